From an optimization exercise on the open Yosys and OpenROAD flow, aimed at small area and a short achievable clock period; shortcuts taken in it are not production practice.
RTL that was checked went through simulation tests only; none was proved equivalent to the original.
The runs stand in the order in which they began. Some may have run side by side, so a run need not build on the results above it, and the first need not be the original design.
The series may have gaps, and a smaller design here may also do less where the tests do not look.
No functional check of the RTL was part of runs 2 and 3.
Power is estimated from default activity; no workload was simulated.

## flow/config.mk

```make
export PLATFORM = sky130hd
export DESIGN_NAME = SymbolsCounter
export DESIGN_NICKNAME = SymbolsCounter
export VERILOG_FILES = /design/flow/design.v
export SDC_FILE = /design/flow/constraint.sdc
export NUM_CORES = 4
export LEC_CHECK = 0
export CAP_MARGIN = 35
export CORE_MARGIN = 2
export CORE_UTILIZATION = 30
export PLACE_DENSITY = 0.45
export SLEW_MARGIN = 35
```

## flow/constraint.sdc

```tcl
create_clock -name core_clock -period 10.0 [get_ports {clock}]
set_input_delay 2.0000 -clock core_clock [delete_from_list [all_inputs] [get_ports {clock}]]
set_output_delay 2.0000 -clock core_clock [all_outputs]
set_load 0.01 [all_outputs]
```

## flow/design.v

```verilog
`timescale 1ns / 1ps
module SingleCount
#(
    parameter S_WIDTH = 8  
)(
    input mode,  
    input [S_WIDTH-1:0]alphabet_symbol,  
    input [S_WIDTH-1:0]symbol_in,  
    input [7:0]symbol_cnt_in,  
    output [7:0]symbol_cnt_out  
);
assign symbol_cnt_out = mode && (alphabet_symbol == symbol_in) ? symbol_cnt_in + 1 : symbol_cnt_in;
endmodule
`timescale 1ns / 1ps
module SymbolsCounter
#(
    parameter S_WIDTH = 8  
)(
    input clock,  
    input reset,  
    input start,  
    input mode,  
    input end_flag,  
    input [S_WIDTH-1:0]symbol_in,  
    output reg [7:0]count_array,  
    output reg [S_WIDTH-1:0]symbol_out,  
    output ready_out  
);
reg [S_WIDTH-1:0]alphabet_memory[255:0];  
reg [7:0]alphabet_counter;  
reg ready;
reg [7:0]result_memory[255:0];  
reg [7:0]result_counter;
reg [7:0]output_counter;
parameter S1 = 4'h01, S2 = 4'h02, S3 = 4'h03, S4 = 4'h04;
reg [2:0] state;
wire [S_WIDTH-1:0]memory_write;  
wire [7:0]result_write[255:0];  
assign memory_write = symbol_in;
integer i;
always @(posedge clock)
begin
    if(reset == 1'b1)  
    begin
        result_counter <= 0;
        alphabet_counter <= 0;
        output_counter <= 0;
        ready <= 0;
        state <= S1;
        count_array <= 0;
        symbol_out <= 0;
        for(i = 0; i < 256; i = i + 1)
        begin
            result_memory[i] <= 0;
            alphabet_memory[i] <= 0;
        end
    end
    else  
    begin
        case(state)
        S1:
            begin
                if(start == 1'b1) state <= S2; else state <= S1;
            end
        S2:
            begin
                ready <= 0;
                state <= S3;
            end        
        S3:
            begin
                if (end_flag != 1'b1)
                begin
                    case(mode)
                        0: 
                        begin  
                            alphabet_memory[alphabet_counter] <= memory_write;
                            alphabet_counter <= alphabet_counter + 1;
                            result_counter <= alphabet_counter + 1;
                        end
                        1: 
                        begin  
                            for(i = 0; i < 256; i = i + 1)
                            begin
                                if(i < result_counter) result_memory[i] <= result_write[i];
                            end
                        end
                    endcase
                end
                else  
                begin
                    if(result_counter > 0)
                    begin
                        count_array <= result_memory[output_counter];
                        symbol_out <= alphabet_memory[output_counter];
                        result_counter <= result_counter - 1;
                        output_counter <= output_counter + 1;
                    end
                    else
                    begin
                        result_counter <= output_counter;
                        output_counter <= 0;
                    end
                end
                ready <= 1;
                state <= S4;
            end
        S4:
            begin
                if(start == 1'b0) state <= S1; else state <= S4;
            end
        endcase
    end
end
assign ready_out = ready;  
genvar j;
generate for (j=0; j<256; j=j+1)
    begin: counter_loop
    SingleCount #(.S_WIDTH(S_WIDTH)) counter_step_0 (
        .mode(mode),
        .alphabet_symbol(alphabet_memory[j]),
        .symbol_in(symbol_in),
        .symbol_cnt_in(result_memory[j]),
        .symbol_cnt_out(result_write[j])
    );
    end
endgenerate
endmodule
```

## flow/run.sh

```bash
#!/bin/bash
# synth_recipe.tcl (not shown) runs the flow's synth.tcl, then flattens the netlist and writes it again
# the make line also repeats each setting of config.mk as NAME=value (left out here)
make -C /OpenROAD-flow-scripts/flow DESIGN_CONFIG=/design/flow/config.mk WORK_HOME=/design/flow/orfs CLKGATE_MAP_FILE= SYNTH_SCRIPT=/design/flow/synth_recipe.tcl finish
```

==> results of run 1 <==
[report_power, final]
group | internal [mW] | total (mW) | switching [mW]
combinational | 0.843 | 2.68 | 1.84
clock | 10.9 | 19.2 | 8.28
sequential | 18.1 | 18.5 | 0.335
[layout make-up]
class                   instances  share of cell area, %
clock inverters               185                  0.812
diodes                        249                  0.243
multi-input cells           15200                   44.3
well taps                    9796                   4.79
repair buffers               1038                   3.59
flip-flops and latches       4132                   40.4
clock buffers                 745                   5.79
inverters                      60                 0.0909
[cells in the mapped netlist (112+ instances only)]
| master | number |
|---|---|
| edfxtp_1 | 2048 |
| dfxtp_1 | 2084 |
| mux4_2 | 644 |
| o22ai_1 | 132 |
| clkbuf_1 | 1231 |
| and3_1 | 2307 |
| nor2_1 | 1963 |
| ha_1 | 266 |
| mux2i_1 | 290 |
| nor4_1 | 245 |
| or3_1 | 452 |
| a22o_1 | 112 |
| nand2_1 | 1287 |
| nor4_2 | 115 |
| and2_1 | 220 |
| nand4_1 | 711 |
| a22oi_1 | 624 |
| a21oi_1 | 584 |
| nand3_1 | 665 |
| buf_1 | 176 |
| o21ai_0 | 505 |
| buf_2 | 251 |
| xnor2_1 | 1686 |
| xor2_1 | 1713 |
[per-layer routing]
layer / track usage (%) / part of all wire [%]
met2: 50.9 / 40
met4: 27.8 / 8.8
met5: 1.02 / 0.092
met1: 48.1 / 41
met3: 13.6 / 11
[worst paths after layout]
kind / to
setup / recovery: count_array[0]
setup reg to reg: count_array[0]
hold / removal: result_memory[219][7]
hold reg to reg: result_memory[219][7]
[flip-flops by register name, summed over array words and instances (netlist names)]
register          cells
alphabet_memory    2048
alphabet_counter      8
output_counter        8
count_array           8
symbol_out            8
ready                 1
state                 3
result_memory      2040
result_counter        8
[cell families after synthesis]
logic type                 after synthesis
AOI/OAI and AO/OA                     2369
xor gates and xnor gates              3399
adders and majority gates              266
buffers and inverters                 1754
DFF                                   4132
muxes                                  944
and+or+nand+nor                       8253
[per-stage QoR]
stage / util, % / worst slack, ns / hold WS (ns) / instance area (sq um) / power, mW
floorplan: - / 5.27 / 0.455 / 221000 / 20.2
global placement: 32.3 / 2.64 / 0.466 / 236000 / 21.4
detailed placement: 32.5 / 2.68 / 0.476 / 238000 / 21.5
CTS: 34.8 / 3.93 / 0.483 / 255000 / 40.5
global route: 34.9 / 3.71 / 0.498 / 255000 / 41.3
finish: 35.0 / 3.43 / 0.484 / 256000 / 40.3
[worst max-delay path, stage by stage, from the launching register on]
cell	delay, ns
dfxtp_4	0.40
buf_4	0.35
buf_4	0.44
nand3_1	0.31
buf_4	0.31
buf_4	0.45
nor2_1	0.08
buf_4	0.22
a32o_1	0.28
a221oi_1	0.68
nand3_1	0.96
nor4_1	0.50
buf_4	0.26
nand4_1	0.13
or4_1	0.54
a22oi_1	0.17
nor2_1	0.06
==> flow_summary.json, run 1 <==
{
  "syn_area_sq_um": 221000,
  "portBuffers": 29,
  "cp.required_ns": 11.00,
  "synth.area.top_cells": "edfxtp_1 28%, dfxtp_1 19%, xor2_1 6.8%, xnor2_1 6.7%, mux4_2 6.6%",
  "critPathKind": "register to register",
  "layout_commonest_cell": "and3_1",
  "powerDensity_nw_per_um2": 158,
  "layout-drive-gt1-share_pct": 14.2,
  "synth_cell_types": 96,
  "setup_tns_ns": 0,
  "synthCells": 21100,
  "worstSetupStartpoint": "output_counter[2]",
  "vias": 189000,
  "drt_pass1_iterations": 9,
  "fin_crit_ns": 6.57,
  "cts_made_buffers": 524,
  "hold_start": "result_memory[219][7]",
  "postRouteWirelength_um": 1440000,
  "ioPinCount": 30,
  "post_cts_buffers": 0,
  "syn2layout_area_growth_pct": 16.0,
  "final_cell_mix": "2303 x and3_1, 2048 x edfxtp_1, 2041 x dfxtp_1",
  "fillers": 73200,
  "ys_ff_latch": 4132,
  "synth_top_family_by_area": "simple AND/OR/NAND/NOR gates",
  "synth_ff_type": "dfxtp_1",
  "arrival_ns": 7.58,
  "cts_tree": "built",
  "grt_pass1_wl_um": 1820000,
  "ir_drop_uv": 203,
  "drt_iter0_markers": 28700,
  "finalSetupViolations": 0,
  "viasPerCell": 6.01,
  "power_leakage_nw": 91.5,
  "synth_compound_area_share_pct": 7.06,
  "synth_area_leader_cell": "edfxtp_1",
  "max_clock_freq_mhz": 152,
  "r2r_setup_slack_ns": 3.43,
  "hold_viol": 0,
  "synth_enable_flop_cells": 2048,
  "multi_input_area_sq_um": 113000,
  "grt.total_usage_pct": 37.4,
  "die_area_sq_um": 742000,
  "grt_pass1_vias": 169000,
  "dp_hpwl_um": 1130000,
  "antenna_found_initial": 330,
  "hold_buffers": 0,
  "die_w_um": 861,
  "yosysWarnings": 3,
  "wire_per_inst_um": 45.7,
  "dp.cells": 30200,
  "slew_headroom_pct": 24.4,
  "post_cts_resize_count": 0,
  "drc": 0,
  "initial_core_util_pct": 30.1,
  "syn_nets": 21400,
  "insertion_delay_ns": 1.15,
  "clk_pin_slew_worst_paths_ns": 0.07,
  "end_kind": "register",
  "outcome": "timing/DRC/antenna clean",
  "fin_skew_ns": 0.0773,
  "synthSimpleGateAreaFrac_pct": 20.0,
  "clk_path_buf_depth": 4,
  "holdPathStages": 2,
  "slew_viol_final": 0,
  "fin_crit_sh_pct": 65.7,
  "grt_max_degree": 192,
  "synth_area_per_cell_sq_um": 10.4,
  "yosys.area_share.adder_pct": 1.51,
  "gr-total-overflow": 0,
  "finalNetCount": 21300,
  "rsz0062_at_grt": "no",
  "hp-class": "register to register",
  "worstRegToRegCells": 16,
  "htreeDepth": 6,
  "die_h_um": 861,
  "r2r_start": "output_counter[2]",
  "synthArstFlopShare_pct": 0,
  "fin_cells": 31400,
  "start_kind": "register",
  "max_slew.worst_pin.slew_ns": 1.13,
  "seq_area_sq_um": 103000,
  "core_sq_um": 732000,
  "cts_sinks": 4132,
  "rows": 314,
  "clock-root-buffer": "clkbuf_16",
  "timing.max_cap.violations": 0,
  "synth_top_area_share_pct": 27.9,
  "gp_congestion": 1.21,
  "muxShareOfSynthArea_pct": 7.94,
  "yosysSeqAreaShare_pct": 46.8,
  "synth_xor_area_share_pct": 13.5,
  "drtAntennaViolNets": 0,
  "critPathMaxFanout": 23
}
==> run 2: changes to the inputs <==
==> flow/design.v (replaced) <==
`timescale 1ns / 1ps
module SingleCount
#(
    parameter S_WIDTH = 8
)(
    input clock,
    input reset,
    input we,                        
    input tv,                        
    input [S_WIDTH-1:0] wsym,        
    output reg [S_WIDTH-1:0] sym,    
    output reg [7:0] cnt             
);
wire hit = tv && (sym == wsym);
wire [7:0] cnt_nxt = {~cnt[6:0], cnt[7] ^ (~cnt[0] & ~cnt[4]) ^ (cnt[6:0] == 7'h2a)};
always @(posedge clock)
begin
    if (reset | we) sym <= reset ? {S_WIDTH{1'b0}} : wsym;
    if (reset | hit) cnt <= reset ? 8'd0 : cnt_nxt;
end
endmodule
`timescale 1ns / 1ps
module SymbolsCounter
#(
    parameter S_WIDTH = 8
)(
    input clock,
    input reset,
    input start,
    input mode,
    input end_flag,
    input [S_WIDTH-1:0] symbol_in,
    output reg [7:0] count_array,
    output reg [S_WIDTH-1:0] symbol_out,
    output ready_out
);
localparam S1 = 2'd0, S2 = 2'd1, S3 = 2'd2, S4 = 2'd3;
reg [1:0] state;
reg ready;
reg [7:0] alphabet_counter;
reg [7:0] result_counter;
reg [7:0] output_counter;
reg [S_WIDTH-1:0] psym;    
reg pw;                    
reg pt;                    
wire [S_WIDTH-1:0] sym_mem [0:255];
wire [7:0] cnt_mem [0:255];
reg [S_WIDTH-1:0] rd_sym;
reg [7:0] rd_cnt;
always @(posedge clock)
begin
    rd_sym <= sym_mem[output_counter];
    rd_cnt <= cnt_mem[output_counter];
    if (state == S3) psym <= symbol_in;
end
reg [7:0] cnt_dec;
always @*
begin
    case (rd_cnt)
        8'h00: cnt_dec = 8'd0;
        8'hff: cnt_dec = 8'd1;
        8'h01: cnt_dec = 8'd2;
        8'hfc: cnt_dec = 8'd3;
        8'h07: cnt_dec = 8'd4;
        8'hf0: cnt_dec = 8'd5;
        8'h1f: cnt_dec = 8'd6;
        8'hc0: cnt_dec = 8'd7;
        8'h7e: cnt_dec = 8'd8;
        8'h02: cnt_dec = 8'd9;
        8'hfb: cnt_dec = 8'd10;
        8'h09: cnt_dec = 8'd11;
        8'hec: cnt_dec = 8'd12;
        8'h26: cnt_dec = 8'd13;
        8'hb3: cnt_dec = 8'd14;
        8'h99: cnt_dec = 8'd15;
        8'hcd: cnt_dec = 8'd16;
        8'h65: cnt_dec = 8'd17;
        8'h34: cnt_dec = 8'd18;
        8'h96: cnt_dec = 8'd19;
        8'hd3: cnt_dec = 8'd20;
        8'h59: cnt_dec = 8'd21;
        8'h4c: cnt_dec = 8'd22;
        8'h67: cnt_dec = 8'd23;
        8'h30: cnt_dec = 8'd24;
        8'h9e: cnt_dec = 8'd25;
        8'hc3: cnt_dec = 8'd26;
        8'h79: cnt_dec = 8'd27;
        8'h0c: cnt_dec = 8'd28;
        8'he7: cnt_dec = 8'd29;
        8'h31: cnt_dec = 8'd30;
        8'h9c: cnt_dec = 8'd31;
        8'hc7: cnt_dec = 8'd32;
        8'h71: cnt_dec = 8'd33;
        8'h1c: cnt_dec = 8'd34;
        8'hc6: cnt_dec = 8'd35;
        8'h72: cnt_dec = 8'd36;
        8'h1a: cnt_dec = 8'd37;
        8'hca: cnt_dec = 8'd38;
        8'h6a: cnt_dec = 8'd39;
        8'h2b: cnt_dec = 8'd40;
        8'ha8: cnt_dec = 8'd41;
        8'hae: cnt_dec = 8'd42;
        8'ha2: cnt_dec = 8'd43;
        8'hba: cnt_dec = 8'd44;
        8'h8b: cnt_dec = 8'd45;
        8'he9: cnt_dec = 8'd46;
        8'h2d: cnt_dec = 8'd47;
        8'ha4: cnt_dec = 8'd48;
        8'hb6: cnt_dec = 8'd49;
        8'h93: cnt_dec = 8'd50;
        8'hd9: cnt_dec = 8'd51;
        8'h4d: cnt_dec = 8'd52;
        8'h64: cnt_dec = 8'd53;
        8'h37: cnt_dec = 8'd54;
        8'h90: cnt_dec = 8'd55;
        8'hdf: cnt_dec = 8'd56;
        8'h41: cnt_dec = 8'd57;
        8'h7c: cnt_dec = 8'd58;
        8'h06: cnt_dec = 8'd59;
        8'hf3: cnt_dec = 8'd60;
        8'h19: cnt_dec = 8'd61;
        8'hcc: cnt_dec = 8'd62;
        8'h66: cnt_dec = 8'd63;
        8'h33: cnt_dec = 8'd64;
        8'h98: cnt_dec = 8'd65;
        8'hcf: cnt_dec = 8'd66;
        8'h61: cnt_dec = 8'd67;
        8'h3c: cnt_dec = 8'd68;
        8'h86: cnt_dec = 8'd69;
        8'hf2: cnt_dec = 8'd70;
        8'h1b: cnt_dec = 8'd71;
        8'hc8: cnt_dec = 8'd72;
        8'h6e: cnt_dec = 8'd73;
        8'h23: cnt_dec = 8'd74;
        8'hb8: cnt_dec = 8'd75;
        8'h8f: cnt_dec = 8'd76;
        8'he1: cnt_dec = 8'd77;
        8'h3d: cnt_dec = 8'd78;
        8'h84: cnt_dec = 8'd79;
        8'hf6: cnt_dec = 8'd80;
        8'h13: cnt_dec = 8'd81;
        8'hd8: cnt_dec = 8'd82;
        8'h4f: cnt_dec = 8'd83;
        8'h60: cnt_dec = 8'd84;
        8'h3f: cnt_dec = 8'd85;
        8'h80: cnt_dec = 8'd86;
        8'hfe: cnt_dec = 8'd87;
        8'h03: cnt_dec = 8'd88;
        8'hf8: cnt_dec = 8'd89;
        8'h0f: cnt_dec = 8'd90;
        8'he0: cnt_dec = 8'd91;
        8'h3e: cnt_dec = 8'd92;
        8'h82: cnt_dec = 8'd93;
        8'hfa: cnt_dec = 8'd94;
        8'h0b: cnt_dec = 8'd95;
        8'he8: cnt_dec = 8'd96;
        8'h2e: cnt_dec = 8'd97;
        8'ha3: cnt_dec = 8'd98;
        8'hb9: cnt_dec = 8'd99;
        8'h8d: cnt_dec = 8'd100;
        8'he5: cnt_dec = 8'd101;
        8'h35: cnt_dec = 8'd102;
        8'h94: cnt_dec = 8'd103;
        8'hd7: cnt_dec = 8'd104;
        8'h51: cnt_dec = 8'd105;
        8'h5c: cnt_dec = 8'd106;
        8'h46: cnt_dec = 8'd107;
        8'h73: cnt_dec = 8'd108;
        8'h18: cnt_dec = 8'd109;
        8'hce: cnt_dec = 8'd110;
        8'h62: cnt_dec = 8'd111;
        8'h3b: cnt_dec = 8'd112;
        8'h88: cnt_dec = 8'd113;
        8'hee: cnt_dec = 8'd114;
        8'h22: cnt_dec = 8'd115;
        8'hbb: cnt_dec = 8'd116;
        8'h89: cnt_dec = 8'd117;
        8'hed: cnt_dec = 8'd118;
        8'h25: cnt_dec = 8'd119;
        8'hb4: cnt_dec = 8'd120;
        8'h97: cnt_dec = 8'd121;
        8'hd1: cnt_dec = 8'd122;
        8'h5d: cnt_dec = 8'd123;
        8'h44: cnt_dec = 8'd124;
        8'h77: cnt_dec = 8'd125;
        8'h10: cnt_dec = 8'd126;
        8'hde: cnt_dec = 8'd127;
        8'h43: cnt_dec = 8'd128;
        8'h78: cnt_dec = 8'd129;
        8'h0e: cnt_dec = 8'd130;
        8'he3: cnt_dec = 8'd131;
        8'h39: cnt_dec = 8'd132;
        8'h8c: cnt_dec = 8'd133;
        8'he6: cnt_dec = 8'd134;
        8'h32: cnt_dec = 8'd135;
        8'h9a: cnt_dec = 8'd136;
        8'hcb: cnt_dec = 8'd137;
        8'h69: cnt_dec = 8'd138;
        8'h2c: cnt_dec = 8'd139;
        8'ha7: cnt_dec = 8'd140;
        8'hb1: cnt_dec = 8'd141;
        8'h9d: cnt_dec = 8'd142;
        8'hc5: cnt_dec = 8'd143;
        8'h75: cnt_dec = 8'd144;
        8'h14: cnt_dec = 8'd145;
        8'hd6: cnt_dec = 8'd146;
        8'h53: cnt_dec = 8'd147;
        8'h58: cnt_dec = 8'd148;
        8'h4e: cnt_dec = 8'd149;
        8'h63: cnt_dec = 8'd150;
        8'h38: cnt_dec = 8'd151;
        8'h8e: cnt_dec = 8'd152;
        8'he2: cnt_dec = 8'd153;
        8'h3a: cnt_dec = 8'd154;
        8'h8a: cnt_dec = 8'd155;
        8'hea: cnt_dec = 8'd156;
        8'h2a: cnt_dec = 8'd157;
        8'haa: cnt_dec = 8'd158;
        8'hab: cnt_dec = 8'd159;
        8'ha9: cnt_dec = 8'd160;
        8'had: cnt_dec = 8'd161;
        8'ha5: cnt_dec = 8'd162;
        8'hb5: cnt_dec = 8'd163;
        8'h95: cnt_dec = 8'd164;
        8'hd5: cnt_dec = 8'd165;
        8'h55: cnt_dec = 8'd166;
        8'h54: cnt_dec = 8'd167;
        8'h56: cnt_dec = 8'd168;
        8'h52: cnt_dec = 8'd169;
        8'h5a: cnt_dec = 8'd170;
        8'h4a: cnt_dec = 8'd171;
        8'h6b: cnt_dec = 8'd172;
        8'h28: cnt_dec = 8'd173;
        8'haf: cnt_dec = 8'd174;
        8'ha1: cnt_dec = 8'd175;
        8'hbd: cnt_dec = 8'd176;
        8'h85: cnt_dec = 8'd177;
        8'hf5: cnt_dec = 8'd178;
        8'h15: cnt_dec = 8'd179;
        8'hd4: cnt_dec = 8'd180;
        8'h57: cnt_dec = 8'd181;
        8'h50: cnt_dec = 8'd182;
        8'h5e: cnt_dec = 8'd183;
        8'h42: cnt_dec = 8'd184;
        8'h7b: cnt_dec = 8'd185;
        8'h08: cnt_dec = 8'd186;
        8'hef: cnt_dec = 8'd187;
        8'h21: cnt_dec = 8'd188;
        8'hbc: cnt_dec = 8'd189;
        8'h87: cnt_dec = 8'd190;
        8'hf1: cnt_dec = 8'd191;
        8'h1d: cnt_dec = 8'd192;
        8'hc4: cnt_dec = 8'd193;
        8'h76: cnt_dec = 8'd194;
        8'h12: cnt_dec = 8'd195;
        8'hda: cnt_dec = 8'd196;
        8'h4b: cnt_dec = 8'd197;
        8'h68: cnt_dec = 8'd198;
        8'h2f: cnt_dec = 8'd199;
        8'ha0: cnt_dec = 8'd200;
        8'hbe: cnt_dec = 8'd201;
        8'h83: cnt_dec = 8'd202;
        8'hf9: cnt_dec = 8'd203;
        8'h0d: cnt_dec = 8'd204;
        8'he4: cnt_dec = 8'd205;
        8'h36: cnt_dec = 8'd206;
        8'h92: cnt_dec = 8'd207;
        8'hdb: cnt_dec = 8'd208;
        8'h49: cnt_dec = 8'd209;
        8'h6c: cnt_dec = 8'd210;
        8'h27: cnt_dec = 8'd211;
        8'hb0: cnt_dec = 8'd212;
        8'h9f: cnt_dec = 8'd213;
        8'hc1: cnt_dec = 8'd214;
        8'h7d: cnt_dec = 8'd215;
        8'h04: cnt_dec = 8'd216;
        8'hf7: cnt_dec = 8'd217;
        8'h11: cnt_dec = 8'd218;
        8'hdc: cnt_dec = 8'd219;
        8'h47: cnt_dec = 8'd220;
        8'h70: cnt_dec = 8'd221;
        8'h1e: cnt_dec = 8'd222;
        8'hc2: cnt_dec = 8'd223;
        8'h7a: cnt_dec = 8'd224;
        8'h0a: cnt_dec = 8'd225;
        8'heb: cnt_dec = 8'd226;
        8'h29: cnt_dec = 8'd227;
        8'hac: cnt_dec = 8'd228;
        8'ha6: cnt_dec = 8'd229;
        8'hb2: cnt_dec = 8'd230;
        8'h9b: cnt_dec = 8'd231;
        8'hc9: cnt_dec = 8'd232;
        8'h6d: cnt_dec = 8'd233;
        8'h24: cnt_dec = 8'd234;
        8'hb7: cnt_dec = 8'd235;
        8'h91: cnt_dec = 8'd236;
        8'hdd: cnt_dec = 8'd237;
        8'h45: cnt_dec = 8'd238;
        8'h74: cnt_dec = 8'd239;
        8'h16: cnt_dec = 8'd240;
        8'hd2: cnt_dec = 8'd241;
        8'h5b: cnt_dec = 8'd242;
        8'h48: cnt_dec = 8'd243;
        8'h6f: cnt_dec = 8'd244;
        8'h20: cnt_dec = 8'd245;
        8'hbf: cnt_dec = 8'd246;
        8'h81: cnt_dec = 8'd247;
        8'hfd: cnt_dec = 8'd248;
        8'h05: cnt_dec = 8'd249;
        8'hf4: cnt_dec = 8'd250;
        8'h17: cnt_dec = 8'd251;
        8'hd0: cnt_dec = 8'd252;
        8'h5f: cnt_dec = 8'd253;
        8'h40: cnt_dec = 8'd254;
        8'h7f: cnt_dec = 8'd255;
        default: cnt_dec = 8'd0;
    endcase
end
always @(posedge clock)
begin
    if (reset == 1'b1)
    begin
        state <= S1;
        ready <= 1'b0;
        alphabet_counter <= 8'd0;
        result_counter <= 8'd0;
        output_counter <= 8'd0;
        count_array <= 8'd0;
        symbol_out <= {S_WIDTH{1'b0}};
        pw <= 1'b0;
        pt <= 1'b0;
    end
    else
    begin
        pw <= 1'b0;
        pt <= 1'b0;
        if (pw) alphabet_counter <= alphabet_counter + 8'd1;
        case (state)
        S1: if (start == 1'b1) state <= S2;
        S2:
            begin
                ready <= 1'b0;
                state <= S3;
            end
        S3:
            begin
                if (end_flag != 1'b1)
                begin
                    if (mode == 1'b0)
                    begin
                        pw <= 1'b1;
                        result_counter <= alphabet_counter + 8'd1;
                    end
                    else
                        pt <= 1'b1;
                end
                else if (result_counter != 8'd0)
                begin
                    count_array <= cnt_dec;
                    symbol_out <= rd_sym;
                    result_counter <= result_counter - 8'd1;
                    output_counter <= output_counter + 8'd1;
                end
                else
                begin
                    result_counter <= output_counter;
                    output_counter <= 8'd0;
                end
                ready <= 1'b1;
                state <= S4;
            end
        S4: if (start == 1'b0) state <= S1;
        endcase
    end
end
assign ready_out = ready;
wire [15:0] tv_gt_hi, tv_eq_hi, gt_lo, we_hi, we_lo;
genvar h;
generate for (h = 0; h < 16; h = h + 1)
    begin: nib
    assign tv_gt_hi[h] = pt && (result_counter[7:4] > h);
    assign tv_eq_hi[h] = pt && (result_counter[7:4] == h);
    assign gt_lo[h] = (result_counter[3:0] > h);
    assign we_hi[h] = pw && (alphabet_counter[7:4] == h);
    assign we_lo[h] = (alphabet_counter[3:0] == h);
    end
endgenerate
genvar j;
generate for (j = 0; j < 256; j = j + 1)
    begin: entry
    SingleCount #(.S_WIDTH(S_WIDTH)) e (
        .clock(clock),
        .reset(reset),
        .we(we_hi[j / 16] && we_lo[j % 16]),
        .tv(tv_gt_hi[j / 16] || (tv_eq_hi[j / 16] && gt_lo[j % 16])),
        .wsym(psym),
        .sym(sym_mem[j]),
        .cnt(cnt_mem[j])
    );
    end
endgenerate
endmodule
--- a/flow/config.mk
+++ b/flow/config.mk
@@ -7,6 +7,7 @@
 export LEC_CHECK = 0
 export CAP_MARGIN = 35
 export CORE_MARGIN = 2
-export CORE_UTILIZATION = 30
-export PLACE_DENSITY = 0.45
+export CORE_UTILIZATION = 50
+export PLACE_DENSITY = 0.6
+export SETUP_SLACK_MARGIN = 5
 export SLEW_MARGIN = 35
==> run 2 against run 1 <==
The flow now stops in global routing. Synthesized cell count is 21% lower. Synthesized area is 9.2% lower.
==> flow_summary.json, run 2 <==
{
  "rows": 232,
  "clk_path_buf_depth": 4,
  "toolErrorMsg": "[ERROR GRT-0116] Global routing finished with congestion. Check the congestion regions in the DRC Viewer.",
  "syn_nets": 16800,
  "synthCells": 16700,
  "grt_pass1_wl_um": 2620000,
  "yosysWarnings": 2,
  "cts_sinks": 4165,
  "synth_cell_types": 92,
  "synth_ff_type": "edfxtp_1",
  "die_h_um": 637,
  "synth.area.top_cells": "edfxtp_1 62%, xor2_1 6.9%, nor2_1 4.6%, a22oi_1 4.5%, xnor2_1 3.2%",
  "syn_area_sq_um": 200000,
  "haltStage": "global routing",
  "synth_area_per_cell_sq_um": 12.0,
  "portBuffers": 29,
  "grt.total_usage_pct": 96.9,
  "ys_ff_latch": 4165,
  "gr-total-overflow": 23300,
  "ioPinCount": 30,
  "yosysSeqAreaShare_pct": 62.1,
  "synth_area_leader_cell": "edfxtp_1",
  "htreeDepth": 5,
  "netlist_top_cells_count": "4104 x edfxtp_1, 2435 x nor2_1, 1571 x xor2_1",
  "synthArstFlopShare_pct": 0,
  "initial_core_util_pct": 50.2,
  "outcome": "aborted with a tool error",
  "synth_enable_flop_cells": 4104,
  "grt_pass1_vias": 214000,
  "die_w_um": 637,
  "clock-root-buffer": "clkbuf_16",
  "synth_top_area_share_pct": 61.5,
  "dp_hpwl_um": 1330000,
  "gp_congestion": 1.52,
  "cts_made_buffers": 448,
  "grt_max_degree": 218,
  "yosysMostFrequentCell": "edfxtp_1"
}
## run 2: cell count changes after synthesis, moves of 501 or more
cell      previous run  this run
edfxtp_1          2048      4104
dfxtp_1           2084        61
and3_1            2307       318
xnor2_1           1686       742
nand2_1           1287       609
mux4_2             644        10
a22oi_1            624      1192
nor3_1             100       601
## run 2: how the worst max path moves through the flow
| stage | cells past startpoint | startpoint | endpoint | slack [ns] |
|---|---|---|---|---|
| 2_1_floorplan | 4 | reset | entry[0].e.sym[4] | 4.85 |
| 3_3_place_gp | 9 | output_counter[4] | rd_cnt[6] | 4.09 |
| 3_5_place_dp | 10 | output_counter[4] | rd_cnt[3] | 4.45 |
| 4_1_cts | 12 | output_counter[0] | rd_cnt[3] | 4.97 |
## run 2: power groups by stage
stage	Clock, mW	Combinational [mW]	Sequential, mW
floorplan	0	4.14	22.2
global placement	0	6.97	24.4
detailed placement	0	7.09	24.4
CTS	17.2	7.13	24.1
## run 2: cells by family after synthesis
logic type	count (synthesis)	synth area share [%]
and+or+nand+nor	6112	14.5
DFF	4165	62.1
AOI/OAI and AO/OA	2825	10.2
xor gates and xnor gates	2313	10.1
buffers and inverters	1240	2.48
muxes	43	0.279
adders and majority gates	36	0.224
## run 2: layer usage
layer / track usage [%] / GRT overflow
met5: 73.8 / 196
met4: 93.3 / 4650
met3: 86.3 / 1405
met2: 112 / 15200
met1: 94.3 / 1861
## run 2: through the flow
step	instance area [sq um]	worst slack [ns]	hold WS (ns)	cells
floorplan	200000	4.85	0.417	16700
CTS	227000	4.97	0.455	22500
detailed placement	212000	4.45	0.447	21700
global placement	211000	4.09	0.446	21600
## run 2: repair_timing
item / in CTS
buffers inserted: 6
hold buffers: 0
endpoints found under the setup margin: 16
gates resized for setup: 24
pin swaps: 1
==> run 3: changes to the inputs <==
--- a/flow/design.v
+++ b/flow/design.v
@@ -4,7 +4,7 @@
     parameter S_WIDTH = 8
 )(
     input clock,
-    input reset,
+    input reset,                     
     input we,                        
     input tv,                        
     input [S_WIDTH-1:0] wsym,        
@@ -37,26 +37,27 @@
 localparam S1 = 2'd0, S2 = 2'd1, S3 = 2'd2, S4 = 2'd3;
 reg [1:0] state;
 reg ready;
+reg reset_d;
 reg [7:0] alphabet_counter;
 reg [7:0] result_counter;
 reg [7:0] output_counter;
-reg [S_WIDTH-1:0] psym;    
-reg pw;                    
-reg pt;                    
+reg cmd;
+reg cmd_end;
+reg cmd_mode;
+reg [S_WIDTH-1:0] cmd_sym;
+wire pw = cmd && !cmd_end && !cmd_mode;    
+wire pt = cmd && !cmd_end && cmd_mode;     
+wire pr = cmd && cmd_end;                  
 wire [S_WIDTH-1:0] sym_mem [0:255];
 wire [7:0] cnt_mem [0:255];
-reg [S_WIDTH-1:0] rd_sym;
-reg [7:0] rd_cnt;
-always @(posedge clock)
-begin
-    rd_sym <= sym_mem[output_counter];
-    rd_cnt <= cnt_mem[output_counter];
-    if (state == S3) psym <= symbol_in;
-end
+reg [S_WIDTH-1:0] rd_a_sym [0:3];
+reg [7:0] rd_a_cnt [0:3];
+reg [S_WIDTH-1:0] rd_b_sym;
+reg [7:0] rd_b_cnt;
 reg [7:0] cnt_dec;
 always @*
 begin
-    case (rd_cnt)
+    case (rd_a_cnt[output_counter[1:0]])
         8'h00: cnt_dec = 8'd0;
         8'hff: cnt_dec = 8'd1;
         8'h01: cnt_dec = 8'd2;
@@ -316,25 +317,34 @@
         default: cnt_dec = 8'd0;
     endcase
 end
+integer k;
+always @(posedge clock)
+begin
+    for (k = 0; k < 4; k = k + 1)
+    begin
+        rd_a_sym[k] <= reset_d ? {S_WIDTH{1'b0}} : sym_mem[{output_counter[7:2], k[1:0]}];
+        rd_a_cnt[k] <= reset_d ? 8'd0 : cnt_mem[{output_counter[7:2], k[1:0]}];
+    end
+    rd_b_sym <= reset_d ? {S_WIDTH{1'b0}} : rd_a_sym[output_counter[1:0]];
+    rd_b_cnt <= reset_d ? 8'd0 : cnt_dec;
+    cmd_end <= end_flag;
+    cmd_mode <= mode;
+    cmd_sym <= symbol_in;
+    reset_d <= reset;
+end
 always @(posedge clock)
 begin
     if (reset == 1'b1)
     begin
         state <= S1;
         ready <= 1'b0;
-        alphabet_counter <= 8'd0;
-        result_counter <= 8'd0;
-        output_counter <= 8'd0;
+        cmd <= 1'b0;
         count_array <= 8'd0;
         symbol_out <= {S_WIDTH{1'b0}};
-        pw <= 1'b0;
-        pt <= 1'b0;
     end
     else
     begin
-        pw <= 1'b0;
-        pt <= 1'b0;
-        if (pw) alphabet_counter <= alphabet_counter + 8'd1;
+        cmd <= (state == S3);
         case (state)
         S1: if (start == 1'b1) state <= S2;
         S2:
@@ -344,27 +354,10 @@
             end
         S3:
             begin
-                if (end_flag != 1'b1)
-                begin
-                    if (mode == 1'b0)
-                    begin
-                        pw <= 1'b1;
-                        result_counter <= alphabet_counter + 8'd1;
-                    end
-                    else
-                        pt <= 1'b1;
-                end
-                else if (result_counter != 8'd0)
+                if (end_flag == 1'b1 && result_counter != 8'd0)
                 begin
-                    count_array <= cnt_dec;
-                    symbol_out <= rd_sym;
-                    result_counter <= result_counter - 8'd1;
-                    output_counter <= output_counter + 8'd1;
-                end
-                else
-                begin
-                    result_counter <= output_counter;
-                    output_counter <= 8'd0;
+                    count_array <= rd_b_cnt;
+                    symbol_out <= rd_b_sym;
                 end
                 ready <= 1'b1;
                 state <= S4;
@@ -373,6 +366,33 @@
         endcase
     end
 end
+always @(posedge clock)
+begin
+    if (reset_d == 1'b1)
+    begin
+        alphabet_counter <= 8'd0;
+        result_counter <= 8'd0;
+        output_counter <= 8'd0;
+    end
+    else if (pw)
+    begin
+        alphabet_counter <= alphabet_counter + 8'd1;
+        result_counter <= alphabet_counter + 8'd1;
+    end
+    else if (pr)
+    begin
+        if (result_counter != 8'd0)
+        begin
+            result_counter <= result_counter - 8'd1;
+            output_counter <= output_counter + 8'd1;
+        end
+        else
+        begin
+            result_counter <= output_counter;
+            output_counter <= 8'd0;
+        end
+    end
+end
 assign ready_out = ready;
 wire [15:0] tv_gt_hi, tv_eq_hi, gt_lo, we_hi, we_lo;
 genvar h;
@@ -390,10 +410,10 @@
     begin: entry
     SingleCount #(.S_WIDTH(S_WIDTH)) e (
         .clock(clock),
-        .reset(reset),
+        .reset(reset_d),
         .we(we_hi[j / 16] && we_lo[j % 16]),
         .tv(tv_gt_hi[j / 16] || (tv_eq_hi[j / 16] && gt_lo[j % 16])),
-        .wsym(psym),
+        .wsym(cmd_sym),
         .sym(sym_mem[j]),
         .cnt(cnt_mem[j])
     );
--- a/flow/config.mk
+++ b/flow/config.mk
@@ -7,7 +7,7 @@
 export LEC_CHECK = 0
 export CAP_MARGIN = 35
 export CORE_MARGIN = 2
-export CORE_UTILIZATION = 50
-export PLACE_DENSITY = 0.6
+export CORE_UTILIZATION = 40
+export PLACE_DENSITY = 0.55
 export SETUP_SLACK_MARGIN = 5
 export SLEW_MARGIN = 35
==> run 3 against run 2 <==
The run now finishes clean. Synthesized cell count fell by 6.7%. Synthesized area fell by 1.8%.
==> flow_summary.json, run 3 <==
{
  "outcome": "timing/DRC/antenna clean",
  "cp_num_cells": 13,
  "cp_slowest_cell": "a22oi_1",
  "synth_ff_type": "edfxtp_1",
  "synthCells": 15600,
  "finalNetCount": 15700,
  "cts_tree": "built",
  "layout_commonest_cell": "edfxtp_1",
  "r2r_start": "output_counter[0]",
  "max_clock_freq_mhz": 199,
  "grt.total_usage_pct": 41.2,
  "ioPinCount": 30,
  "powerDensity_nw_per_um2": 198,
  "arrival_ns": 5.96,
  "critPathMaxFanout": 18,
  "slew_headroom_pct": 21.3,
  "clock-root-buffer": "clkbuf_16",
  "rows": 257,
  "synth_top_area_share_pct": 62.5,
  "cp.required_ns": 10.94,
  "htreeDepth": 5,
  "cts_made_buffers": 457,
  "vias": 164000,
  "cts_sinks": 4231,
  "antenna_found_initial": 115,
  "critPathTopFamily": "compound AO/OA/AOI/OAI gates",
  "setup_ws_ns": 4.98,
  "initial_core_util_pct": 40.2,
  "grt_max_degree": 223,
  "hold_viol": 0,
  "core_sq_um": 490000,
  "clk_pin_slew_worst_paths_ns": 0.07,
  "critPathBufInv": 4,
  "fin_crit_sh_pct": 50.2,
  "end_kind": "register",
  "synthArstFlopShare_pct": 0,
  "crit_end": "rd_b_cnt[6]",
  "place_ws_ns": 4.87,
  "final_cell_area_sq_um": 223000,
  "setup_tns_ns": 0,
  "fillers": 44400,
  "gp_congestion": 1.08,
  "synth_cell_types": 81,
  "dp_hpwl_um": 745000,
  "drc": 0,
  "r2r_end": "rd_b_cnt[6]",
  "multi_input_area_sq_um": 67800,
  "rsz0062_at_grt": "no",
  "netlist_top_cells_count": "4096 x edfxtp_1, 2428 x nor2_1, 1842 x xor2_1",
  "portBuffers": 29,
  "worstSetupStartpoint": "output_counter[0]",
  "seq_area_sq_um": 126000,
  "final_cell_mix": "4096 x edfxtp_1, 2408 x nor2_1, 1842 x xor2_1",
  "finalSetupViolations": 0,
  "gr-total-overflow": 0,
  "layout-drive-gt1-share_pct": 10.1,
  "ys_ff_latch": 4231,
  "fin_skew_ns": 0.0928,
  "fin_crit_ns": 5.02,
  "worstRegToRegCells": 13,
  "die_h_um": 705,
  "die_area_sq_um": 497000,
  "place_area_sq_um": 207000,
  "slowest_delay_ns": 0.73,
  "synth.area.top_cells": "edfxtp_1 63%, xor2_1 8.2%, nor2_1 4.6%, a22oi_1 4.3%, xnor2_1 2.1%",
  "yosysSeqAreaShare_pct": 63.9,
  "hold_buffers": 0,
  "grt_pass1_vias": 143000,
  "syn2layout_area_growth_pct": 13.5,
  "largestRegisters": "entry.e.cnt (2048), entry.e.sym (2048)",
  "die_w_um": 705,
  "finalPower_mw": 44.1,
  "yosysMostFrequentCell": "edfxtp_1",
  "drtAntennaViolNets": 0,
  "drt_iter0_markers": 36600,
  "syn_nets": 15700,
  "max_slew.worst_pin.slew_ns": 1.18,
  "critPathKind": "register to register",
  "wire_per_inst_um": 47.3,
  "path_cells": "inv_1 > ha_2 > a22oi_1 > a22o_1 > buf_4 > clkinvlp_4 > ha_1 > inv_1 > nor3_1 > a211oi_1 > o21ai_0 > nor3_1 > o41ai_2",
  "synth_area_per_cell_sq_um": 12.6,
  "power_leakage_nw": 75.3,
  "insertion_delay_ns": 1.11,
  "drt_pass1_iterations": 9,
  "hp-class": "register to register",
  "grt_pass1_wl_um": 1380000,
  "fin_cells": 22600,
  "syn_area_sq_um": 197000,
  "ir_drop_uv": 167,
  "synth_enable_flop_cells": 4096,
  "dp.cells": 21600,
  "postRouteWirelength_um": 1070000,
  "yosysWarnings": 6,
  "synth_area_leader_cell": "edfxtp_1",
  "clk_path_buf_depth": 4,
  "viasPerCell": 7.23,
  "slew_viol_final": 0,
  "r2r_setup_slack_ns": 4.98,
  "timing.max_cap.violations": 0,
  "start_kind": "register"
}
[run 3: cell count changes after synthesis, sizes merged, moves of 121 or more]
cell / delta
xor2: +271
o22ai: -150
xnor2: -271
o31ai: +121
a22o: +289
nand2: -177
and3: -300
nand4b: +178
clkbuf: -196
nand3: -583
nor3: -345
a221oi: +388
[run 3: cell type report]
class / instances / share of cell area [%]
antenna: 141 / 0.158
clock buffer: 550 / 5.41
clock inverter: 295 / 1.33
inverter: 27 / 0.0516
multi-input combinational: 10200 / 30.4
sequential: 4231 / 56.3
tap: 6475 / 3.63
timing repair buffer: 667 / 2.71
[run 3: through the flow]
stage / utilization (%) / hold slack [ns]
6_report: 45.6 / 0.440
5_1_grt: 45.5 / 0.467
4_1_cts: 45.4 / 0.445
3_5_place_dp: 42.3 / 0.432
3_3_place_gp: 42.2 / 0.454
2_1_floorplan: - / 0.417
[run 3: worst reg2reg max path: cells and delay by family (launching register included)]
family	cells	cell delay (ns)
AOI/OAI and AO/OA	5	1.84
adders and majority gates	2	0.94
buffers and inverters	4	1.20
DFF	1	0.48
and+or+nand+nor	2	0.40
[run 3: layer usage]
layer  vias to the layer above  GRT usage [%]  wire [um]
met4                        74           22.9      77400
met5                         -          0.346        900
met3                      3473           22.0     199000
li1                      59800              -          -
met2                     17200           53.9     410000
met1                     83000           53.7     382000
[run 3: timing repair]
action                                  CTS  global route
endpoints found under the hold margin     0             0
buffers inserted                          0             0
pin swaps                                 0             0
gates resized for setup                   2             1
endpoints found under the setup margin    4             2
[run 3: power breakdown]
group / switching, mW / total (mW) / internal [mW]
Sequential: 1.83 / 22.8 / 21.0
Combinational: 2.49 / 3.58 / 1.08
Clock: 7.78 / 17.7 / 9.92
Total: 12.1 / 44.1 / 32.0
[run 3: worst min path at each step]
stage,start,end,slack [ns],cells after the start
CTS,rd_b_sym[0],symbol_out[0],0.45,2
floorplan,rd_b_cnt[0],count_array[0],0.42,2
global route,rd_b_sym[6],symbol_out[6],0.47,2
finish,rd_b_sym[6],symbol_out[6],0.44,2
global placement,rd_b_sym[0],symbol_out[0],0.45,2
detailed placement,rd_b_sym[0],symbol_out[0],0.43,2
[run 3: logic make-up after synthesis]
group	after synthesis	share of synthesized area (%)
DFF	4231	63.9
buffers and inverters	1153	2.48
adders and majority gates	29	0.185
muxes	10	0.0522
xor gates and xnor gates	2313	10.3
AOI/OAI and AO/OA	3173	11.9
and+or+nand+nor	4702	11.2
==> run 4: changes to the inputs <==
--- a/flow/design.v
+++ b/flow/design.v
@@ -8,14 +8,15 @@
     input we,                        
     input tv,                        
     input [S_WIDTH-1:0] wsym,        
+    input [S_WIDTH-1:0] csym,        
     output reg [S_WIDTH-1:0] sym,    
     output reg [7:0] cnt             
 );
-wire hit = tv && (sym == wsym);
+wire hit = tv && (sym == csym);
 wire [7:0] cnt_nxt = {~cnt[6:0], cnt[7] ^ (~cnt[0] & ~cnt[4]) ^ (cnt[6:0] == 7'h2a)};
 always @(posedge clock)
 begin
-    if (reset | we) sym <= reset ? {S_WIDTH{1'b0}} : wsym;
+    if (reset | we) sym <= wsym;
     if (reset | hit) cnt <= reset ? 8'd0 : cnt_nxt;
 end
 endmodule
@@ -41,23 +42,49 @@
 reg [7:0] alphabet_counter;
 reg [7:0] result_counter;
 reg [7:0] output_counter;
-reg cmd;
-reg cmd_end;
-reg cmd_mode;
-reg [S_WIDTH-1:0] cmd_sym;
-wire pw = cmd && !cmd_end && !cmd_mode;    
-wire pt = cmd && !cmd_end && cmd_mode;     
-wire pr = cmd && cmd_end;                  
+wire [7:0] oc_inc = output_counter + 8'd1;
+reg pw;                    
+reg pt;                    
+reg pr;                    
+reg [S_WIDTH-1:0] cmd_sym;   
+reg [S_WIDTH-1:0] wsym;      
 wire [S_WIDTH-1:0] sym_mem [0:255];
 wire [7:0] cnt_mem [0:255];
-reg [S_WIDTH-1:0] rd_a_sym [0:3];
-reg [7:0] rd_a_cnt [0:3];
-reg [S_WIDTH-1:0] rd_b_sym;
-reg [7:0] rd_b_cnt;
+reg [3:0] oc_1h0, oc_1h1, oc_1h2, oc_1h3;
+reg [S_WIDTH-1:0] rd_sym;
+reg [7:0] rd_cnt;
+wire [255:0] ent_sel;
+genvar g;
+generate for (g = 0; g < 256; g = g + 1)
+    begin: esel
+    assign ent_sel[g] = oc_1h0[g % 4] & oc_1h1[(g / 4) % 4] & oc_1h2[(g / 16) % 4] & oc_1h3[g / 64];
+    end
+endgenerate
+reg [S_WIDTH-1:0] mux_sym;
+reg [7:0] mux_cnt;
+integer m;
+always @*
+begin
+    mux_sym = {S_WIDTH{1'b0}};
+    mux_cnt = 8'd0;
+    for (m = 0; m < 256; m = m + 1)
+    begin
+        mux_sym = mux_sym | ({S_WIDTH{ent_sel[m]}} & sym_mem[m]);
+        mux_cnt = mux_cnt | ({8{ent_sel[m]}} & cnt_mem[m]);
+    end
+end
+always @(posedge clock)
+begin
+    rd_sym <= mux_sym;
+    rd_cnt <= mux_cnt;
+    cmd_sym <= symbol_in;
+    wsym <= reset ? {S_WIDTH{1'b0}} : symbol_in;
+    reset_d <= reset;
+end
 reg [7:0] cnt_dec;
 always @*
 begin
-    case (rd_a_cnt[output_counter[1:0]])
+    case (rd_cnt)
         8'h00: cnt_dec = 8'd0;
         8'hff: cnt_dec = 8'd1;
         8'h01: cnt_dec = 8'd2;
@@ -317,20 +344,29 @@
         default: cnt_dec = 8'd0;
     endcase
 end
-integer k;
 always @(posedge clock)
 begin
-    for (k = 0; k < 4; k = k + 1)
+    if (reset == 1'b1)
     begin
-        rd_a_sym[k] <= reset_d ? {S_WIDTH{1'b0}} : sym_mem[{output_counter[7:2], k[1:0]}];
-        rd_a_cnt[k] <= reset_d ? 8'd0 : cnt_mem[{output_counter[7:2], k[1:0]}];
+        oc_1h0 <= 4'b0000;
+        oc_1h1 <= 4'b0000;
+        oc_1h2 <= 4'b0000;
+        oc_1h3 <= 4'b0000;
+    end
+    else if (reset_d == 1'b1 || (pr && result_counter == 8'd0))
+    begin
+        oc_1h0 <= 4'b0001;
+        oc_1h1 <= 4'b0001;
+        oc_1h2 <= 4'b0001;
+        oc_1h3 <= 4'b0001;
+    end
+    else if (pr)
+    begin
+        oc_1h0 <= 4'b0001 << oc_inc[1:0];
+        oc_1h1 <= 4'b0001 << oc_inc[3:2];
+        oc_1h2 <= 4'b0001 << oc_inc[5:4];
+        oc_1h3 <= 4'b0001 << oc_inc[7:6];
     end
-    rd_b_sym <= reset_d ? {S_WIDTH{1'b0}} : rd_a_sym[output_counter[1:0]];
-    rd_b_cnt <= reset_d ? 8'd0 : cnt_dec;
-    cmd_end <= end_flag;
-    cmd_mode <= mode;
-    cmd_sym <= symbol_in;
-    reset_d <= reset;
 end
 always @(posedge clock)
 begin
@@ -338,13 +374,17 @@
     begin
         state <= S1;
         ready <= 1'b0;
-        cmd <= 1'b0;
+        pw <= 1'b0;
+        pt <= 1'b0;
+        pr <= 1'b0;
         count_array <= 8'd0;
         symbol_out <= {S_WIDTH{1'b0}};
     end
     else
     begin
-        cmd <= (state == S3);
+        pw <= (state == S3) && !end_flag && !mode;
+        pt <= (state == S3) && !end_flag && mode;
+        pr <= (state == S3) && end_flag;
         case (state)
         S1: if (start == 1'b1) state <= S2;
         S2:
@@ -356,8 +396,8 @@
             begin
                 if (end_flag == 1'b1 && result_counter != 8'd0)
                 begin
-                    count_array <= rd_b_cnt;
-                    symbol_out <= rd_b_sym;
+                    count_array <= cnt_dec;
+                    symbol_out <= rd_sym;
                 end
                 ready <= 1'b1;
                 state <= S4;
@@ -384,7 +424,7 @@
         if (result_counter != 8'd0)
         begin
             result_counter <= result_counter - 8'd1;
-            output_counter <= output_counter + 8'd1;
+            output_counter <= oc_inc;
         end
         else
         begin
@@ -413,7 +453,8 @@
         .reset(reset_d),
         .we(we_hi[j / 16] && we_lo[j % 16]),
         .tv(tv_gt_hi[j / 16] || (tv_eq_hi[j / 16] && gt_lo[j % 16])),
-        .wsym(cmd_sym),
+        .wsym(wsym),
+        .csym(cmd_sym),
         .sym(sym_mem[j]),
         .cnt(cnt_mem[j])
     );
==> flow/flow/run.sh (new file) <==
#!/bin/bash
# Own flow: the standard layout (standard.sh, standard synthesis unchanged),
# with a setup-repair target of 6.5 ns slack at the design's 10 ns clock and
# clock-tree synthesis with fixed sink clusters and no dummy loads.
# The make output goes to standard_make.log; each tool's log is under orfs/logs.
set -euo pipefail
bash standard.sh SETUP_SLACK_MARGIN=6.5 \
  "CTS_ARGS=-sink_clustering_enable -repair_clock_nets -sink_clustering_size 30 -sink_clustering_max_diameter 80 -dont_use_dummy_load" \
  finish > standard_make.log 2>&1
==> flow/standard.sh (new file) <==
#!/bin/bash
# synth_recipe.tcl (not shown) runs the flow's synth.tcl, then flattens the netlist and writes it again
# the make line also repeats each setting of config.mk as NAME=value (left out here)
make -C /OpenROAD-flow-scripts/flow DESIGN_CONFIG=/design/flow/config.mk WORK_HOME=/design/flow/orfs CLKGATE_MAP_FILE= SYNTH_SCRIPT=/design/flow/synth_recipe.tcl "${@:-finish}"
--- a/flow/config.mk
+++ b/flow/config.mk
@@ -7,7 +7,7 @@
 export LEC_CHECK = 0
 export CAP_MARGIN = 35
 export CORE_MARGIN = 2
-export CORE_UTILIZATION = 40
-export PLACE_DENSITY = 0.55
+export CORE_UTILIZATION = 55
+export PLACE_DENSITY = 0.65
 export SETUP_SLACK_MARGIN = 5
 export SLEW_MARGIN = 35
removed: flow/run.sh
==> run 4 against run 3 <==
Synthesized cell count decreased by 0.51%. Synthesized area increased by 0.72%. The run now fails in global routing.
==> flow_summary.json, run 4 <==
{
  "cts_made_buffers": 200,
  "portBuffers": 29,
  "synth.area.top_cells": "edfxtp_1 62%, xor2_1 7.6%, nor2_1 4.2%, a221oi_1 4.2%, a22o_1 4.1%",
  "clk_path_buf_depth": 4,
  "grt_pass1_wl_um": 2330000,
  "yosysMostFrequentCell": "edfxtp_1",
  "initial_core_util_pct": 55.2,
  "yosysSeqAreaShare_pct": 63.1,
  "synth_enable_flop_cells": 4096,
  "netlist_top_cells_count": "4096 x edfxtp_1, 2211 x nor2_1, 1710 x xor2_1",
  "gr-total-overflow": 30200,
  "grt_max_degree": 229,
  "synthArstFlopShare_pct": 0,
  "toolErrorMsg": "[ERROR GRT-0116] Global routing finished with congestion. Check the congestion regions in the DRC Viewer.",
  "synth_area_per_cell_sq_um": 12.8,
  "syn_nets": 15600,
  "grt.total_usage_pct": 96.8,
  "synth_ff_type": "edfxtp_1",
  "gp_congestion": 1.76,
  "htreeDepth": 4,
  "die_w_um": 604,
  "synth_top_area_share_pct": 62.1,
  "grt_pass1_vias": 197000,
  "outcome": "aborted with a tool error",
  "cts_sinks": 4191,
  "yosysWarnings": 2,
  "rows": 220,
  "synth_cell_types": 83,
  "die_h_um": 604,
  "ys_ff_latch": 4191,
  "dp_hpwl_um": 1190000,
  "clock-root-buffer": "clkbuf_16",
  "haltStage": "global routing",
  "ioPinCount": 30,
  "synthCells": 15500,
  "syn_area_sq_um": 198000,
  "synth_area_leader_cell": "edfxtp_1"
}
## run 4: cell count changes after synthesis, moves of 137 or more
| cell | delta |
|---|---|
| nor3_1 | +137 |
| a22oi_1 | -944 |
| nor2_1 | -217 |
| and4_1 | +250 |
| a221oi_1 | +497 |
| buf_2 | +171 |
| a22o_1 | +496 |
| xnor2_1 | +137 |
## run 4: power groups by stage
stage / registers (mW) / clock network, mW / logic [mW]
2_1_floorplan: 21.9 / 0 / 1.92
3_3_place_gp: 24.0 / 0 / 3.09
3_5_place_dp: 24.0 / 0 / 3.21
4_1_cts: 23.6 / 9.13 / 3.31
## run 4: how the worst max path moves through the flow
stage,depth (start not counted),to,slack (ns)
2_1_floorplan,8,entry[208].e.cnt[0],6.81
3_3_place_gp,9,entry[85].e.cnt[1],4.20
3_5_place_dp,7,entry[216].e.cnt[5],5.27
4_1_cts,8,entry[13].e.cnt[2],6.41
## run 4: what timing repair did
action	in CTS
resized for setup	317
hold buffers	0
gates cloned	5
pin swaps	12
buffers inserted	33
endpoints found under the setup margin	2055
## run 4: cells by family after synthesis
logic type	count (synthesis)	synth area share (%)
simple gates	4608	11.3
flops	4191	63.1
compound gates	3018	12.0
xor+xnor	2317	10.2
buf+inv	1351	3.07
fa+ha+maj	35	0.221
mux	12	0.0866
## run 4: layer usage
metal / GRT overflow / global-route usage (%)
met2: 19000 / 117
met4: 4614 / 90.3
met3: 2434 / 82.2
met5: 310 / 69.4
met1: 3788 / 93.9
## run 4: metrics by stage
step / setup slack, ns / cells / util (%) / area (sq um) / hold WS (ns)
2_1_floorplan: 6.81 / 15500 / - / 198000 / 0.417
3_3_place_gp: 4.20 / 19700 / 57.2 / 205000 / 0.446
3_5_place_dp: 5.27 / 19800 / 57.5 / 206000 / 0.451
4_1_cts: 6.41 / 20000 / 59.3 / 213000 / 0.461
==> run 5: changes to the inputs <==
--- a/flow/design.v
+++ b/flow/design.v
@@ -46,31 +46,45 @@
 reg pw;                    
 reg pt;                    
 reg pr;                    
-reg [S_WIDTH-1:0] cmd_sym;   
+reg [S_WIDTH-1:0] cmd_sym;
+reg [S_WIDTH-1:0] cmd_sym_s3;
 reg [S_WIDTH-1:0] wsym;      
 wire [S_WIDTH-1:0] sym_mem [0:255];
 wire [7:0] cnt_mem [0:255];
-reg [3:0] oc_1h0, oc_1h1, oc_1h2, oc_1h3;
+reg [15:0] oc_1h10;
+reg [3:0] oc_1h2, oc_1h3;
 reg [S_WIDTH-1:0] rd_sym;
 reg [7:0] rd_cnt;
-wire [255:0] ent_sel;
+wire [15:0] blk_sel;
 genvar g;
-generate for (g = 0; g < 256; g = g + 1)
-    begin: esel
-    assign ent_sel[g] = oc_1h0[g % 4] & oc_1h1[(g / 4) % 4] & oc_1h2[(g / 16) % 4] & oc_1h3[g / 64];
+generate for (g = 0; g < 16; g = g + 1)
+    begin: bsel
+    assign blk_sel[g] = oc_1h2[g % 4] & oc_1h3[g / 4];
     end
 endgenerate
+reg [S_WIDTH-1:0] blk_sym [0:15];
+reg [7:0] blk_cnt [0:15];
 reg [S_WIDTH-1:0] mux_sym;
 reg [7:0] mux_cnt;
-integer m;
+integer m, n;
 always @*
 begin
+    for (m = 0; m < 16; m = m + 1)
+    begin
+        blk_sym[m] = {S_WIDTH{1'b0}};
+        blk_cnt[m] = 8'd0;
+        for (n = 0; n < 16; n = n + 1)
+        begin
+            blk_sym[m] = blk_sym[m] | ({S_WIDTH{oc_1h10[n]}} & sym_mem[16 * m + n]);
+            blk_cnt[m] = blk_cnt[m] | ({8{oc_1h10[n]}} & cnt_mem[16 * m + n]);
+        end
+    end
     mux_sym = {S_WIDTH{1'b0}};
     mux_cnt = 8'd0;
-    for (m = 0; m < 256; m = m + 1)
+    for (m = 0; m < 16; m = m + 1)
     begin
-        mux_sym = mux_sym | ({S_WIDTH{ent_sel[m]}} & sym_mem[m]);
-        mux_cnt = mux_cnt | ({8{ent_sel[m]}} & cnt_mem[m]);
+        mux_sym = mux_sym | ({S_WIDTH{blk_sel[m]}} & blk_sym[m]);
+        mux_cnt = mux_cnt | ({8{blk_sel[m]}} & blk_cnt[m]);
     end
 end
 always @(posedge clock)
@@ -78,6 +92,7 @@
     rd_sym <= mux_sym;
     rd_cnt <= mux_cnt;
     cmd_sym <= symbol_in;
+    if (state == S3) cmd_sym_s3 <= symbol_in;
     wsym <= reset ? {S_WIDTH{1'b0}} : symbol_in;
     reset_d <= reset;
 end
@@ -348,22 +363,19 @@
 begin
     if (reset == 1'b1)
     begin
-        oc_1h0 <= 4'b0000;
-        oc_1h1 <= 4'b0000;
+        oc_1h10 <= 16'd0;
         oc_1h2 <= 4'b0000;
         oc_1h3 <= 4'b0000;
     end
     else if (reset_d == 1'b1 || (pr && result_counter == 8'd0))
     begin
-        oc_1h0 <= 4'b0001;
-        oc_1h1 <= 4'b0001;
+        oc_1h10 <= 16'd1;
         oc_1h2 <= 4'b0001;
         oc_1h3 <= 4'b0001;
     end
     else if (pr)
     begin
-        oc_1h0 <= 4'b0001 << oc_inc[1:0];
-        oc_1h1 <= 4'b0001 << oc_inc[3:2];
+        oc_1h10 <= 16'd1 << oc_inc[3:0];
         oc_1h2 <= 4'b0001 << oc_inc[5:4];
         oc_1h3 <= 4'b0001 << oc_inc[7:6];
     end
@@ -454,7 +466,7 @@
         .we(we_hi[j / 16] && we_lo[j % 16]),
         .tv(tv_gt_hi[j / 16] || (tv_eq_hi[j / 16] && gt_lo[j % 16])),
         .wsym(wsym),
-        .csym(cmd_sym),
+        .csym(j < 128 ? cmd_sym : cmd_sym_s3),
         .sym(sym_mem[j]),
         .cnt(cnt_mem[j])
     );
--- a/flow/flow/run.sh
+++ b/flow/flow/run.sh
@@ -5,5 +5,5 @@
 # The make output goes to standard_make.log; each tool's log is under orfs/logs.
 set -euo pipefail
 bash standard.sh SETUP_SLACK_MARGIN=6.5 \
-  "CTS_ARGS=-sink_clustering_enable -repair_clock_nets -sink_clustering_size 30 -sink_clustering_max_diameter 80 -dont_use_dummy_load" \
+  "CTS_ARGS=-sink_clustering_enable -repair_clock_nets -sink_clustering_size 20 -sink_clustering_max_diameter 80 -dont_use_dummy_load" \
   finish > standard_make.log 2>&1
==> run 5 against run 4 <==
The run now finishes clean. Synthesized cell count down 0.49%. Synthesized area down 0.87%.
==> flow_summary.json, run 5 <==
{
  "ioPinCount": 30,
  "ir_drop_uv": 152,
  "power_leakage_nw": 68.6,
  "rows": 219,
  "syn2layout_area_growth_pct": 7.37,
  "htreeDepth": 4,
  "clock-root-buffer": "clkbuf_16",
  "critPathKind": "register to register",
  "critPathMaxFanout": 81,
  "grt_max_degree": 243,
  "path_cells": "buf_4 > buf_12 > a22oi_1 > and3_1 > a31oi_1 > nor4_2 > nand4_1",
  "drc": 0,
  "layout-drive-gt1-share_pct": 7.32,
  "synth_area_per_cell_sq_um": 12.7,
  "hp-class": "register to register",
  "critPathBufInv": 2,
  "synthCells": 15500,
  "fin_skew_ns": 0.112,
  "largestRegisters": "entry.e.cnt (2048), entry.e.sym (2048), oc_1h10 (16)",
  "finalPower_mw": 36.7,
  "syn_area_sq_um": 196000,
  "gr-total-overflow": 0,
  "p_int_mw": 26.6,
  "wl_met1_um": 277000,
  "grt.total_usage_pct": 41.8,
  "die_area_sq_um": 362000,
  "total_switching_power_mw": 10.1,
  "switching_share_pct": 27.6,
  "synth_cell_types": 86,
  "dp_hpwl_um": 516000,
  "drt_iter0_markers": 28700,
  "portBuffers": 29,
  "synth_ff_type": "edfxtp_1",
  "wire_per_inst_um": 39.4,
  "hold_buffers": 0,
  "fin_crit_sh_pct": 37.4,
  "yosysMostFrequentCell": "edfxtp_1",
  "rsz0062_at_grt": "yes",
  "die_w_um": 601,
  "syn_nets": 15500,
  "synth_enable_flop_cells": 4104,
  "slowest_delay_ns": 0.71,
  "yosysSeqAreaShare_pct": 63.8,
  "dr_wl_met2_um": 327000,
  "core_sq_um": 356000,
  "ys_ff_latch": 4207,
  "clk_path_buf_depth": 4,
  "synth_top_area_share_pct": 62.8,
  "finalNetCount": 15000,
  "synth_area_leader_cell": "edfxtp_1",
  "arrival_ns": 4.64,
  "powerDensity_nw_per_um2": 174,
  "max_clock_freq_mhz": 267,
  "pwr-share-comb_pct": 12.3,
  "drtAntennaViolNets": 0,
  "outcome": "timing/DRC/antenna clean",
  "slew_viol_final": 0,
  "seq_power_share_pct": 60.4,
  "finalSetupViolations": 0,
  "synthArstFlopShare_pct": 0,
  "synth.area.top_cells": "edfxtp_1 63%, xor2_1 7.4%, nor2_1 4.2%, a221oi_1 3.5%, a22o_1 3.4%",
  "max_slew.worst_pin.slew_ns": 1.22,
  "final_cell_mix": "4104 x edfxtp_1, 2203 x nor2_1, 1662 x xor2_1",
  "grt_pass1_vias": 136000,
  "cp.required_ns": 10.90,
  "netlist_top_cells_count": "4104 x edfxtp_1, 2212 x nor2_1, 1662 x xor2_1",
  "gp_congestion": 1.02,
  "cts_sinks": 4207,
  "place_ws_ns": 5.19,
  "setup_tns_ns": 0,
  "clk_pin_slew_worst_paths_ns": 0.09,
  "drt_pass1_iterations": 18,
  "cts_made_buffers": 241,
  "antenna_found_initial": 70,
  "viasPerCell": 7.43,
  "setup_ws_ns": 6.26,
  "timing.max_cap.violations": 0,
  "start_kind": "register",
  "vias": 147000,
  "fin_crit_ns": 3.74,
  "pwr-share-clk_pct": 27.4,
  "slew_headroom_pct": 18.5,
  "postRouteWirelength_um": 782000,
  "layout_commonest_cell": "edfxtp_1",
  "end_kind": "register",
  "insertion_delay_ns": 1.03,
  "hold_viol": 0,
  "initial_core_util_pct": 55.2,
  "yosysWarnings": 6,
  "critPathTopFamily": "buffers and inverters",
  "die_h_um": 601,
  "met3_length_um": 124000,
  "dr.max_layer_used": "met5",
  "grt_pass1_wl_um": 1070000,
  "cts_tree": "built",
  "cp_slowest_cell": "dfxtp_4"
}
## run 5: cell count changes after synthesis, moves of 49 or more
cell	before	now
a31oi_1	18	269
a22o_1	933	769
clkbuf_1	711	769
xnor2_1	607	656
and3_1	17	271
and4_1	250	0
nand4_1	397	133
buf_6	59	8
buf_2	430	262
a221oi_1	942	774
a22oi_1	182	519
## run 5: layout make-up
cell class	count	area, sq um
Multi-Input combinational cell	10000	68100
Inverter	25	110
Timing Repair Buffer	476	4830
Fill cell	28400	145000
Antenna cell	90	225
Tap cell	4751	5940
Clock buffer	241	6030
Sequential cell	4207	125000
Timing Repair inverter	1	5.00
## run 5: logic make-up after synthesis
logic type      after synthesis  synth area share, %
flops                      4207                 63.8
xor+xnor                   2318                 10.3
fa+ha+maj                    36                0.229
simple gates               4378                 10.3
buf+inv                    1208                 2.51
mux                           8               0.0427
compound gates             3301                 12.7
## run 5: metal layers
| layer | track usage (%) | up-vias |
|---|---|---|
| met5 | 0.330 | - |
| met4 | 24.9 | 46 |
| met3 | 14.6 | 2493 |
| met2 | 59.2 | 13200 |
| met1 | 55.7 | 73500 |
| li1 | - | 58000 |
## run 5: final timing paths
check,startpoint,endpoint,slack [ns],cells after the start
setup reg to reg,oc_1h10[12],rd_cnt[6],6.26,7
setup / recovery,oc_1h10[12],rd_cnt[6],6.26,7
hold reg to reg,rd_sym[1],symbol_out[1],0.44,2
hold / removal,rd_sym[1],symbol_out[1],0.44,2
## run 5: what timing repair did
action / 4_1_cts / 5_1_grt
cloned: 3 / 3
gates resized for setup: 217 / 65
endpoints found under the setup margin: 1941 / 627
setup buffers: 17 / 1
pin swaps: 4 / 2
## run 5: power by group through the flow
stage               Sequential [mW]  Clock, mW  Combinational, mW
floorplan                      22.0          0               2.83
global placement               22.5          0               4.08
detailed placement             22.5          0               4.20
CTS                            22.1       9.99               4.31
global route                   22.2       10.6               4.71
finish                         22.2       10.1               4.50
## run 5: worst register-to-register path: cells and delay by family, from the launching register on
kind / cells / cell delay (ns)
simple gates: 3 / 0.73
buf+inv: 2 / 1.10
compound gates: 2 / 1.10
flops: 1 / 0.71
## run 5: stage by stage
stage,area [sq um],hold WS [ns],instances,utilization [%]
after floorplan,196000,0.417,15500,-
after global placement,202000,0.453,19500,56.9
after detailed placement,203000,0.434,19500,57.1
after CTS,210000,0.435,19700,59.0
after global routing,211000,0.453,19800,59.2
final,211000,0.436,19800,59.3
==> run 6: changes to the inputs <==
--- a/flow/design.v
+++ b/flow/design.v
@@ -55,15 +55,12 @@
 reg [3:0] oc_1h2, oc_1h3;
 reg [S_WIDTH-1:0] rd_sym;
 reg [7:0] rd_cnt;
-wire [15:0] blk_sel;
-genvar g;
-generate for (g = 0; g < 16; g = g + 1)
-    begin: bsel
-    assign blk_sel[g] = oc_1h2[g % 4] & oc_1h3[g / 4];
-    end
-endgenerate
 reg [S_WIDTH-1:0] blk_sym [0:15];
 reg [7:0] blk_cnt [0:15];
+reg [S_WIDTH-1:0] q_sym [0:3];
+reg [7:0] q_cnt [0:3];
+reg [S_WIDTH-1:0] rd_q_sym [0:3];
+reg [7:0] rd_q_cnt [0:3];
 reg [S_WIDTH-1:0] mux_sym;
 reg [7:0] mux_cnt;
 integer m, n;
@@ -79,16 +76,31 @@
             blk_cnt[m] = blk_cnt[m] | ({8{oc_1h10[n]}} & cnt_mem[16 * m + n]);
         end
     end
+    for (m = 0; m < 4; m = m + 1)
+    begin
+        q_sym[m] = {S_WIDTH{1'b0}};
+        q_cnt[m] = 8'd0;
+        for (n = 0; n < 4; n = n + 1)
+        begin
+            q_sym[m] = q_sym[m] | ({S_WIDTH{oc_1h2[n]}} & blk_sym[4 * m + n]);
+            q_cnt[m] = q_cnt[m] | ({8{oc_1h2[n]}} & blk_cnt[4 * m + n]);
+        end
+    end
     mux_sym = {S_WIDTH{1'b0}};
     mux_cnt = 8'd0;
-    for (m = 0; m < 16; m = m + 1)
+    for (m = 0; m < 4; m = m + 1)
     begin
-        mux_sym = mux_sym | ({S_WIDTH{blk_sel[m]}} & blk_sym[m]);
-        mux_cnt = mux_cnt | ({8{blk_sel[m]}} & blk_cnt[m]);
+        mux_sym = mux_sym | ({S_WIDTH{oc_1h3[m]}} & rd_q_sym[m]);
+        mux_cnt = mux_cnt | ({8{oc_1h3[m]}} & rd_q_cnt[m]);
     end
 end
 always @(posedge clock)
 begin
+    for (m = 0; m < 4; m = m + 1)
+    begin
+        rd_q_sym[m] <= q_sym[m];
+        rd_q_cnt[m] <= q_cnt[m];
+    end
     rd_sym <= mux_sym;
     rd_cnt <= mux_cnt;
     cmd_sym <= symbol_in;
@@ -446,13 +458,19 @@
     end
 end
 assign ready_out = ready;
-wire [15:0] tv_gt_hi, tv_eq_hi, gt_lo, we_hi, we_lo;
+reg [15:0] rc_gt_hi, rc_eq_hi, rc_gt_lo;
+wire [15:0] tv_gt_hi, tv_eq_hi, we_hi, we_lo;
 genvar h;
 generate for (h = 0; h < 16; h = h + 1)
     begin: nib
-    assign tv_gt_hi[h] = pt && (result_counter[7:4] > h);
-    assign tv_eq_hi[h] = pt && (result_counter[7:4] == h);
-    assign gt_lo[h] = (result_counter[3:0] > h);
+    always @(posedge clock)
+    begin
+        rc_gt_hi[h] <= (result_counter[7:4] > h);
+        rc_eq_hi[h] <= (result_counter[7:4] == h);
+        rc_gt_lo[h] <= (result_counter[3:0] > h);
+    end
+    assign tv_gt_hi[h] = pt && rc_gt_hi[h];
+    assign tv_eq_hi[h] = pt && rc_eq_hi[h];
     assign we_hi[h] = pw && (alphabet_counter[7:4] == h);
     assign we_lo[h] = (alphabet_counter[3:0] == h);
     end
@@ -464,7 +482,7 @@
         .clock(clock),
         .reset(reset_d),
         .we(we_hi[j / 16] && we_lo[j % 16]),
-        .tv(tv_gt_hi[j / 16] || (tv_eq_hi[j / 16] && gt_lo[j % 16])),
+        .tv(tv_gt_hi[j / 16] || (tv_eq_hi[j / 16] && rc_gt_lo[j % 16])),
         .wsym(wsym),
         .csym(j < 128 ? cmd_sym : cmd_sym_s3),
         .sym(sym_mem[j]),
==> run 6 against run 5 <==
Register-to-register slack got worse by 0.098 ns. Largest power group unchanged. Critical path type unchanged. Fmax fell by 2.6%. Highest routed layer unchanged. Via count fell by 1.2%. Synthesized cell count is 0.76% higher. Global-route usage fell by 2.7 points. Die area increased by 1.1%. Combinational power is 4% higher. Clock power is essentially flat.
==> flow_summary.json, run 6 <==
{
  "largestRegisters": "entry.e.cnt (2048), entry.e.sym (2048)",
  "finalSetupViolations": 0,
  "synthCells": 15600,
  "synth_ff_type": "edfxtp_1",
  "layout_commonest_cell": "edfxtp_1",
  "ioPinCount": 30,
  "fillers": 28400,
  "end_kind": "register",
  "cts_tree": "built",
  "drc": 0,
  "dp_hpwl_um": 475000,
  "grt_pass1_wl_um": 1030000,
  "powerDensity_nw_per_um2": 176,
  "outcome": "timing/DRC/antenna clean",
  "viasPerCell": 7.28,
  "final_cell_mix": "4104 x edfxtp_1, 2211 x nor2_1, 2045 x xnor2_1",
  "postRouteWirelength_um": 737000,
  "critPathKind": "register to register",
  "max_clock_freq_mhz": 261,
  "synth_area_leader_cell": "edfxtp_1",
  "clk_pin_slew_worst_paths_ns": 0.09,
  "grt.total_usage_pct": 39.1,
  "layout-drive-gt1-share_pct": 6.89,
  "netlist_top_cells_count": "4104 x edfxtp_1, 2212 x nor2_1, 2045 x xnor2_1",
  "grt_pass1_vias": 139000,
  "synth_top_area_share_pct": 62.1,
  "vias": 146000,
  "syn_area_sq_um": 198000,
  "drt_iter0_markers": 25100,
  "syn2layout_area_growth_pct": 7.18,
  "critPathMaxFanout": 104,
  "ys_ff_latch": 4317,
  "htreeDepth": 4,
  "gr-total-overflow": 0,
  "drt_pass1_iterations": 9,
  "yosysWarnings": 14,
  "grt_max_degree": 201,
  "start_kind": "register",
  "ir_drop_uv": 188,
  "fin_skew_ns": 0.121,
  "slew_headroom_pct": 25.4,
  "die_h_um": 605,
  "power_leakage_nw": 67.8,
  "max_slew.worst_pin.slew_ns": 1.11,
  "wire_per_inst_um": 36.9,
  "synth_cell_types": 86,
  "rows": 220,
  "clk_path_buf_depth": 4,
  "fin_crit_sh_pct": 38.4,
  "synth_area_per_cell_sq_um": 12.7,
  "cts_sinks": 4317,
  "cts_made_buffers": 242,
  "gp_congestion": 0.986,
  "hold_viol": 0,
  "insertion_delay_ns": 1.04,
  "slew_viol_final": 0,
  "rsz0062_at_grt": "yes",
  "syn_nets": 15600,
  "core_sq_um": 359000,
  "die_w_um": 605,
  "cp.required_ns": 10.72,
  "synth_enable_flop_cells": 4104,
  "portBuffers": 29,
  "finalNetCount": 15200,
  "arrival_ns": 4.56,
  "synthArstFlopShare_pct": 0,
  "hold_buffers": 0,
  "timing.max_cap.violations": 0,
  "die_area_sq_um": 366000,
  "setup_tns_ns": 0,
  "timing.hold.ws_ns": 0.435,
  "drtAntennaViolNets": 0,
  "yosysSeqAreaShare_pct": 64.3,
  "clock-root-buffer": "clkbuf_16",
  "antenna_found_initial": 45,
  "fin_crit_ns": 3.84,
  "hp-class": "register to register",
  "synth.area.top_cells": "edfxtp_1 62%, xnor2_1 9.0%, nor2_1 4.2%, a221oi_1 3.1%, a22o_1 3.1%",
  "yosysMostFrequentCell": "edfxtp_1",
  "initial_core_util_pct": 55.2
}
==> run 6: cell types whose count changed after synthesis, moves of 208 or more <==
cell	delta
a31oi_1	-254
xnor2_1	+1389
xor2_1	-1386
a22oi_1	+225
nand4_1	+529
nor4_1	-393
o31ai_1	+208
and3_1	-257
==> run 6: cell families (layout without fill, tap and decap cells) <==
logic type	Yosys count	count (layout)	share of synthesized area [%]
buffers and inverters	1275	841	2.53
adder cells (fa/ha/maj)	36	36	0.227
AO/OA/AOI/OAI	3417	3417	12.9
AND/OR/NAND/NOR	4197	4197	9.79
flip-flops	4317	4317	64.3
other	0	79	0
multiplexers	10	10	0.0700
XOR/XNOR	2321	2321	10.2
==> run 6: area by class of cell <==
| class | count | area [sq um] | area share (%) |
|---|---|---|---|
| well taps | 4773 | 5970 | 2.81 |
| multi-input cells | 9981 | 67100 | 31.6 |
| repair buffers | 570 | 5440 | 2.56 |
| clock buffers | 242 | 6060 | 2.85 |
| flip-flops and latches | 4317 | 128000 | 60.1 |
| inverters | 29 | 123 | 0.0577 |
| diodes | 79 | 198 | 0.0930 |
==> run 6: through the flow <==
stage / instance area, sq um / instances / total power, mW / util [%] / setup slack (ns)
floorplan: 198000 / 15600 / 25.5 / - / 6.91
global placement: 205000 / 19600 / 27.3 / 57.0 / 5.25
detailed placement: 206000 / 19700 / 27.5 / 57.2 / 5.42
CTS: 212000 / 19900 / 37.2 / 59.0 / 6.32
global route: 213000 / 19900 / 38.3 / 59.2 / 6.39
finish: 213000 / 20000 / 37.4 / 59.2 / 6.16
==> run 6: critical path, cell delays in order (launching register included) <==
cell,delay [ns]
dfxtp_4,0.58
buf_12,0.37
buf_12,0.30
a22oi_1,0.45
nand4_1,0.18
o21ai_0,0.72
nand3_1,0.56
==> run 6: worst paths after layout <==
| path | start | cells past startpoint | slack, ns | end |
|---|---|---|---|---|
| min reg2reg | rd_sym[1] | 2 | 0.43 | symbol_out[1] |
| max reg2reg | oc_1h10[6] | 6 | 6.16 | rd_q_sym[0][4] |
| min | rd_sym[1] | 2 | 0.43 | symbol_out[1] |
| max | oc_1h10[6] | 6 | 6.16 | rd_q_sym[0][4] |
==> run 6: report_power, final <==
part           switching (mW)  internal [mW]
combinational            2.97           1.72
clock                    5.82           4.28
sequential               1.32           21.3
total                    10.1           27.3
==> run 6: per-layer routing <==
layer / up-vias / track usage (%) / routed length [um]
met3: 2384 / 9.81 / 98600
met4: 16 / 26.0 / 57600
met2: 12200 / 57.8 / 320000
li1: 58400 / - / -
met1: 72600 / 51.4 / 260000
met5: - / 0 / 186
==> run 6: timing repair <==
item,in CTS,in global routing
resized for setup,164,15
cloned,2,3
hold endpoints to repair,0,0
buffers inserted,2,3
endpoints found under the setup margin,1533,724
pin swaps,0,2
==> run 7: changes to the inputs <==
==> flow/flow/run.sh (replaced) <==
#!/bin/bash
# Own flow: the standard layout (standard.sh, standard synthesis unchanged),
# with a setup-repair target of 6.5 ns slack at the design's 10 ns clock,
# clock-tree synthesis with fixed sink clusters and no dummy loads, and the
# ports placed together in the middle of the bottom edge (flow/io.tcl).
# The make output goes to standard_make.log; each tool's log is under orfs/logs.
set -euo pipefail
here=$(pwd)
bash standard.sh SETUP_SLACK_MARGIN=6.5 \
  "CTS_ARGS=-sink_clustering_enable -repair_clock_nets -sink_clustering_size 20 -sink_clustering_max_diameter 80 -dont_use_dummy_load" \
  "IO_CONSTRAINTS=$here/flow/io.tcl" \
  finish > standard_make.log 2>&1
==> flow/flow/io.tcl (new file) <==
# All signal ports together in the middle of the bottom edge.
set die [ord::get_die_area]
set w [expr {[lindex $die 2] - [lindex $die 0]}]
set lo [expr {int($w * 0.42)}]
set hi [expr {int($w * 0.58)}]
set_io_pin_constraint -region bottom:$lo-$hi -pin_names [get_ports *]
--- a/flow/config.mk
+++ b/flow/config.mk
@@ -7,7 +7,7 @@
 export LEC_CHECK = 0
 export CAP_MARGIN = 35
 export CORE_MARGIN = 2
-export CORE_UTILIZATION = 55
-export PLACE_DENSITY = 0.65
+export CORE_UTILIZATION = 60
+export PLACE_DENSITY = 0.7
 export SETUP_SLACK_MARGIN = 5
 export SLEW_MARGIN = 35
==> run 7 against run 6 <==
Worst setup slack better by 0.11 ns. Critical path depth unchanged. Sequential share of layout area up 0.29 points.
==> flow_summary.json, run 7 <==
{
  "crit_top_cell": "nand3_1",
  "timing.max_cap.violations": 0,
  "die_w_um": 579,
  "power_leakage_nw": 67.7,
  "portBuffers": 29,
  "synth_cell_types": 86,
  "rsz0062_at_grt": "yes",
  "grt_pass1_wl_um": 999000,
  "cts_made_buffers": 241,
  "fin_skew_ns": 0.0957,
  "wl_met1_um": 249000,
  "insertion_delay_ns": 1.01,
  "yosysMostFrequentCell": "edfxtp_1",
  "drc": 0,
  "dp.cells": 19200,
  "outcome": "timing/DRC/antenna clean",
  "rows": 211,
  "cts_tree": "built",
  "hp-class": "register to register",
  "timing.hold.ws_ns": 0.442,
  "grt_max_degree": 224,
  "powerDensity_nw_per_um2": 176,
  "cp.required_ns": 10.66,
  "grt_pass1_vias": 139000,
  "dr.max_layer_used": "met5",
  "syn2layout_area_growth_pct": 6.63,
  "synth_enable_flop_cells": 4104,
  "critPathTopFamily": "compound AO/OA/AOI/OAI gates",
  "final_cell_area_sq_um": 212000,
  "gp_congestion": 0.995,
  "setup_tns_ns": 0,
  "yosysWarnings": 14,
  "slew_headroom_pct": 22.9,
  "synth_top_area_share_pct": 62.1,
  "r2r_setup_slack_ns": 6.27,
  "place_area_sq_um": 205000,
  "initial_core_util_pct": 60.2,
  "max_slew.worst_pin.slew_ns": 1.16,
  "clock-root-buffer": "clkbuf_16",
  "drtAntennaViolNets": 0,
  "antenna_found_initial": 47,
  "critPathMaxFanout": 87,
  "synth.area.top_cells": "edfxtp_1 62%, xnor2_1 9.0%, nor2_1 4.2%, a221oi_1 3.1%, a22o_1 3.1%",
  "drt_iter0_markers": 26700,
  "synthArstFlopShare_pct": 0,
  "fillers": 24500,
  "end_kind": "register",
  "gr-total-overflow": 0,
  "syn_nets": 15600,
  "max_clock_freq_mhz": 268,
  "yosysSeqAreaShare_pct": 64.3,
  "cts_sinks": 4317,
  "layout-drive-gt1-share_pct": 6.60,
  "ys_ff_latch": 4317,
  "die_h_um": 579,
  "wire_per_inst_um": 36.2,
  "ioPinCount": 30,
  "slowest_delay_ns": 0.75,
  "ir_drop_uv": 179,
  "drt_pass1_iterations": 9,
  "finalNetCount": 15200,
  "viasPerCell": 7.45,
  "dr_wl_met2_um": 309000,
  "fin_crit_sh_pct": 37.3,
  "synth_area_per_cell_sq_um": 12.7,
  "start_kind": "register",
  "cp_slowest_cell": "o21ai_0",
  "netlist_top_cells_count": "4104 x edfxtp_1, 2212 x nor2_1, 2045 x xnor2_1",
  "syn_area_sq_um": 198000,
  "layout_commonest_cell": "edfxtp_1",
  "clk_path_buf_depth": 4,
  "dp_hpwl_um": 453000,
  "vias": 146000,
  "final_cell_mix": "4104 x edfxtp_1, 2212 x nor2_1, 2045 x xnor2_1",
  "hold_buffers": 0,
  "grt.total_usage_pct": 41.2,
  "synth_area_leader_cell": "edfxtp_1",
  "htreeDepth": 4,
  "synth_ff_type": "edfxtp_1",
  "arrival_ns": 4.38,
  "postRouteWirelength_um": 707000,
  "critPathKind": "register to register",
  "fin_cells": 19500,
  "clk_pin_slew_worst_paths_ns": 0.09,
  "largestRegisters": "entry.e.cnt (2048), entry.e.sym (2048)",
  "finalSetupViolations": 0,
  "core_sq_um": 330000,
  "fin_crit_ns": 3.73,
  "met3_length_um": 102000,
  "synthCells": 15600,
  "slew_viol_final": 0,
  "hold_viol": 0,
  "finalPower_mw": 37.3,
  "path_cells": "buf_4 > buf_12 > a22oi_1 > nand3_1 > o21ai_0 > nand3_1",
  "die_area_sq_um": 335000,
  "critPathBufInv": 2
}
[run 7: cell types whose count changed in the layout (fill, tap and decap cells not counted), moves of 9 or more]
cell,delta
o21ai_1,-21
dfxtp_1,+9
o21ai_0,+16
o31ai_1,+14
diode_2,-28
buf_2,+12
buf_4,-22
o31ai_2,-11
dfxtp_4,-14
[run 7: worst paths after layout]
| check | from | to | cells after the start |
|---|---|---|---|
| worst min register to register | rd_sym[1] | symbol_out[1] | 2 |
| worst max-delay path | oc_1h10[13] | rd_q_cnt[0][1] | 6 |
| worst min-delay path | rd_sym[1] | symbol_out[1] | 2 |
| worst max register to register | oc_1h10[13] | rd_q_cnt[0][1] | 6 |
[run 7: layout make-up]
class / count / area (sq um) / area share [%]
timing repair buffer: 547 / 5090 / 2.41
clock buffer: 241 / 6030 / 2.85
inverter: 29 / 121 / 0.0574
multi-input combinational: 9981 / 67000 / 31.7
sequential: 4317 / 128000 / 60.4
antenna: 51 / 128 / 0.0603
tap: 4366 / 5460 / 2.58
[run 7: power breakdown]
part	switching, mW	internal (mW)	total (mW)
sequential	1.32	21.3	22.6
clock	5.78	4.26	10.0
combinational	2.89	1.72	4.60
[run 7: tightest hold or removal path, delay by kind of cell (launching register included)]
kind | cells | cell delay, ns
flops | 1 | 0.30
compound gates | 1 | 0.05
simple gates | 1 | 0.05
[run 7: what timing repair did]
action / in CTS / in global routing
pin swaps: 0 / 0
cloned: 3 / 3
setup buffers: 4 / 12
resized for setup: 107 / 32
setup endpoints to repair: 1758 / 1140
[run 7: metal layers]
layer  global-route usage [%]  vias to the layer above
met2                     60.9                    12600
met5                        0                        -
li1                         -                    58300
met1                     54.9                    72100
met3                     11.3                     2489
met4                     23.8                       30
[run 7: kinds of logic (layout without fill, tap and decap cells)]
family | Yosys count | count (layout) | synth area share (%)
multiplexers | 10 | 10 | 0.0700
buffers and inverters | 1275 | 817 | 2.53
flip-flops | 4317 | 4317 | 64.3
AO/OA/AOI/OAI | 3417 | 3417 | 12.9
AND/OR/NAND/NOR | 4197 | 4197 | 9.79
other | 0 | 51 | 0
XOR/XNOR | 2321 | 2321 | 10.2
adder cells (fa/ha/maj) | 36 | 36 | 0.227
[run 7: per-stage QoR]
stage	util (%)	setup slack (ns)
3_3_place_gp	61.9	5.23
6_report	64.2	6.27
3_5_place_dp	62.0	5.98
4_1_cts	63.9	6.49
2_1_floorplan	-	6.91
5_1_grt	64.1	6.33
==> run 8: changes to the inputs <==
--- a/flow/design.v
+++ b/flow/design.v
@@ -458,8 +458,8 @@
     end
 end
 assign ready_out = ready;
-reg [15:0] rc_gt_hi, rc_eq_hi, rc_gt_lo;
-wire [15:0] tv_gt_hi, tv_eq_hi, we_hi, we_lo;
+reg [15:0] rc_gt_hi, rc_eq_hi, rc_gt_lo, ac_eq_hi, ac_eq_lo;
+wire [15:0] tv_gt_hi, tv_eq_hi, we_hi;
 genvar h;
 generate for (h = 0; h < 16; h = h + 1)
     begin: nib
@@ -468,11 +468,12 @@
         rc_gt_hi[h] <= (result_counter[7:4] > h);
         rc_eq_hi[h] <= (result_counter[7:4] == h);
         rc_gt_lo[h] <= (result_counter[3:0] > h);
+        ac_eq_hi[h] <= (alphabet_counter[7:4] == h);
+        ac_eq_lo[h] <= (alphabet_counter[3:0] == h);
     end
     assign tv_gt_hi[h] = pt && rc_gt_hi[h];
     assign tv_eq_hi[h] = pt && rc_eq_hi[h];
-    assign we_hi[h] = pw && (alphabet_counter[7:4] == h);
-    assign we_lo[h] = (alphabet_counter[3:0] == h);
+    assign we_hi[h] = pw && ac_eq_hi[h];
     end
 endgenerate
 genvar j;
@@ -481,7 +482,7 @@
     SingleCount #(.S_WIDTH(S_WIDTH)) e (
         .clock(clock),
         .reset(reset_d),
-        .we(we_hi[j / 16] && we_lo[j % 16]),
+        .we(we_hi[j / 16] && ac_eq_lo[j % 16]),
         .tv(tv_gt_hi[j / 16] || (tv_eq_hi[j / 16] && rc_gt_lo[j % 16])),
         .wsym(wsym),
         .csym(j < 128 ? cmd_sym : cmd_sym_s3),
==> flow/flow/run.sh (replaced) <==
#!/bin/bash
# Own flow: the standard layout (standard.sh, standard synthesis unchanged),
# with a setup-repair target of 6.8 ns slack at the design's 10 ns clock,
# clock-tree synthesis with fixed sink clusters and no dummy loads, and the
# ports placed together in the middle of the bottom edge (flow/io.tcl).
# The make output goes to standard_make.log; each tool's log is under orfs/logs.
set -euo pipefail
here=$(pwd)
bash standard.sh SETUP_SLACK_MARGIN=6.8 \
  "CTS_ARGS=-sink_clustering_enable -repair_clock_nets -sink_clustering_size 20 -sink_clustering_max_diameter 80 -dont_use_dummy_load" \
  "IO_CONSTRAINTS=$here/flow/io.tcl" \
  finish > standard_make.log 2>&1
==> run 8 against run 7 <==
Via count is essentially flat. Worst hold slack lost 0.0073 ns. Combinational power shrank 7.0%. Synthesized area grew 1.0%. Critical endpoint is now count_array[7]. Utilization shrank 0.83 points. Final area shrank 0.35%. Still clean.
==> flow_summary.json, run 8 <==
{
  "outcome": "timing/DRC/antenna clean",
  "place_area_sq_um": 203000,
  "r2r_end": "rd_q_sym[0][3]",
  "slew_headroom_pct": 9.57,
  "critPathBufInv": 1,
  "yosysWarnings": 14,
  "dp.cells": 19000,
  "drt_iter0_markers": 25500,
  "multi_input_area_sq_um": 67100,
  "ir_drop_uv": 200,
  "critPathKind": "register to output pin",
  "syn_area_sq_um": 200000,
  "arrival_ns": 1.52,
  "worstSetupStartpoint": "count_array[7]",
  "cts_tree": "built",
  "clk_pin_slew_worst_paths_ns": 0.08,
  "holdPathStages": 2,
  "worstRegToRegCells": 6,
  "portBuffers": 29,
  "finalNetCount": 15000,
  "ioPinCount": 30,
  "vias": 146000,
  "ys_ff_latch": 4349,
  "synthCells": 15700,
  "viasPerCell": 7.52,
  "hold_start": "rd_sym[7]",
  "fin_cells": 19400,
  "fin_crit_ns": 3.52,
  "drc": 0,
  "syn_nets": 15700,
  "insertion_delay_ns": 1.02,
  "end_kind": "output pin",
  "yosysSeqAreaShare_pct": 63.9,
  "max_slew.worst_pin.slew_ns": 1.36,
  "antenna_found_initial": 33,
  "fin_crit_sh_pct": 35.2,
  "synth.area.top_cells": "edfxtp_1 61%, xor2_1 6.9%, nor2_1 4.2%, xnor2_1 3.2%, a221oi_1 3.1%",
  "cts_sinks": 4349,
  "largestRegisters": "entry.e.cnt (2048), entry.e.sym (2048)",
  "final_cell_mix": "4104 x edfxtp_1, 2220 x nor2_1, 1584 x xor2_1",
  "cts_made_buffers": 241,
  "synth_area_leader_cell": "edfxtp_1",
  "synth_top_area_share_pct": 61.5,
  "fillers": 24700,
  "setup_tns_ns": 0,
  "grt_pass1_vias": 137000,
  "seq_area_sq_um": 128000,
  "drtAntennaViolNets": 0,
  "core_sq_um": 333000,
  "cp.required_ns": 8.00,
  "finalSetupViolations": 0,
  "gp_congestion": 1.03,
  "holdPathEnd": "symbol_out[7]",
  "die_h_um": 582,
  "rsz0062_at_grt": "yes",
  "netlist_top_cells_count": "4104 x edfxtp_1, 2220 x nor2_1, 1584 x xor2_1",
  "timing.max_cap.violations": 0,
  "final_cell_area_sq_um": 211000,
  "die_w_um": 582,
  "r2r_setup_slack_ns": 6.59,
  "yosysMostFrequentCell": "edfxtp_1",
  "hold_buffers": 0,
  "synth_area_per_cell_sq_um": 12.8,
  "max_clock_freq_mhz": 284,
  "syn2layout_area_growth_pct": 5.18,
  "clock-root-buffer": "clkbuf_16",
  "powerDensity_nw_per_um2": 176,
  "grt.total_usage_pct": 40.8,
  "slowest_delay_ns": 0.40,
  "cp_slowest_cell": "dfxtp_4",
  "dp_hpwl_um": 454000,
  "synth_enable_flop_cells": 4104,
  "initial_core_util_pct": 60.2,
  "r2r_start": "oc_1h10[10]",
  "slew_viol_final": 0,
  "synthArstFlopShare_pct": 0,
  "grt_max_degree": 224,
  "power_leakage_nw": 72.5,
  "synth_ff_type": "edfxtp_1",
  "gr-total-overflow": 0,
  "layout_commonest_cell": "edfxtp_1",
  "hold_viol": 0,
  "start_kind": "register",
  "grt_pass1_wl_um": 1000000,
  "die_area_sq_um": 339000,
  "fin_skew_ns": 0.0822,
  "hp-class": "register to register",
  "rows": 212,
  "drt_pass1_iterations": 8,
  "critPathTopFamily": "flip-flops",
  "postRouteWirelength_um": 716000,
  "critPathMaxFanout": 2,
  "timing.hold.ws_ns": 0.435,
  "clk_path_buf_depth": 4,
  "wire_per_inst_um": 37.0,
  "synth_cell_types": 79,
  "path_cells": "buf_6",
  "layout-drive-gt1-share_pct": 4.59,
  "htreeDepth": 4
}
==> run 8: cell types whose count changed in the layout (fill, tap and decap cells not counted), moves of 31 or more <==
cell and delta:
xnor2_1 -1308, xor2_1 +1308, nand4_1 -449, buf_4 -296, a21o_1 +259, nor3_1 +259
a41o_1 +247, nor4_1 +224, o21ai_1 -183, o31ai_1 -164, o21ai_0 -59, o31ai_4 -33
buf_6 +31
==> run 8: per-layer routing <==
metal  GRT usage, %  wire length, um  vias to the layer above
li1               -                -                    57900
met3           13.0           111000                     2429
met2           58.9           303000                    13000
met4           22.5            46900                       38
met5          0.269              406                        -
met1           55.0           254000                    72100
==> run 8: logic make-up (layout without fill, tap and decap cells) <==
group | Yosys count | in the layout | share of synthesized area [%]
buffers and inverters | 1315 | 564 | 2.66
muxes | 12 | 12 | 0.0849
adders and majority gates | 37 | 37 | 0.231
and+or+nand+nor | 4221 | 4221 | 9.65
xor gates and xnor gates | 2321 | 2321 | 10.1
DFF | 4349 | 4349 | 63.9
other | 0 | 54 | 0
AOI/OAI and AO/OA | 3406 | 3406 | 13.3
==> run 8: layout make-up <==
type,count,area share [%]
Multi-Input combinational cell,9997,31.8
Sequential cell,4349,60.9
Clock buffer,241,2.86
Inverter,35,0.0677
Antenna cell,54,0.0641
Tap cell,4387,2.60
Timing Repair Buffer,288,1.67
==> run 8: per-stage QoR <==
step | total power [mW] | worst slack [ns] | util [%]
floorplan | 25.4 | 6.88 | -
global placement | 27.1 | 5.52 | 61.0
detailed placement | 27.2 | 5.49 | 61.1
CTS | 36.9 | 6.45 | 63.1
global route | 38.0 | 6.48 | 63.3
finish | 37.2 | 6.48 | 63.3
==> run 8: worst max path at each step <==
| stage | end | slack [ns] | cells after the start |
|---|---|---|---|
| global placement | count_array[4] | 5.52 | 6 |
| detailed placement | count_array[4] | 5.49 | 6 |
| finish | count_array[7] | 6.48 | 1 |
| CTS | count_array[7] | 6.45 | 1 |
| global route | count_array[7] | 6.48 | 1 |
| floorplan | count_array[4] | 6.88 | 5 |
==> run 8: worst min-delay path: stages, from the launching register on <==
cell and delay [ns]:
dfxtp_1 0.30, nand2_1 0.05, a21oi_1 0.05
==> run 8: report_power, final <==
group | switching, mW | internal (mW)
Combinational | 2.84 | 1.44
Clock | 5.79 | 4.26
Sequential | 1.39 | 21.5
Total | 10.0 | 27.2
==> run 8: repair_timing <==
item | in CTS | in global routing
resized for setup | 185 | 57
gates cloned | 1 | 3
buffers inserted | 12 | 19
setup endpoints to repair | 2538 | 959
pin swaps | 1 | 9

-- static timing again, ports no longer ideal --
In the flow no input, the clock included, has a driving cell. The finished layouts below were timed again as built, in two steps.
Step 1, drivers: a clkbuf_16 drives clock and a buf_2 each remaining input, both assumed.
Step 2, shift: input delay + t, output delay - t, t = (earliest + latest rising clock arrival at the registers) / 2. This alone moves slack from input paths to output paths.
Three values: ideal ports, drivers, drivers and shift; two values: the first two.
run	t (ns)	setup WS [ns]	worst setup path at the end	worst register clock-pin slew, ns
run 1	1.256	3.425 / 3.425 / 2.605	input to register	0.07 / 0.07
run 3	1.180	4.978 / 4.978 / 4.978	register to register	0.07 / 0.07
run 5	1.104	6.261 / 6.261 / 5.868	input to register	0.10 / 0.10
run 6	1.092	6.163 / 6.163 / 5.651	input to register	0.10 / 0.10
run 7	1.059	6.271 / 6.271 / 6.013	input to register	0.09 / 0.09
run 8	1.075	6.485 / 6.395 / 5.995	input to register	0.09 / 0.09
After both steps setup and hold are still met in every run listed. For run 1, which loses most, drivers alone change the setup slack by 0.000 ns; drivers and shift together by -0.820 ns.
